Source: an optimization exercise on an open RTL-to-GDS flow (aim: small area). Production flows keep margins and buffers that such runs may drop. At most, simulation tests tie the RTL to the original design; equivalence was not proved. Order is by start time. A run may have started before the one above it ended, and the first run may already hold edits. The series may have gaps, and a smaller design here may also do less where the tests do not look. No functional check of the RTL was part of runs 4 to 7. Power figures rest on the tool's default switching activity, not on a simulated workload.

File: flow/config.mk
export PLATFORM = sky130hd
export DESIGN_NAME = slot_machine_v2
export DESIGN_NICKNAME = slot_machine_v2
export VERILOG_FILES = /design/flow/design.v
export SDC_FILE = /design/flow/constraint.sdc
export NUM_CORES = 4
export LEC_CHECK = 0
export CAP_MARGIN = 20
export CORE_MARGIN = 2
export CORE_UTILIZATION = 40
export SLEW_MARGIN = 20
File: flow/constraint.sdc
create_clock -name core_clock -period 15.0 [get_ports {MAX10_CLK1_50}]
set_input_delay 3.0000 -clock core_clock [delete_from_list [all_inputs] [get_ports {MAX10_CLK1_50}]]
set_output_delay 3.0000 -clock core_clock [all_outputs]
set_load 0.01 [all_outputs]
File: flow/design.v
module debounce (
    input clk,
    input rst,
    input btn_in,      
    output reg state   
);
    localparam STABLE_CYCLES = 7'd99;
    reg [6:0] count;
    reg last_btn;
    always @(posedge clk) begin
        if (rst) begin
            count <= 0;
            last_btn <= 1'b1;
            state <= 1'b0;
        end else if (btn_in == last_btn) begin
            if (count < STABLE_CYCLES) count <= count + 1;
            else state <= ~btn_in;  
        end else begin
            count <= 0;
            last_btn <= btn_in;
        end
    end
endmodule
module lfsr (
    input clk,
    input rst,
    output reg [15:0] random_out
);
    always @(posedge clk) begin
        if (rst)
            random_out <= 16'hACE1;
        else if (random_out == 0) 
            random_out <= 16'hACE1;
        else begin
            random_out <= {random_out[14:0], 
                           random_out[15] ^ random_out[13] ^ random_out[12] ^ random_out[10]};
        end
    end
endmodule
module slot_machine_controller (
    input clk,
    input rst,
    input btn_spin,      
    input btn_reset,     
    input cheat_mode,    
    input [2:0] sw_bet,  
    input [15:0] random_seed, 
    output reg [2:0] symbol_left,
    output reg [2:0] symbol_right,
    output reg [9:0] leds,
    output wire [9:0] current_credits, 
    output wire [3:0] current_bet      
);
	 localparam START_CREDITS = 12'd100; 
    localparam MULT_SEVEN    = 20;
    localparam MULT_CHERRY   = 5;
    localparam MULT_BAR      = 2;
    localparam MULT_QUEST    = 1;
    localparam STATE_IDLE = 2'd0;
    localparam STATE_SPIN = 2'd1;
    localparam STATE_WIN  = 2'd2; 
    localparam TIME_STOP_LEFT  = 14'd10_000; 
    localparam TIME_STOP_RIGHT = 14'd15_000; 
    localparam TIME_FLASH_SPD  = 14'd1_250; 
    localparam TIME_ANIM       = 9'd500;
    localparam TIME_LED        = 8'd250;
    reg [1:0] state;
    reg [13:0] spin_timer;      
    reg [8:0] animation_speed;
    reg [7:0] led_timer;       
    reg prev_spin, prev_reset;
    wire start_spin = (btn_spin && !prev_spin);
    wire do_reset   = (btn_reset && !prev_reset);
    reg [2:0] target_left;
    reg [2:0] target_right;
    reg [3:0] flash_count;
    reg [11:0] balance; 
    reg [3:0] active_bet; 
    assign current_credits = balance[9:0];
    assign current_bet = {1'b0, sw_bet} + 4'd1;
    always @(posedge clk) begin
      if (rst) begin
        prev_spin <= 1'b0;
        prev_reset <= 1'b0;
        balance <= START_CREDITS;
        state <= STATE_IDLE;
        leds <= 10'b0;
        active_bet <= 4'd0;
        spin_timer <= 0;
        animation_speed <= 0;
        led_timer <= 0;
        target_left <= 3'd0;
        target_right <= 3'd0;
        flash_count <= 4'd0;
        symbol_left <= 3'd0;
        symbol_right <= 3'd0;
      end else begin
        prev_spin  <= btn_spin;
        prev_reset <= btn_reset;
        if (do_reset) begin
            balance <= START_CREDITS; 
            state <= STATE_IDLE;
            leds <= 10'b0;
        end 
        else case (state)
            STATE_IDLE: begin
                leds <= 10'b0; 
                if (start_spin) begin
                    if (balance >= current_bet) begin
                        active_bet <= current_bet;       
                        balance <= balance - current_bet; 
                        state <= STATE_SPIN;
                        spin_timer <= 0;
                        animation_speed <= 0;
                        led_timer <= 0;
                        leds <= 10'b1000000000; 
                        target_left <= random_seed[1:0]; 
                        if (cheat_mode) target_right <= random_seed[1:0]; 
                        else target_right <= random_seed[3:2]; 
                    end
                end
            end
            STATE_SPIN: begin
                spin_timer <= spin_timer + 1;
                if (animation_speed < TIME_ANIM) animation_speed <= animation_speed + 1;
                else begin
                    animation_speed <= 0;
                    if (spin_timer < TIME_STOP_LEFT) 
                        if (symbol_left >= 3'd3) symbol_left <= 0; else symbol_left <= symbol_left + 1;
                    if (spin_timer < TIME_STOP_RIGHT) 
                        if (symbol_right >= 3'd3) symbol_right <= 0; else symbol_right <= symbol_right + 1;
                end
                if (led_timer < TIME_LED) led_timer <= led_timer + 1;
                else begin
                    led_timer <= 0;
                    leds <= {leds[0], leds[9:1]}; 
                end
                if (spin_timer == TIME_STOP_LEFT) symbol_left <= target_left;
                if (spin_timer >= TIME_STOP_RIGHT) begin
                    symbol_right <= target_right;
                    if (target_left == target_right) begin
                        state <= STATE_WIN;
                        spin_timer <= 0;
                        flash_count <= 0;
                        leds <= 10'b1111111111; 
                    end else begin
                        state <= STATE_IDLE; 
                    end
                end
            end
            STATE_WIN: begin
                spin_timer <= spin_timer + 1;
                if (spin_timer >= TIME_FLASH_SPD) begin
                    spin_timer <= 0;
                    leds <= ~leds; 
                    if (leds[0] == 1'b1) begin 
                        if (flash_count < 3) begin
                            flash_count <= flash_count + 1;
                        end else begin
                            state <= STATE_IDLE;
                            case (target_left)
                                3'd0: begin  
                                    if ((balance + (active_bet * MULT_SEVEN)) > 12'd999) balance <= 12'd999;
                                    else balance <= balance + (active_bet * MULT_SEVEN);
                                end
                                3'd1: begin  
                                    if ((balance + (active_bet * MULT_CHERRY)) > 12'd999) balance <= 12'd999;
                                    else balance <= balance + (active_bet * MULT_CHERRY);
                                end
                                3'd2: begin  
                                    if ((balance + (active_bet * MULT_BAR)) > 12'd999) balance <= 12'd999;
                                    else balance <= balance + (active_bet * MULT_BAR);
                                end
                                3'd3: begin  
                                    if ((balance + (active_bet * MULT_QUEST)) > 12'd999) balance <= 12'd999;
                                    else balance <= balance + (active_bet * MULT_QUEST);
                                end
                                default: balance <= balance;
                            endcase
                        end
                    end
                end
            end
        endcase
      end
    end
endmodule
module seven_seg_decoder (
    input [3:0] num,
    output reg [6:0] seg  
);
    always @(*) begin
        case (num)
            4'd0: seg = 7'b1000000;
            4'd1: seg = 7'b1111001;
            4'd2: seg = 7'b0100100;
            4'd3: seg = 7'b0110000;
            4'd4: seg = 7'b0011001;
            4'd5: seg = 7'b0010010;
            4'd6: seg = 7'b0000010;
            4'd7: seg = 7'b1111000;
            4'd8: seg = 7'b0000000;
            4'd9: seg = 7'b0010000;
            default: seg = 7'b1111111; 
        endcase
    end
endmodule
module symbol_rom (
    input [2:0] symbol_id,
    input [2:0] row_idx,
    output reg [7:0] pixels
);
    always @(*) begin
        case (symbol_id)
            3'd0: begin
                 case (row_idx)
                    3'd0: pixels = 8'b00110000; 
                    3'd1: pixels = 8'b00110000; 
                    3'd2: pixels = 8'b00110000; 
                    3'd3: pixels = 8'b00011000; 
                    3'd4: pixels = 8'b00001100; 
                    3'd5: pixels = 8'b00000110; 
                    3'd6: pixels = 8'b01111110; 
                    3'd7: pixels = 8'b01111110; 
                endcase
            end
            3'd1: begin
                case (row_idx)
                    3'd0: pixels = 8'b00011000; 
                    3'd1: pixels = 8'b00111100; 
                    3'd2: pixels = 8'b00111100; 
                    3'd3: pixels = 8'b00011000; 
                    3'd4: pixels = 8'b00001000; 
                    3'd5: pixels = 8'b00000100; 
                    3'd6: pixels = 8'b00000010; 
                    3'd7: pixels = 8'b00001100; 
                endcase
            end
            3'd2: begin
                case (row_idx)
                    3'd0: pixels = 8'b00000000; 
                    3'd1: pixels = 8'b01111110; 
                    3'd2: pixels = 8'b01111110; 
                    3'd3: pixels = 8'b00000000; 
                    3'd4: pixels = 8'b00000000; 
                    3'd5: pixels = 8'b01111110; 
                    3'd6: pixels = 8'b01111110; 
                    3'd7: pixels = 8'b00000000;
                endcase
            end
            3'd3: begin
                 case (row_idx)
                    3'd0: pixels = 8'b00011000; 
                    3'd1: pixels = 8'b00000000;
                    3'd2: pixels = 8'b00011000; 
                    3'd3: pixels = 8'b00011100; 
                    3'd4: pixels = 8'b00001110; 
                    3'd5: pixels = 8'b01100110; 
                    3'd6: pixels = 8'b01111110; 
                    3'd7: pixels = 8'b00111100; 
                endcase
            end
            default: pixels = 8'b00000000;
        endcase
    end
endmodule
module matrix_driver (
    input clk,
    input rst,
    input [7:0] pixels_left,
    input [7:0] pixels_right,
    output reg [2:0] current_row,
    output reg [7:0] rows,       
    output reg [7:0] cols_left,  
    output reg [7:0] cols_right  
);
    reg [3:0] scan_timer;
    always @(posedge clk) begin
        if (rst) begin
            scan_timer <= 0;
            current_row <= 0;
        end else begin
            scan_timer <= scan_timer + 1;
            if (scan_timer == 0) begin
                current_row <= current_row + 1;
            end
        end
    end
    always @(*) begin
        case (current_row)
            3'd0: rows = 8'b11111110; 
            3'd1: rows = 8'b11111101;
            3'd2: rows = 8'b11111011;
            3'd3: rows = 8'b11110111;
            3'd4: rows = 8'b11101111;
            3'd5: rows = 8'b11011111;
            3'd6: rows = 8'b10111111;
            3'd7: rows = 8'b01111111;
            default: rows = 8'b11111111;
        endcase
        cols_left  = pixels_left;
        cols_right = pixels_right;
    end
endmodule
module slot_machine_v2 (
    input MAX10_CLK1_50,
    input RST,    
    input KEY0,  
    input KEY1,  
    input SW0, SW1, SW2,  
    input SW9,            
    output LEDR0, LEDR1, LEDR2, LEDR3, LEDR4, LEDR5, LEDR6, LEDR7, LEDR8, LEDR9,
    output HEX00, HEX01, HEX02, HEX03, HEX04, HEX05, HEX06, 
    output HEX30, HEX31, HEX32, HEX33, HEX34, HEX35, HEX36, 
    output HEX40, HEX41, HEX42, HEX43, HEX44, HEX45, HEX46, 
    output HEX50, HEX51, HEX52, HEX53, HEX54, HEX55, HEX56, 
    output DMR0, DMR1, DMR2, DMR3, DMR4, DMR5, DMR6, DMR7,
    output DMC10, DMC11, DMC12, DMC13, DMC14, DMC15, DMC16, DMC17,
    output DMC00, DMC01, DMC02, DMC03, DMC04, DMC05, DMC06, DMC07
);
    wire btn_spin_clean;
    wire btn_reset_clean;
    wire [2:0] idx_L, idx_R;
    wire [7:0] pixels_L, pixels_R;
    wire [2:0] row_scan_idx;
    wire [15:0] rng_value;
    wire [9:0] led_wires;
    wire [9:0] credits_wire;
    wire [3:0] bet_wire;
    debounce db_spin  (.clk(MAX10_CLK1_50), .rst(RST), .btn_in(KEY0), .state(btn_spin_clean));
    debounce db_reset (.clk(MAX10_CLK1_50), .rst(RST), .btn_in(KEY1), .state(btn_reset_clean));
    lfsr rng_inst (.clk(MAX10_CLK1_50), .rst(RST), .random_out(rng_value));
    slot_machine_controller logic_inst (
        .clk(MAX10_CLK1_50),
        .rst(RST),
        .btn_spin(btn_spin_clean),
        .btn_reset(btn_reset_clean),
        .cheat_mode(SW9),             
        .sw_bet({SW2, SW1, SW0}), 
        .random_seed(rng_value), 
        .symbol_left(idx_L),  
        .symbol_right(idx_R),
        .leds(led_wires),
        .current_credits(credits_wire),
        .current_bet(bet_wire)
    );
    wire [6:0] hex0_out, hex3_out, hex4_out, hex5_out;
    seven_seg_decoder hex0_dec (.num(bet_wire), .seg(hex0_out));
    seven_seg_decoder hex3_dec (.num(credits_wire % 10), .seg(hex3_out));
    seven_seg_decoder hex4_dec (.num((credits_wire / 10) % 10), .seg(hex4_out));
    seven_seg_decoder hex5_dec (.num((credits_wire / 100) % 10), .seg(hex5_out));
    assign HEX00=hex0_out[0]; assign HEX01=hex0_out[1]; assign HEX02=hex0_out[2]; assign HEX03=hex0_out[3]; assign HEX04=hex0_out[4]; assign HEX05=hex0_out[5]; assign HEX06=hex0_out[6];
    assign HEX30=hex3_out[0]; assign HEX31=hex3_out[1]; assign HEX32=hex3_out[2]; assign HEX33=hex3_out[3]; assign HEX34=hex3_out[4]; assign HEX35=hex3_out[5]; assign HEX36=hex3_out[6];
    assign HEX40=hex4_out[0]; assign HEX41=hex4_out[1]; assign HEX42=hex4_out[2]; assign HEX43=hex4_out[3]; assign HEX44=hex4_out[4]; assign HEX45=hex4_out[5]; assign HEX46=hex4_out[6];
    assign HEX50=hex5_out[0]; assign HEX51=hex5_out[1]; assign HEX52=hex5_out[2]; assign HEX53=hex5_out[3]; assign HEX54=hex5_out[4]; assign HEX55=hex5_out[5]; assign HEX56=hex5_out[6];
    assign LEDR0 = led_wires[0]; assign LEDR1 = led_wires[1]; assign LEDR2 = led_wires[2]; assign LEDR3 = led_wires[3]; assign LEDR4 = led_wires[4];
    assign LEDR5 = led_wires[5]; assign LEDR6 = led_wires[6]; assign LEDR7 = led_wires[7]; assign LEDR8 = led_wires[8]; assign LEDR9 = led_wires[9];
    symbol_rom rom_left  (.symbol_id(idx_L), .row_idx(row_scan_idx), .pixels(pixels_L));
    symbol_rom rom_right (.symbol_id(idx_R), .row_idx(row_scan_idx), .pixels(pixels_R));
    matrix_driver driver_inst (
        .clk(MAX10_CLK1_50),
        .rst(RST),
        .pixels_left(pixels_L), .pixels_right(pixels_R), .current_row(row_scan_idx),
        .rows({DMR7, DMR6, DMR5, DMR4, DMR3, DMR2, DMR1, DMR0}),
        .cols_left({DMC17, DMC16, DMC15, DMC14, DMC13, DMC12, DMC11, DMC10}),
        .cols_right({DMC07, DMC06, DMC05, DMC04, DMC03, DMC02, DMC01, DMC00})
    );
endmodule
File: flow/run.sh
#!/bin/bash
# synth_recipe.tcl (not shown) runs the flow's synth.tcl, then flattens the netlist and writes it again
# the make line also repeats each setting of config.mk as NAME=value (left out here)
make -C /OpenROAD-flow-scripts/flow DESIGN_CONFIG=/design/flow/config.mk WORK_HOME=/design/flow/orfs CLKGATE_MAP_FILE= SYNTH_SCRIPT=/design/flow/synth_recipe.tcl finish
==> flow_summary.ini, run 1 <==
[timing]
worst_slack_ns = 3.906
fin_crit_ns = 11.09
rsz0062_at_grt = no
hold_violations = 0
fin_crit_sh_pct = 73.96
tightestPinTransition_ns = 1.002
final.setup.tns_ns = 0
setup_violations = 0
slew_viol_final = 0
fmax_ghz = 0.09014
relSlewSlack_pct = 33.12
clock_skew_ns = 0.01115

[routing]
ant_nets = 0
firstDrtPassIters = 5
drt_iter0_markers = 580
drc = 0
wl_per_cell_um = 15.88
finalWirelength_um = 30000
via_per_inst = 5.644
vias = 10660

[cells_and_area]
num_antenna_cells = 0
area_growth_pct = 13.14
fin_util_pct = 46.10
fin_area_um2 = 12840
nets = 1603
drive_gt1_share_pct = 6.089

[die]
start_util_pct = 40.75
die_w_um = 172.5
die-area_um2 = 29740
coreArea_um2 = 27860
die-height_um = 172.5
placementRows = 61
io_pins = 70

[power_and_ir_drop]
ir_drop_mv = 0.08637
p_int_uw = 835.3
clock_power_share_pct = 33.6
seqPwrFrac_pct = 31.7
power.leakage_uw = 0.005086
switching_share_pct = 35.27
p_per_area_nw_per_um2 = 100.5
p_comb_share_pct = 34.7
power_uw = 1290
switching_power_uw = 455.1

[worst_setup_path]
cp_slowest_cell = clkdlybuf4s50_1
cp.arrival_ns = 8.09
reg2reg_slack_ns = 10.64
reg2reg_depth = 16
critPathMostFrequentCell = ha_1
crit_family = compound AO/OA/AOI/OAI gates
crit_fanout = 29
path_buf_inv = 6
r2r_start = logic_inst.balance[2]$_SDFFE_PP1P_
cpPeakStageDelay_ns = 0.58
critPathLaunchType = register
required_ns = 12.00
r2r_end = logic_inst.balance[3]$_SDFFE_PP0P_
critPathKind = register to primary output
endpoint_kind = primary output

[logic_synthesis]
ys.flop_type = dfxtp_1
postSynth.asyncResetShare_pct = 0
synth-simple-area-share_pct = 22.04
yosysSeqAreaShare_pct = 24.86
syn-cell-area_um2 = 11350
synth_top_cell_by_area = dfxtp_1
synth_edf_count = 0
netlist_top_cells_count = 178 x nor2_1, 141 x dfxtp_1, 115 x nand2_1
syn-instance-count = 1477
yosys.area_share.adder_pct = 11.02
ys_ff_latch = 141
synth_xor_area_share_pct = 7.021
netlist-cell-type-count = 95
yosysMostFrequentCell = nor2_1
synth_area_per_cell_um2 = 7.686
synth_top_family_by_area = compound AO/OA/AOI/OAI gates
synth_compound_area_share_pct = 26.64
yosysTopAreaCellShare_pct = 24.86
synth.area.top_cells = dfxtp_1 25%, ha_1 10%, nor2_1 5.9%
synthMuxAreaShare_pct = 3.031
ys_warn_count = 9

[global_routing]
grt_max_degree = 43
grt-busiest-layer = met2
grt_use_total_pct = 20.28
grt.met2_usage_pct = 34.40
gr-usage-met1_pct = 25.75
grt_use_met3_pct = 2.655
grt_first_pass_wirelength_um = 49440
grt_antenna_before_repair = 0
grt_overflow = 0
grt_pass1_vias = 10050

[cts]
cts_inserted_buffers = 17
cts_sinks = 141
cts_tree = done
cts_root_buf = clkbuf_16
path_clk_slew_ns = 0.06
cts_hold_buffers = 0
postCtsSetupBuffers = 0
cts_resized = 0
h-tree-depth = 4
clk_latency_ns = 0.42
cts_buffer_depth = 2

[hold_path]
min_path_type = register to register
min_from = rng_inst.random_out[14]$_SDFF_PP0_
whs_endpoint = rng_inst.random_out[15]$_SDFF_PP1_
worst_hold_path.num_cells = 1

[flow_run]
maxCapViolations = 0

[placement]
hpwl_um = 22160
io_buffers = 65
postPlaceCellArea_um2 = 12230
gp_routability_congestion = 0.8921
pre_cts_ws_ns = 4.462

[run_status]
status = no timing/DRC/antenna violations
==> worst reg2reg max path, delay by kind of cell (launching register included) <==
family                   cells  cell delay [ns]
AND/OR/NAND/NOR              5             0.91
XOR/XNOR                     1             0.16
flip-flops                   1             0.90
adder cells (fa/ha/maj)      1             0.37
AO/OA/AOI/OAI                9             1.92
==> cells by family after synthesis <==
group           after synthesis
simple gates                513
flops                       141
mux                          33
other cells                   1
xor+xnor                     91
compound gates              450
fa+ha+maj                    97
buf+inv                     151
==> metal layers <==
metal,vias to the layer above,wire [µm]
met5,-,0
met4,0,1002
met3,59,1037
met2,240,14210
met1,4990,13740
li1,5373,-
==> per-stage QoR <==
stage | hold slack (ns) | instances
after floorplan | 0.4113 | 1480
after global placement | 0.4222 | 1857
after detailed placement | 0.4288 | 1857
after CTS | 0.4434 | 1889
after global routing | 0.4557 | 1889
final | 0.4399 | 1889
==> power groups by stage <==
stage | combinational, µW | sequential [µW] | clock, µW
2_1_floorplan | 272 | 411 | 0
3_3_place_gp | 445 | 417 | 0
3_5_place_dp | 448 | 417 | 0
4_1_cts | 451 | 409 | 445
5_1_grt | 497 | 412 | 460
6_report | 448 | 409 | 434
==> cell type report <==
type / count / area (µm²)
clock inverters: 14 / 168.9
inverters: 76 / 285.3
multi-input cells: 1188 / 7936
repair buffers: 74 / 718.2
fillers: 2800 / 15010
flip-flops and latches: 141 / 2823
clock buffers: 18 / 439.2
well taps: 378 / 473.0
==> worst max path at each step <==
stage                       end                                from  cells after the start
after floorplan           HEX45  logic_inst.balance[7]$_SDFFE_PP0P_                     27
after global placement    HEX45  logic_inst.balance[7]$_SDFFE_PP0P_                     29
after detailed placement  HEX46  logic_inst.balance[7]$_SDFFE_PP0P_                     29
after CTS                 HEX46  logic_inst.balance[7]$_SDFFE_PP0P_                     29
after global routing      HEX43  logic_inst.balance[7]$_SDFFE_PP0P_                     29
final                     HEX46  logic_inst.balance[7]$_SDFFE_PP0P_                     29
==> cell usage in the layout, fill, tap and decap left out, types with 7 or more instances in the layout <==
cell type / n
a211o_1: 10
a211oi_1: 18
a21o_1: 23
a21oi_1: 114
a22oi_1: 30
a31oi_1: 28
and2_1: 17
and3_1: 13
buf_4: 9
clkbuf_16: 17
clkdlybuf4s50_1: 65
dfxtp_1: 141
ha_1: 92
inv_1: 69
mux2i_1: 28
nand2_1: 115
nand2b_1: 24
nand3_1: 38
nand4_1: 23
nor2_1: 178
nor2b_1: 18
nor3_1: 24
nor3b_1: 7
nor4_1: 10
o211ai_1: 14
o21ai_0: 86
o21ai_1: 13
o21bai_1: 11
o22ai_1: 18
o31ai_1: 8
or2_2: 7
or3_1: 7
xnor2_1: 54
xor2_1: 37
==> run 2: changes to the inputs <==
==> flow/design.v (replaced) <==
module debounce (
    input clk,
    input rst,
    input btn_in,      
    output reg state   
);
    localparam [6:0] END = 7'd75;
    reg [6:0] count;
    reg last_btn;
    always @(posedge clk) begin
        if (rst) begin
            count <= 7'd0;
            last_btn <= 1'b1;
            state <= 1'b0;
        end else begin
            last_btn <= btn_in;
            if (btn_in == last_btn) begin
                count <= {count[5:0], ~(count[6] ^ count[5])};
                if (count == END) state <= ~btn_in;
            end else begin
                count <= 7'd0;
            end
        end
    end
endmodule
module lfsr (
    input clk,
    input rst,
    output reg [15:0] random_out
);
    always @(posedge clk) begin
        if (rst)
            random_out <= 16'hACE1;
        else
            random_out <= {random_out[14:0],
                           random_out[15] ^ random_out[13] ^ random_out[12] ^ random_out[10]};
    end
endmodule
module slot_machine_controller (
    input clk,
    input rst,
    input btn_spin,
    input btn_reset,
    input cheat_mode,
    input [2:0] sw_bet,
    input [3:0] random_seed,
    output reg [1:0] symbol_left,
    output reg [1:0] symbol_right,
    output [9:0] leds,
    output reg [3:0] bal_h,      
    output reg [3:0] bal_t,      
    output reg [3:0] bal_o       
);
    localparam [1:0] IDLE      = 2'd0;
    localparam [1:0] IDLE_SHOW = 2'd1;
    localparam [1:0] SPIN      = 2'd2;
    localparam [1:0] WIN       = 2'd3;
    reg [1:0] state;
    reg [7:0] d;
    reg [5:0] n;
    reg [3:0] pos;
    reg [2:0] bet;           
    reg [1:0] target_left;
    reg [1:0] target_right;
    reg prev_spin, prev_reset;
    wire start_spin = btn_spin & ~prev_spin;
    wire do_reset   = btn_reset & ~prev_reset;
    wire d_zero   = (d == 8'd0);
    wire anim     = n[0] & (d == {3'd0, n[5:1]});
    wire stop_l   = (n == 6'd41) & (d == 8'd39);
    wire stop_r   = (n == 6'd61) & (d == 8'd59);
    wire flash    = (n == 6'd6) & (d == 8'd4);
    wire is_win = state[1] & state[0];
    reg [3:0] xh, xt, xo;
    wire [3:0] b_plus1 = {1'b0, bet} + 4'd1;                           
    wire [3:0] b2_ones = {1'b0, bet[1:0], 1'b0} + {2'd0, ~bet[2], 1'b0};  
    always @(*) begin
        if (!is_win) begin
            xh = 4'd9; xt = 4'd9; xo = 4'd9 - {1'b0, sw_bet};
        end else begin
            case (symbol_left)
                2'd0: begin  
                    xh = {3'd0, bet[2]}; xt = b2_ones; xo = 4'd0;
                end
                2'd1: begin  
                    xh = 4'd0; xt = {1'b0, b_plus1[3:1]}; xo = bet[0] ? 4'd0 : 4'd5;
                end
                2'd2: begin  
                    xh = 4'd0; xt = {3'd0, bet[2]}; xo = b2_ones;
                end
                default: begin  
                    xh = 4'd0; xt = 4'd0; xo = b_plus1;
                end
            endcase
        end
    end
    wire [4:0] so = bal_o + xo;
    wire co = (so > 5'd9);
    wire [3:0] ro = co ? so[3:0] + 4'd6 : so[3:0];
    wire [4:0] st_ = bal_t + xt + {4'd0, co};
    wire ct = (st_ > 5'd9);
    wire [3:0] rt = ct ? st_[3:0] + 4'd6 : st_[3:0];
    wire [4:0] sh = bal_h + xh + {4'd0, ct};
    wire ch = (sh > 5'd9);
    wire [3:0] rh = ch ? sh[3:0] + 4'd6 : sh[3:0];
    assign leds = (state == WIN) ? {10{pos[0]}} :
                  (state == IDLE) ? 10'd0 : (10'd1 << pos);
    always @(posedge clk) begin
        prev_spin  <= btn_spin;
        prev_reset <= btn_reset;
        d <= d_zero ? 8'd250 : d - 8'd1;
        if (d_zero) n <= n + 6'd1;
        if (rst) begin
            state <= IDLE;
            bal_h <= 4'd1; bal_t <= 4'd0; bal_o <= 4'd0;
            symbol_left <= 2'd0;
            symbol_right <= 2'd0;
        end else if (do_reset) begin
            bal_h <= 4'd1; bal_t <= 4'd0; bal_o <= 4'd0;
            state <= IDLE;
        end else case (state)
            IDLE, IDLE_SHOW: begin
                state <= IDLE;
                if (start_spin && ch) begin
                    bet <= sw_bet;
                    bal_h <= rh; bal_t <= rt; bal_o <= ro;
                    state <= SPIN;
                    d <= 8'd250;
                    n <= 6'd2;
                    pos <= 4'd9;
                    target_left <= random_seed[1:0];
                    target_right <= cheat_mode ? random_seed[1:0] : random_seed[3:2];
                end
            end
            SPIN: begin
                if (d_zero) pos <= (pos == 4'd0) ? 4'd9 : pos - 4'd1;
                if (anim) begin
                    if (n < 6'd40) symbol_left <= symbol_left + 2'd1;
                    symbol_right <= symbol_right + 2'd1;
                end
                if (stop_l) symbol_left <= target_left;
                if (stop_r) begin
                    symbol_right <= target_right;
                    if (symbol_left == target_right) begin
                        state <= WIN;
                        d <= 8'd250;
                        n <= 6'd2;
                        pos <= 4'd9;
                    end else begin
                        state <= IDLE_SHOW;
                    end
                end
            end
            default: begin  
                if (flash) begin
                    d <= 8'd250;
                    n <= 6'd2;
                    pos <= pos - 4'd1;
                    if (pos == 4'd3) begin
                        state <= IDLE;
                        if (ch) begin
                            bal_h <= 4'd9; bal_t <= 4'd9; bal_o <= 4'd9;
                        end else begin
                            bal_h <= rh; bal_t <= rt; bal_o <= ro;
                        end
                    end
                end
            end
        endcase
    end
endmodule
module seven_seg_decoder (
    input [3:0] num,    
    output [6:0] seg    
);
    wire A = num[3], B = num[2], C = num[1], D = num[0];
    assign seg[0] = ~(A | C | (B & D) | (~B & ~D));
    assign seg[1] = ~(~B | (~C & ~D) | (C & D));
    assign seg[2] = ~(B | ~C | D);
    assign seg[3] = ~(A | (~B & ~D) | (~B & C) | (C & ~D) | (B & ~C & D));
    assign seg[4] = ~((~B & ~D) | (C & ~D));
    assign seg[5] = ~(A | (~C & ~D) | (B & ~C) | (B & ~D));
    assign seg[6] = ~(A | (~B & C) | (B & ~C) | (C & ~D));
endmodule
module symbol_rom (
    input [1:0] symbol_id,
    input [2:0] row_idx,
    output reg [7:0] pixels
);
    always @(*) begin
        case ({symbol_id, row_idx})
            5'd0:  pixels = 8'b00110000;
            5'd1:  pixels = 8'b00110000;
            5'd2:  pixels = 8'b00110000;
            5'd3:  pixels = 8'b00011000;
            5'd4:  pixels = 8'b00001100;
            5'd5:  pixels = 8'b00000110;
            5'd6:  pixels = 8'b01111110;
            5'd7:  pixels = 8'b01111110;
            5'd8:  pixels = 8'b00011000;
            5'd9:  pixels = 8'b00111100;
            5'd10: pixels = 8'b00111100;
            5'd11: pixels = 8'b00011000;
            5'd12: pixels = 8'b00001000;
            5'd13: pixels = 8'b00000100;
            5'd14: pixels = 8'b00000010;
            5'd15: pixels = 8'b00001100;
            5'd16: pixels = 8'b00000000;
            5'd17: pixels = 8'b01111110;
            5'd18: pixels = 8'b01111110;
            5'd19: pixels = 8'b00000000;
            5'd20: pixels = 8'b00000000;
            5'd21: pixels = 8'b01111110;
            5'd22: pixels = 8'b01111110;
            5'd23: pixels = 8'b00000000;
            5'd24: pixels = 8'b00011000;
            5'd25: pixels = 8'b00000000;
            5'd26: pixels = 8'b00011000;
            5'd27: pixels = 8'b00011100;
            5'd28: pixels = 8'b00001110;
            5'd29: pixels = 8'b01100110;
            5'd30: pixels = 8'b01111110;
            default: pixels = 8'b00111100;
        endcase
    end
endmodule
module matrix_driver (
    input clk,
    input rst,
    output [2:0] current_row,
    output reg [7:0] rows        
);
    reg [6:0] scan;
    always @(posedge clk) begin
        if (rst) scan <= 7'd15;
        else     scan <= scan + 7'd1;
    end
    assign current_row = scan[6:4];
    always @(*) begin
        case (current_row)
            3'd0: rows = 8'b11111110;
            3'd1: rows = 8'b11111101;
            3'd2: rows = 8'b11111011;
            3'd3: rows = 8'b11110111;
            3'd4: rows = 8'b11101111;
            3'd5: rows = 8'b11011111;
            3'd6: rows = 8'b10111111;
            default: rows = 8'b01111111;
        endcase
    end
endmodule
module slot_machine_v2 (
    input MAX10_CLK1_50,
    input RST,    
    input KEY0,  
    input KEY1,  
    input SW0, SW1, SW2,  
    input SW9,            
    output LEDR0, LEDR1, LEDR2, LEDR3, LEDR4, LEDR5, LEDR6, LEDR7, LEDR8, LEDR9,
    output HEX00, HEX01, HEX02, HEX03, HEX04, HEX05, HEX06,
    output HEX30, HEX31, HEX32, HEX33, HEX34, HEX35, HEX36,
    output HEX40, HEX41, HEX42, HEX43, HEX44, HEX45, HEX46,
    output HEX50, HEX51, HEX52, HEX53, HEX54, HEX55, HEX56,
    output DMR0, DMR1, DMR2, DMR3, DMR4, DMR5, DMR6, DMR7,
    output DMC10, DMC11, DMC12, DMC13, DMC14, DMC15, DMC16, DMC17,
    output DMC00, DMC01, DMC02, DMC03, DMC04, DMC05, DMC06, DMC07
);
    wire btn_spin_clean;
    wire btn_reset_clean;
    wire [1:0] idx_L, idx_R;
    wire [7:0] pixels_L, pixels_R;
    wire [2:0] row_scan_idx;
    wire [15:0] rng_value;
    wire [9:0] led_wires;
    wire [3:0] bal_h, bal_t, bal_o;
    debounce db_spin  (.clk(MAX10_CLK1_50), .rst(RST), .btn_in(KEY0), .state(btn_spin_clean));
    debounce db_reset (.clk(MAX10_CLK1_50), .rst(RST), .btn_in(KEY1), .state(btn_reset_clean));
    lfsr rng_inst (.clk(MAX10_CLK1_50), .rst(RST), .random_out(rng_value));
    slot_machine_controller logic_inst (
        .clk(MAX10_CLK1_50),
        .rst(RST),
        .btn_spin(btn_spin_clean),
        .btn_reset(btn_reset_clean),
        .cheat_mode(SW9),
        .sw_bet({SW2, SW1, SW0}),
        .random_seed(rng_value[3:0]),
        .symbol_left(idx_L),
        .symbol_right(idx_R),
        .leds(led_wires),
        .bal_h(bal_h), .bal_t(bal_t), .bal_o(bal_o)
    );
    wire [6:0] hex0_out, hex3_out, hex4_out, hex5_out;
    seven_seg_decoder hex0_dec (.num({1'b0, SW2, SW1, SW0} + 4'd1), .seg(hex0_out));
    seven_seg_decoder hex3_dec (.num(bal_o), .seg(hex3_out));
    seven_seg_decoder hex4_dec (.num(bal_t), .seg(hex4_out));
    seven_seg_decoder hex5_dec (.num(bal_h), .seg(hex5_out));
    assign HEX00=hex0_out[0]; assign HEX01=hex0_out[1]; assign HEX02=hex0_out[2]; assign HEX03=hex0_out[3]; assign HEX04=hex0_out[4]; assign HEX05=hex0_out[5]; assign HEX06=hex0_out[6];
    assign HEX30=hex3_out[0]; assign HEX31=hex3_out[1]; assign HEX32=hex3_out[2]; assign HEX33=hex3_out[3]; assign HEX34=hex3_out[4]; assign HEX35=hex3_out[5]; assign HEX36=hex3_out[6];
    assign HEX40=hex4_out[0]; assign HEX41=hex4_out[1]; assign HEX42=hex4_out[2]; assign HEX43=hex4_out[3]; assign HEX44=hex4_out[4]; assign HEX45=hex4_out[5]; assign HEX46=hex4_out[6];
    assign HEX50=hex5_out[0]; assign HEX51=hex5_out[1]; assign HEX52=hex5_out[2]; assign HEX53=hex5_out[3]; assign HEX54=hex5_out[4]; assign HEX55=hex5_out[5]; assign HEX56=hex5_out[6];
    assign LEDR0 = led_wires[0]; assign LEDR1 = led_wires[1]; assign LEDR2 = led_wires[2]; assign LEDR3 = led_wires[3]; assign LEDR4 = led_wires[4];
    assign LEDR5 = led_wires[5]; assign LEDR6 = led_wires[6]; assign LEDR7 = led_wires[7]; assign LEDR8 = led_wires[8]; assign LEDR9 = led_wires[9];
    symbol_rom rom_left  (.symbol_id(idx_L), .row_idx(row_scan_idx), .pixels(pixels_L));
    symbol_rom rom_right (.symbol_id(idx_R), .row_idx(row_scan_idx), .pixels(pixels_R));
    matrix_driver driver_inst (
        .clk(MAX10_CLK1_50),
        .rst(RST),
        .current_row(row_scan_idx),
        .rows({DMR7, DMR6, DMR5, DMR4, DMR3, DMR2, DMR1, DMR0})
    );
    assign {DMC17, DMC16, DMC15, DMC14, DMC13, DMC12, DMC11, DMC10} = pixels_L;
    assign {DMC07, DMC06, DMC05, DMC04, DMC03, DMC02, DMC01, DMC00} = pixels_R;
endmodule
--- a/flow/config.mk
+++ b/flow/config.mk
@@ -5,6 +5,7 @@
 export SDC_FILE = /design/flow/constraint.sdc
 export NUM_CORES = 4
 export LEC_CHECK = 0
+export ABC_AREA = 1
 export CAP_MARGIN = 20
 export CORE_MARGIN = 2
 export CORE_UTILIZATION = 40
==> flow_summary.ini, run 2 <==
[power_and_ir_drop]
power.leakage_uw = 0.003062
p_per_area_nw_per_um2 = 100.3
ir_drop_mv = 0.07247

[cells_and_area]
area_growth_pct = 19.63
nets = 931
fin_area_um2 = 6686
layout_commonest_cell = nand2_1
drive_gt1_share_pct = 4.432
final_cell_mix = 146 x nand2_1, 125 x nor2_1, 123 x inv_1
num_antenna_cells = 0
largest_reg_flops = 16
regMostFlops = rng_inst.random_out
instances_no_fill = 1060
reg.largest.list = rng_inst.random_out x16, logic_inst.d x8

[routing]
vias = 5171
firstDrtPassIters = 5
drc = 0
ant_nets = 0
drt_iter0_markers = 422
via_per_inst = 4.878
finalWirelength_um = 12780
wl_per_cell_um = 12.06

[logic_synthesis]
ys.flop_type = dfxtp_1
synth_area_per_cell_um2 = 6.866
synth.area.top_cells = dfxtp_1 27%, ha_1 9.9%, nand2_1 9.8%
synth_edf_count = 11
postSynth.asyncResetShare_pct = 0
yosysSeqAreaShare_pct = 32.77
ys_warn_count = 5
netlist_top_cells_count = 146 x nand2_1, 125 x nor2_1, 123 x inv_1
syn-instance-count = 814
synth_top_cell_by_area = dfxtp_1
syn-cell-area_um2 = 5589
ys_ff_latch = 86
yosysTopAreaCellShare_pct = 26.86
netlist-cell-type-count = 47
yosysMostFrequentCell = nand2_1

[timing]
fmax_ghz = 0.1118
fin_crit_ns = 8.946
tightestPinTransition_ns = 0.7578
timing.hold.ws_ns = 0.3494
worst_slack_ns = 6.054
relSlewSlack_pct = 49.30
rsz0062_at_grt = no
clock_skew_ns = 0.01231
setup_violations = 0
hold_violations = 0
final.setup.tns_ns = 0
fin_crit_sh_pct = 59.64
slew_viol_final = 0

[die]
io_pins = 70
die_w_um = 122.2
die-height_um = 122.2
coreArea_um2 = 13770
placementRows = 43
die-area_um2 = 14930
start_util_pct = 40.58

[cts]
path_clk_slew_ns = 0.06
cts_hold_buffers = 0
postCtsSetupBuffers = 0
clk_latency_ns = 0.35
cts_root_buf = clkbuf_16
cts_inserted_buffers = 9
h-tree-depth = 3
cts_sinks = 86
cts_tree = done
cts_resized = 0
cts_buffer_depth = 2

[flow_run]
maxCapViolations = 0

[worst_setup_path]
critPathKind = input port to register
path_buf_inv = 6
reg2reg_slack_ns = 8.24
startpoint = SW1
endpoint_kind = register
cpPeakStageDelay_ns = 0.57
crit_end = logic_inst.bal_h[0]$_SDFFE_PN1P_
r2r_start = logic_inst.state[1]$_SDFFE_PN0P_
crit_cells = 36
critPathLaunchType = input port
crit_family = adder cells
required_ns = 15.19
reg2reg_depth = 36
critPathMostFrequentCell = nand2_1
cp_slowest_cell = clkdlybuf4s50_1
r2r_end = logic_inst.bal_h[0]$_SDFFE_PN1P_
cp.arrival_ns = 9.14
crit_fanout = 15

[placement]
pre_cts_ws_ns = 5.682
io_buffers = 65
gp_routability_congestion = 0.8873
hpwl_um = 9822
postPlaceCellArea_um2 = 6379
dp_cells = 1044

[global_routing]
grt_use_total_pct = 18.01
grt-busiest-layer = met2
grt_first_pass_wirelength_um = 21980
grt_use_met3_pct = 2.996
grt_overflow = 0
grt.met2_usage_pct = 28.78
grt_pass1_vias = 4756
grt_antenna_before_repair = 0
gr-usage-met1_pct = 24.90
grt_max_degree = 27

[run_status]
status = no timing/DRC/antenna violations

[hold_path]
min_path_type = register to register
-- run 2: worst min path at each step --
stage | startpoint | end | slack, ns | depth (start not counted)
6_report | db_reset.state$_SDFFE_PP0P_ | logic_inst.prev_reset$_DFF_P_ | 0.35 | 0
5_1_grt | db_reset.state$_SDFFE_PP0P_ | logic_inst.prev_reset$_DFF_P_ | 0.36 | 0
4_1_cts | db_reset.state$_SDFFE_PP0P_ | logic_inst.prev_reset$_DFF_P_ | 0.35 | 0
3_5_place_dp | db_reset.state$_SDFFE_PP0P_ | logic_inst.prev_reset$_DFF_P_ | 0.34 | 0
3_3_place_gp | db_reset.state$_SDFFE_PP0P_ | logic_inst.prev_reset$_DFF_P_ | 0.33 | 0
2_1_floorplan | db_reset.state$_SDFFE_PP0P_ | logic_inst.prev_reset$_DFF_P_ | 0.33 | 0
-- run 2: per-stage QoR --
step                      utilization (%)  total power, µW
after global routing                48.55            718.2
final                               48.55            670.7
after detailed placement            46.31            446.7
after CTS                           48.55            677.6
after floorplan                         -            403.6
after global placement              46.31            446.3
-- run 2: kinds of logic after synthesis --
kind of cell | share of synthesized area, %
simple gates | 28.90
buf+inv | 10.54
compound gates | 14.24
flops | 32.77
fa+ha+maj | 11.28
xor+xnor | 2.194
other cells | 0.06709
-- run 2: per-layer routing --
| metal | part of all wire, % | routed length [µm] | vias to the layer above |
|---|---|---|---|
| met2 | 45 | 5695 | 97 |
| met5 | 0 | 0 | - |
| met3 | 3.8 | 482 | 8 |
| met4 | 0.93 | 119 | 0 |
| li1 | - | - | 2763 |
| met1 | 51 | 6484 | 2303 |
-- run 2: power by group --
group,switching [µW],total [µW],internal [µW]
Sequential,32.0,289,257
Combinational,92.8,154,61.0
Clock,98.5,228,129
Total,223,671,447
-- run 2: layout make-up --
type                    instances  area [µm²]
flip-flops and latches         86        1832
repair buffers                 66       658.1
fillers                      1440        7087
inverters                     129       484.2
multi-input cells             583        3179
well taps                     180       225.2
clock buffers                  11       264.0
clock inverters                 5       43.79
==> run 3: changes to the inputs <==
==> flow/flow/run.sh (new file) <==
#!/bin/bash
# Own layout flow: the standard synthesis, then a stronger area re-mapping of the
# combinational logic between the (unchanged) registers, then the standard
# ORFS layout with small port buffers.
set -euo pipefail
WORK=$(pwd)
R=$WORK/orfs/results/$FLOW_PLATFORM/slot_machine_v2/base
YOSYS=${FLOW_HOME}/../tools/install/yosys/bin/yosys
[ -x "$YOSYS" ] || YOSYS=yosys

bash standard.sh synth > "$WORK/log_synth.txt" 2>&1

cp "$R/1_2_yosys.v" "$WORK/std_synth.v"
LIB=$FLOW_HOME/platforms/$FLOW_PLATFORM/lib/sky130_fd_sc_hd__tt_025C_1v80.lib \
IN=$WORK/std_synth.v OUT=$WORK/reopt.v SCRIPT=$WORK/flow/area.abc \
  "$YOSYS" -c "$WORK/flow/reopt.tcl" > "$WORK/log_reopt.txt" 2>&1
cp "$WORK/reopt.v" "$R/1_2_yosys.v"
rm -f "$R/1_synth.odb"

bash standard.sh "BUFFER_PORTS_ARGS=-buffer_cell sky130_fd_sc_hd__buf_1" finish > "$WORK/log_layout.txt" 2>&1
==> flow/flow/area.abc (new file) <==
strash
balance -l
resub -K 6 -l
rewrite -l
resub -K 6 -N 2 -l
refactor -l
resub -K 8 -l
balance -l
resub -K 8 -N 2 -l
rewrite -l
resub -K 10 -l
rewrite -z -l
resub -K 10 -N 2 -l
balance -l
resub -K 12 -l
refactor -z -l
resub -K 12 -N 2 -l
rewrite -z -l
balance -l
balance -l
resub -K 6 -l
rewrite -l
resub -K 6 -N 2 -l
refactor -l
resub -K 8 -l
balance -l
resub -K 8 -N 2 -l
rewrite -l
resub -K 10 -l
rewrite -z -l
resub -K 10 -N 2 -l
balance -l
resub -K 12 -l
refactor -z -l
resub -K 12 -N 2 -l
rewrite -z -l
balance -l
dch -f
amap
==> flow/flow/reopt.tcl (new file) <==
# Re-map the combinational logic of the standard synthesis for area. Registers
# keep their instances, names and cell types.
yosys -import
set lib $::env(LIB)
read_liberty -ignore_miss_func $lib
read_verilog $::env(IN)
hierarchy -top slot_machine_v2
# registers stay cell instances; every other cell is flattened into its function
blackbox sky130_fd_sc_hd__df* sky130_fd_sc_hd__edf* sky130_fd_sc_hd__sdf*
flatten
opt_clean -purge
tee -o $::env(OUT).before.txt stat -liberty $lib
set du {}
foreach c {probe_p_8 probec_p_8 lpflow_bleeder_1 lpflow_clkbufkapwr_1 lpflow_clkbufkapwr_16 lpflow_clkbufkapwr_2 lpflow_clkbufkapwr_4 lpflow_clkbufkapwr_8 lpflow_clkinvkapwr_1 lpflow_clkinvkapwr_16 lpflow_clkinvkapwr_2 lpflow_clkinvkapwr_4 lpflow_clkinvkapwr_8 lpflow_decapkapwr_12 lpflow_decapkapwr_3 lpflow_decapkapwr_4 lpflow_decapkapwr_6 lpflow_decapkapwr_8 lpflow_inputiso0n_1 lpflow_inputiso0p_1 lpflow_inputiso1n_1 lpflow_inputiso1p_1 lpflow_inputisolatch_1 lpflow_isobufsrc_1 lpflow_isobufsrc_16 lpflow_isobufsrc_2 lpflow_isobufsrc_4 lpflow_isobufsrc_8 lpflow_isobufsrckapwr_16 lpflow_lsbuf_lh_hl_isowell_tap_1 lpflow_lsbuf_lh_hl_isowell_tap_2 lpflow_lsbuf_lh_hl_isowell_tap_4 lpflow_lsbuf_lh_isowell_4 lpflow_lsbuf_lh_isowell_tap_1 lpflow_lsbuf_lh_isowell_tap_2 lpflow_lsbuf_lh_isowell_tap_4} {
  lappend du -dont_use sky130_fd_sc_hd__$c
}
abc -liberty $lib {*}$du -script $::env(SCRIPT) slot_machine_v2
opt_clean -purge
read_liberty -lib -overwrite -ignore_miss_func $lib
hilomap -singleton -hicell sky130_fd_sc_hd__conb_1 HI -locell sky130_fd_sc_hd__conb_1 LO
insbuf -buf sky130_fd_sc_hd__buf_1 A X
opt_clean -purge
yosys rename -enumerate -pattern _r%_
tee -o $::env(OUT).after.txt stat -liberty $lib
check -assert
write_verilog -noattr -nohex -nodec $::env(OUT)
==> flow/standard.sh (new file) <==
#!/bin/bash
# synth_recipe.tcl (not shown) runs the flow's synth.tcl, then flattens the netlist and writes it again
# the make line also repeats each setting of config.mk as NAME=value (left out here)
make -C /OpenROAD-flow-scripts/flow DESIGN_CONFIG=/design/flow/config.mk WORK_HOME=/design/flow/orfs CLKGATE_MAP_FILE= SYNTH_SCRIPT=/design/flow/synth_recipe.tcl "${@:-finish}"
removed: flow/run.sh
==> flow_summary.ini, run 3 <==
[logic_synthesis]
synth_area_per_cell_um2 = 7.159
ys_warn_count = 5
syn-instance-count = 611
syn-cell-area_um2 = 4374

[die]
die_w_um = 108.6
io_pins = 70
die-height_um = 108.6
placementRows = 38
start_util_pct = 40.71
die-area_um2 = 11790
coreArea_um2 = 10750

[routing]
firstDrtPassIters = 6
drc = 0
via_per_inst = 5.252
ant_nets = 0
finalWirelength_um = 10460
vias = 4370
wl_per_cell_um = 12.57
drt_iter0_markers = 370

[timing]
rsz0062_at_grt = no
final.setup.tns_ns = 0
fin_crit_ns = 8.621
setup_violations = 0
slew_viol_final = 0
tightestPinTransition_ns = 0.9453
hold_violations = 0
fin_crit_sh_pct = 57.47
relSlewSlack_pct = 36.40
clock_skew_ns = 0.01655
timing.hold.ws_ns = 0.3726
worst_slack_ns = 6.379
fmax_ghz = 0.1160

[cts]
cts_root_buf = clkbuf_8
clk_latency_ns = 0.37
cts_hold_buffers = 0
cts_buffer_depth = 2
h-tree-depth = 3
cts_inserted_buffers = 9
cts_resized = 0
cts_tree = done
path_clk_slew_ns = 0.09
postCtsSetupBuffers = 0
cts_sinks = 86

[cells_and_area]
reg.largest.list = rng_inst.random_out x16, logic_inst.d x8
final_cell_mix = 136 x nor2_1, 77 x clkinv_1, 75 x dfxtp_1
nets = 695
largest_reg_flops = 16
instances_no_fill = 832
num_antenna_cells = 0
regMostFlops = rng_inst.random_out
fillers = 1112
drive_gt1_share_pct = 2.312
fin_area_um2 = 4979
layout_commonest_cell = nor2_1
area_growth_pct = 13.82

[worst_setup_path]
crit_fanout = 8
required_ns = 15.24
reg2reg_slack_ns = 8.06
critPathMostFrequentCell = nor2_1
cp_slowest_cell = or4b_1
critPathLaunchType = input port
path_buf_inv = 4
crit_family = simple AND/OR/NAND/NOR gates
critPathKind = input port to register
endpoint_kind = register
cpPeakStageDelay_ns = 0.59
cp.arrival_ns = 8.86

[hold_path]
min_path_type = register to register

[placement]
gp_routability_congestion = 0.9053
postPlaceCellArea_um2 = 4797
pre_cts_ws_ns = 6.113
dp_cells = 816
hpwl_um = 7993
io_buffers = 65

[power_and_ir_drop]
ir_drop_mv = 0.07066
p_per_area_nw_per_um2 = 99.23
power.leakage_uw = 0.001711

[global_routing]
grt_pass1_vias = 3746
grt_overflow = 0
grt_first_pass_wirelength_um = 16910
grt_max_degree = 31
grt_use_total_pct = 17.91
grt_antenna_before_repair = 0

[flow_run]
maxCapViolations = 0

[run_status]
status = no timing/DRC/antenna violations
-- run 3: final timing paths --
check,to,cells past startpoint,start
worst max-delay path,logic_inst.d[2]$_DFF_P_,36,SW1
worst min-delay path,logic_inst.prev_reset$_DFF_P_,0,db_reset.state$_SDFFE_PP0P_
worst max register to register,logic_inst.d[2]$_DFF_P_,37,logic_inst.state[1]$_SDFFE_PN0P_
worst min register to register,logic_inst.prev_reset$_DFF_P_,0,db_reset.state$_SDFFE_PP0P_
-- run 3: power breakdown --
group | switching, µW | total, µW | internal (µW)
registers | 16.2 | 269 | 253
clock network | 89.4 | 153 | 63.5
logic | 44.9 | 72.1 | 27.2
-- run 3: stage by stage --
stage	util (%)	power, µW
after floorplan	-	325.9
after global placement	44.64	343.6
after detailed placement	44.64	346.1
after CTS	46.33	499.5
after global routing	46.33	523.0
final	46.33	494.0
-- run 3: metal layers --
metal / vias up / global-route usage, % / wire length (µm) / part of all wire, %
met4: 0 / 5.037 / 193 / 1.8
met2: 124 / 30.00 / 4864 / 47
li1: 2243 / - / - / -
met5: - / 0 / 0 / 0
met1: 1983 / 23.11 / 4891 / 47
met3: 20 / 4.099 / 511 / 4.9
-- run 3: layout make-up --
type | instances | area, µm² | area share (%)
tap | 140 | 175.2 | 3.518
timing repair buffer | 66 | 251.5 | 5.052
clock inverter | 6 | 53.80 | 1.081
sequential | 86 | 1832 | 36.79
multi-input combinational | 447 | 2250 | 45.19
clock buffer | 10 | 127.6 | 2.563
inverter | 77 | 289.0 | 5.805
==> run 4: changes to the inputs <==
--- a/flow/design.v
+++ b/flow/design.v
@@ -2,24 +2,27 @@
     input clk,
     input rst,
     input btn_in,      
-    output reg state   
+    output state,      
+    output rise        
 );
-    localparam [6:0] END = 7'd75;
+    localparam [6:0] S100 = 7'd22;
     reg [6:0] count;
     reg last_btn;
+    reg state_d;       
+    assign state = (count == S100) ? ~last_btn : state_d;
+    assign rise  = state & ~state_d;
     always @(posedge clk) begin
         if (rst) begin
             count <= 7'd0;
             last_btn <= 1'b1;
-            state <= 1'b0;
+            state_d <= 1'b0;
         end else begin
             last_btn <= btn_in;
-            if (btn_in == last_btn) begin
+            state_d <= state;
+            if (btn_in == last_btn)
                 count <= {count[5:0], ~(count[6] ^ count[5])};
-                if (count == END) state <= ~btn_in;
-            end else begin
+            else
                 count <= 7'd0;
-            end
         end
     end
 endmodule
@@ -39,8 +42,8 @@
 module slot_machine_controller (
     input clk,
     input rst,
-    input btn_spin,
-    input btn_reset,
+    input start_spin,    
+    input do_reset,      
     input cheat_mode,
     input [2:0] sw_bet,
     input [3:0] random_seed,
@@ -62,9 +65,6 @@
     reg [2:0] bet;           
     reg [1:0] target_left;
     reg [1:0] target_right;
-    reg prev_spin, prev_reset;
-    wire start_spin = btn_spin & ~prev_spin;
-    wire do_reset   = btn_reset & ~prev_reset;
     wire d_zero   = (d == 8'd0);
     wire anim     = n[0] & (d == {3'd0, n[5:1]});
     wire stop_l   = (n == 6'd41) & (d == 8'd39);
@@ -106,8 +106,6 @@
     assign leds = (state == WIN) ? {10{pos[0]}} :
                   (state == IDLE) ? 10'd0 : (10'd1 << pos);
     always @(posedge clk) begin
-        prev_spin  <= btn_spin;
-        prev_reset <= btn_reset;
         d <= d_zero ? 8'd250 : d - 8'd1;
         if (d_zero) n <= n + 6'd1;
         if (rst) begin
@@ -273,14 +271,15 @@
     wire [15:0] rng_value;
     wire [9:0] led_wires;
     wire [3:0] bal_h, bal_t, bal_o;
-    debounce db_spin  (.clk(MAX10_CLK1_50), .rst(RST), .btn_in(KEY0), .state(btn_spin_clean));
-    debounce db_reset (.clk(MAX10_CLK1_50), .rst(RST), .btn_in(KEY1), .state(btn_reset_clean));
+    wire spin_rise, reset_rise;
+    debounce db_spin  (.clk(MAX10_CLK1_50), .rst(RST), .btn_in(KEY0), .state(btn_spin_clean), .rise(spin_rise));
+    debounce db_reset (.clk(MAX10_CLK1_50), .rst(RST), .btn_in(KEY1), .state(btn_reset_clean), .rise(reset_rise));
     lfsr rng_inst (.clk(MAX10_CLK1_50), .rst(RST), .random_out(rng_value));
     slot_machine_controller logic_inst (
         .clk(MAX10_CLK1_50),
         .rst(RST),
-        .btn_spin(btn_spin_clean),
-        .btn_reset(btn_reset_clean),
+        .start_spin(spin_rise),
+        .do_reset(reset_rise),
         .cheat_mode(SW9),
         .sw_bet({SW2, SW1, SW0}),
         .random_seed(rng_value[3:0]),
--- a/flow/flow/run.sh
+++ b/flow/flow/run.sh
@@ -17,4 +17,8 @@
 cp "$WORK/reopt.v" "$R/1_2_yosys.v"
 rm -f "$R/1_synth.odb"
 
-bash standard.sh "BUFFER_PORTS_ARGS=-buffer_cell sky130_fd_sc_hd__buf_1" finish > "$WORK/log_layout.txt" 2>&1
+EXTRA=("BUFFER_PORTS_ARGS=-buffer_cell sky130_fd_sc_hd__buf_1")
+if [ -f "$WORK/flow/cts_args.txt" ]; then
+  EXTRA+=("CTS_ARGS=$(cat "$WORK/flow/cts_args.txt")")
+fi
+bash standard.sh "${EXTRA[@]}" finish > "$WORK/log_layout.txt" 2>&1
==> flow/flow/cts_args.txt (new file) <==
-sink_clustering_enable -repair_clock_nets -dont_use_dummy_load
==> flow_summary.ini, run 4 <==
[routing]
wl_per_cell_um = 12.94
drt_iter0_markers = 229
drc = 0
firstDrtPassIters = 4
vias = 4342
ant_nets = 0
via_per_inst = 5.238
finalWirelength_um = 10730

[cts]
path_clk_slew_ns = 0.08
postCtsSetupBuffers = 0
cts_tree = done
cts_resized = 0
clk_latency_ns = 0.35
cts_root_buf = clkbuf_8
h-tree-depth = 3
cts_buffer_depth = 2
cts_sinks = 84
cts_inserted_buffers = 9
cts_hold_buffers = 0

[placement]
gp_routability_congestion = 0.8555
pre_cts_ws_ns = 6.198
hpwl_um = 8369
io_buffers = 65
postPlaceCellArea_um2 = 4768

[timing]
worst_slack_ns = 6.584
fin_crit_sh_pct = 56.11
slew_viol_final = 0
rsz0062_at_grt = no
tightestPinTransition_ns = 0.8473
fin_crit_ns = 8.416
setup_violations = 0
relSlewSlack_pct = 42.05
fmax_ghz = 0.1188
clock_skew_ns = 0.01790
final.setup.tns_ns = 0
hold_violations = 0

[die]
placementRows = 38
die-height_um = 108.2
coreArea_um2 = 10700
die_w_um = 108.2
die-area_um2 = 11710
start_util_pct = 40.62
io_pins = 70

[worst_setup_path]
critPathKind = input port to register
cp_slowest_cell = clkinv_1
cpPeakStageDelay_ns = 0.47
required_ns = 15.22
critPathMostFrequentCell = nor2_1
endpoint_kind = register
crit_fanout = 11
critPathLaunchType = input port
cp.arrival_ns = 8.64

[cells_and_area]
regArea_um2 = 1792
nets = 699
multi_input_area_um2 = 2220
drive_gt1_share_pct = 1.451
fin_util_pct = 45.73
final_cell_mix = 139 x nor2_1, 88 x clkinv_1, 73 x dfxtp_1
area_growth_pct = 12.58
largest_reg_flops = 16
fillers = 1069
layout_commonest_cell = nor2_1
reg.largest.list = rng_inst.random_out x16, logic_inst.d x8
regMostFlops = rng_inst.random_out
num_antenna_cells = 0
fin_area_um2 = 4892

[global_routing]
grt_antenna_before_repair = 0
grt_max_degree = 28
grt_use_met3_pct = 4.340
grt_pass1_vias = 4016
grt_first_pass_wirelength_um = 18070
gr-usage-met1_pct = 23.34
grt_overflow = 0
grt_use_total_pct = 19.23
grt-busiest-layer = met2
grt.met2_usage_pct = 32.84

[logic_synthesis]
syn-instance-count = 615
syn-cell-area_um2 = 4345
ys_warn_count = 5
synth_area_per_cell_um2 = 7.066

[hold_path]
min_path_type = register to register

[run_status]
status = no timing/DRC/antenna violations

[flow_run]
maxCapViolations = 0

[power_and_ir_drop]
power.leakage_uw = 0.001673
power_uw = 464.4
ir_drop_mv = 0.05591
p_per_area_nw_per_um2 = 94.92
## run 4: final timing paths
check / endpoint / slack [ns] / from / cells past startpoint
worst min register to register: driver_inst.scan[0]$_SDFF_PP1_ / 0.42 / driver_inst.scan[0]$_SDFF_PP1_ / 1
worst min-delay path: driver_inst.scan[0]$_SDFF_PP1_ / 0.42 / driver_inst.scan[0]$_SDFF_PP1_ / 1
worst max register to register: logic_inst.bal_t[2]$_SDFFE_PN0P_ / 8.32 / logic_inst.state[1]$_SDFFE_PN0P_ / 35
worst max-delay path: logic_inst.bal_t[2]$_SDFFE_PN0P_ / 6.58 / SW1 / 33
## run 4: critical path, delay by kind of cell
| family | cells | cell delay [ns] |
|---|---|---|
| and+or+nand+nor | 17 | 2.27 |
| AOI/OAI and AO/OA | 11 | 2.23 |
| buffers and inverters | 5 | 1.14 |
## run 4: per-stage QoR
step / hold slack (ns) / instances
2_1_floorplan: 0.3845 / 618
3_3_place_gp: 0.3957 / 820
5_1_grt: 0.4307 / 829
4_1_cts: 0.4231 / 829
6_report: 0.4202 / 829
3_5_place_dp: 0.4045 / 820
## run 4: cell type report
class,count,area share (%)
clock buffer,9,2.532
inverter,88,6.752
multi-input combinational,442,45.37
sequential,84,36.62
tap,140,3.581
timing repair buffer,66,5.141
## run 4: report_power, final
group,internal [µW],switching [µW],leakage (µW)
Sequential,250,20.4,0.000698
Clock,53.7,68.7,0.0000647
Combinational,29.1,42.8,0.000910
Total,332,132,0.00167
## run 4: layer usage
| layer | part of all wire (%) | vias up |
|---|---|---|
| met5 | 0 | - |
| met4 | 1.6 | 0 |
| met3 | 4.1 | 16 |
| met2 | 49 | 101 |
| met1 | 45 | 1962 |
| li1 | - | 2263 |
==> run 5: changes to the inputs <==
==> flow/flow/cts_args.txt (replaced) <==
-sink_clustering_enable -repair_clock_nets -dont_use_dummy_load -buf_list sky130_fd_sc_hd__clkbuf_8 -sink_clustering_size 25
==> flow_summary.ini, run 5 <==
[timing]
relSlewSlack_pct = 42.05
rsz0062_at_grt = no
tightestPinTransition_ns = 0.8473
fin_crit_ns = 8.416
hold_violations = 0
fmax_ghz = 0.1188
final.setup.tns_ns = 0
fin_crit_sh_pct = 56.11
slew_viol_final = 0
clock_skew_ns = 0.01790
setup_violations = 0

[cells_and_area]
drive_gt1_share_pct = 1.451
reg.largest.list = rng_inst.random_out x16, logic_inst.d x8
layout_commonest_cell = nor2_1
largest_reg_flops = 16
final_cell_mix = 139 x nor2_1, 88 x clkinv_1, 73 x dfxtp_1
area_growth_pct = 12.58
regMostFlops = rng_inst.random_out
fin_util_pct = 45.73
nets = 699
num_antenna_cells = 0
fillers = 1069

[cts]
clk_latency_ns = 0.35
cts_resized = 0
cts_buffer_depth = 2
h-tree-depth = 3
cts_hold_buffers = 0
path_clk_slew_ns = 0.08
cts_tree = done
cts_root_buf = clkbuf_8
cts_sinks = 84
cts_inserted_buffers = 9
postCtsSetupBuffers = 0

[worst_setup_path]
reg2reg_depth = 35
cp.arrival_ns = 8.64
critPathLaunchType = input port
cpPeakStageDelay_ns = 0.47
required_ns = 15.22
endpoint_kind = register
critPathMostFrequentCell = nor2_1
cp_slowest_cell = clkinv_1
critPathKind = input port to register
crit_fanout = 11

[global_routing]
grt_antenna_before_repair = 0
grt_pass1_vias = 4016
grt_max_degree = 28
gr-usage-met1_pct = 23.34
grt.met2_usage_pct = 32.84
grt_use_met3_pct = 4.340
grt-busiest-layer = met2
grt_use_total_pct = 19.23
grt_first_pass_wirelength_um = 18070
grt_overflow = 0

[logic_synthesis]
syn-cell-area_um2 = 4345
synth_area_per_cell_um2 = 7.066
syn-instance-count = 615
ys_warn_count = 5

[routing]
vias = 4342
via_per_inst = 5.238
firstDrtPassIters = 4
drc = 0
finalWirelength_um = 10730
drt_iter0_markers = 229
ant_nets = 0
wl_per_cell_um = 12.94

[die]
coreArea_um2 = 10700
die_w_um = 108.2
die-height_um = 108.2
start_util_pct = 40.62
placementRows = 38
io_pins = 70
die-area_um2 = 11710

[power_and_ir_drop]
p_int_uw = 332.5
clock_power_share_pct = 26.4
power.leakage_uw = 0.001673
switching_share_pct = 28.40
seqPwrFrac_pct = 58.2
p_per_area_nw_per_um2 = 94.92
switching_power_uw = 131.9
p_comb_share_pct = 15.5
ir_drop_mv = 0.05591

[flow_run]
maxCapViolations = 0

[hold_path]
worst_hold_path.num_cells = 1
min_path_type = register to register

[placement]
hpwl_um = 8369
gp_routability_congestion = 0.8555
io_buffers = 65

[run_status]
status = no timing/DRC/antenna violations
run 5: power by group through the flow:
stage,clock [µW],combinational [µW],sequential [µW]
4_1_cts,127,71.9,270
6_report,122,71.9,270
3_5_place_dp,0,71.6,275
5_1_grt,137,83.2,274
3_3_place_gp,0,70.6,275
2_1_floorplan,0,56.2,270
run 5: worst paths after layout:
path	endpoint	startpoint	slack [ns]
worst max-delay path	logic_inst.bal_t[2]$_SDFFE_PN0P_	SW1	6.58
worst max register to register	logic_inst.bal_t[2]$_SDFFE_PN0P_	logic_inst.state[1]$_SDFFE_PN0P_	8.32
worst min-delay path	driver_inst.scan[0]$_SDFF_PP1_	driver_inst.scan[0]$_SDFF_PP1_	0.42
worst min register to register	driver_inst.scan[0]$_SDFF_PP1_	driver_inst.scan[0]$_SDFF_PP1_	0.42
run 5: routing by layer:
metal | up-vias | part of all wire (%)
met4 | 0 | 1.6
met3 | 16 | 4.1
met5 | - | 0
met1 | 1962 | 45
met2 | 101 | 49
li1 | 2263 | -
run 5: cell type report:
class | instances | area, µm² | share of cell area, %
Clock buffer | 9 | 123.9 | 2.532
Inverter | 88 | 330.3 | 6.752
Multi-Input combinational cell | 442 | 2220 | 45.37
Sequential cell | 84 | 1792 | 36.62
Tap cell | 140 | 175.2 | 3.581
Timing Repair Buffer | 66 | 251.5 | 5.141
run 5: worst max-delay path: cells and delay by family:
family | cells | cell delay, ns
compound gates | 11 | 2.23
simple gates | 17 | 2.27
buf+inv | 5 | 1.14
run 5: per-stage QoR:
step | cell area (µm²) | setup slack (ns) | instances | hold WS (ns) | total power, µW
after floorplan | 4357 | 7.456 | 618 | 0.3845 | 326.2
after global routing | 4892 | 5.842 | 829 | 0.4307 | 494.2
after CTS | 4892 | 6.555 | 829 | 0.4231 | 469.1
final | 4892 | 6.584 | 829 | 0.4202 | 464.4
after global placement | 4768 | 6.605 | 820 | 0.3957 | 345.2
after detailed placement | 4768 | 6.198 | 820 | 0.4045 | 346.8
==> run 6: changes to the inputs <==
==> flow/flow/cts_args.txt (replaced) <==
-sink_clustering_enable -repair_clock_nets -dont_use_dummy_load
--- a/flow/config.mk
+++ b/flow/config.mk
@@ -8,5 +8,5 @@
 export ABC_AREA = 1
 export CAP_MARGIN = 20
 export CORE_MARGIN = 2
-export CORE_UTILIZATION = 40
+export CORE_UTILIZATION = 70
 export SLEW_MARGIN = 20
==> flow_summary.ini, run 6 <==
[global_routing]
grt_max_degree = 28
gr-usage-met1_pct = 39.57
grt-busiest-layer = met2
grt_use_met3_pct = 9.199
grt.met2_usage_pct = 60.08
grt_pass1_vias = 4319
grt_overflow = 0
grt_first_pass_wirelength_um = 18600
grt_antenna_before_repair = 0
grt_use_total_pct = 35.17

[cts]
cts_inserted_buffers = 9
cts_resized = 0
postCtsSetupBuffers = 0
cts_tree = done
path_clk_slew_ns = 0.10
cts_buffer_depth = 2
clk_latency_ns = 0.37
cts_hold_buffers = 0
h-tree-depth = 3
cts_root_buf = clkbuf_8
cts_sinks = 84

[placement]
gp_routability_congestion = 0.9557
hpwl_um = 8364
io_buffers = 65

[cells_and_area]
num_antenna_cells = 0
reg.largest.list = rng_inst.random_out x16, logic_inst.d x8
fin_util_pct = 80.78
area_growth_pct = 10.71
regMostFlops = rng_inst.random_out
layout_commonest_cell = nor2_1
drive_gt1_share_pct = 1.451
final_cell_mix = 139 x nor2_1, 88 x clkinv_1, 73 x dfxtp_1
multi_input_area_um2 = 2220
regArea_um2 = 1792
nets = 699
fillers = 400
largest_reg_flops = 16

[power_and_ir_drop]
ir_drop_mv = 0.1126
power.leakage_uw = 0.001673
p_per_area_nw_per_um2 = 97.91

[routing]
ant_nets = 0
wl_per_cell_um = 14.96
finalWirelength_um = 11430
via_per_inst = 6.223
vias = 4754
drt_iter0_markers = 459
firstDrtPassIters = 8
drc = 0

[timing]
relSlewSlack_pct = 41.06
fmax_ghz = 0.1121
fin_crit_ns = 8.920
rsz0062_at_grt = no
final.setup.tns_ns = 0
slew_viol_final = 0
timing.hold.ws_ns = 0.4166
clock_skew_ns = 0.03316
setup_violations = 0
tightestPinTransition_ns = 0.8841
fin_crit_sh_pct = 59.46
hold_violations = 0

[worst_setup_path]
crit_family = simple AND/OR/NAND/NOR gates
endpoint_kind = register
critPathMostFrequentCell = nor2_1
cp_slowest_cell = clkinv_1
required_ns = 15.22
path_buf_inv = 5
critPathKind = input port to register
cp.arrival_ns = 9.14
crit_fanout = 11
critPathLaunchType = input port
cpPeakStageDelay_ns = 0.51

[die]
io_pins = 70
start_util_pct = 72.96
die-height_um = 82.79
placementRows = 28
die-area_um2 = 6854
coreArea_um2 = 5956
die_w_um = 82.79

[logic_synthesis]
ys_warn_count = 5
syn-instance-count = 615
syn-cell-area_um2 = 4345
synth_area_per_cell_um2 = 7.066

[hold_path]
min_path_type = register to register

[run_status]
status = no timing/DRC/antenna violations

[flow_run]
maxCapViolations = 0
[run 6: power breakdown]
group / total [µW] / switching [µW] / leakage, µW / internal, µW
clock: 124 / 70.0 / 0.0000647 / 53.7
combinational: 75.3 / 46.1 / 0.000910 / 29.2
sequential: 272 / 22.4 / 0.000698 / 250
total: 471 / 138 / 0.00167 / 333
[run 6: per-stage QoR]
stage	cell area, µm²	setup WS [ns]	cells	power, µW
global route	4811	5.352	764	488.7
global placement	4687	6.723	755	343.1
floorplan	4357	7.456	618	326.2
CTS	4811	6.341	764	467.4
detailed placement	4687	6.081	755	348.2
finish	4811	6.080	764	471.0
[run 6: cell type report]
class	count	share of cell area, %
Multi-Input combinational cell	442	46.14
Timing Repair Buffer	66	5.228
Clock buffer	9	2.575
Inverter	88	6.866
Tap cell	75	1.951
Sequential cell	84	37.24
[run 6: metal layers]
| layer | up-vias | part of all wire [%] |
|---|---|---|
| met4 | 0 | 4.1 |
| li1 | 2255 | - |
| met1 | 2140 | 37 |
| met2 | 291 | 50 |
| met5 | - | 0 |
| met3 | 68 | 8.6 |
[run 6: worst paths after layout]
check	start	endpoint	slack, ns	cells after the start
max	SW1	logic_inst.bal_h[2]$_SDFFE_PN0P_	6.08	34
min	rng_inst.random_out[5]$_SDFF_PP1_	rng_inst.random_out[6]$_SDFF_PP1_	0.42	1
max reg2reg	logic_inst.symbol_left[1]$_SDFFE_PP0P_	logic_inst.bal_h[2]$_SDFFE_PN0P_	7.91	35
min reg2reg	rng_inst.random_out[5]$_SDFF_PP1_	rng_inst.random_out[6]$_SDFF_PP1_	0.42	1
==> run 7: changes to the inputs <==
==> flow/flow/cts_args.txt (replaced) <==
-sink_clustering_enable -repair_clock_nets -dont_use_dummy_load -buf_list {sky130_fd_sc_hd__clkbuf_8 sky130_fd_sc_hd__clkbuf_16} -sink_clustering_size 40 -sink_clustering_max_diameter 300
--- a/flow/config.mk
+++ b/flow/config.mk
@@ -8,5 +8,5 @@
 export ABC_AREA = 1
 export CAP_MARGIN = 20
 export CORE_MARGIN = 2
-export CORE_UTILIZATION = 70
+export CORE_UTILIZATION = 40
 export SLEW_MARGIN = 20
==> flow_summary.ini, run 7 <==
[global_routing]
grt_overflow = 0
grt_pass1_vias = 4016
grt_use_total_pct = 19.23
grt_antenna_before_repair = 0
grt_first_pass_wirelength_um = 18070
grt_max_degree = 28

[worst_setup_path]
crit_fanout = 11
reg2reg_depth = 35
cp_slowest_cell = clkinv_1
critPathMostFrequentCell = nor2_1
required_ns = 15.22
critPathLaunchType = input port
endpoint_kind = register
cpPeakStageDelay_ns = 0.47
cp.arrival_ns = 8.64
critPathKind = input port to register

[die]
die_w_um = 108.2
io_pins = 70
die-area_um2 = 11710
coreArea_um2 = 10700
start_util_pct = 40.62
placementRows = 38
die-height_um = 108.2

[routing]
finalWirelength_um = 10730
ant_nets = 0
via_per_inst = 5.238
drc = 0
firstDrtPassIters = 4
wl_per_cell_um = 12.94
drt_iter0_markers = 229
vias = 4342

[timing]
final.setup.tns_ns = 0
clock_skew_ns = 0.01790
rsz0062_at_grt = no
worst_slack_ns = 6.584
hold_violations = 0
fin_crit_sh_pct = 56.11
setup_violations = 0
fmax_ghz = 0.1188
slew_viol_final = 0
tightestPinTransition_ns = 0.8473
fin_crit_ns = 8.416
relSlewSlack_pct = 42.05

[logic_synthesis]
synth_area_per_cell_um2 = 7.066
syn-instance-count = 615
ys_warn_count = 5
syn-cell-area_um2 = 4345

[power_and_ir_drop]
power.leakage_uw = 0.001673
power_uw = 464.4
ir_drop_mv = 0.05591
p_per_area_nw_per_um2 = 94.92

[cells_and_area]
largest_reg_flops = 16
multi_input_area_um2 = 2220
area_growth_pct = 12.58
fillers = 1069
reg.largest.list = rng_inst.random_out x16, logic_inst.d x8
regMostFlops = rng_inst.random_out
nets = 699
regArea_um2 = 1792
num_antenna_cells = 0
drive_gt1_share_pct = 1.451
layout_commonest_cell = nor2_1
final_cell_mix = 139 x nor2_1, 88 x clkinv_1, 73 x dfxtp_1

[cts]
cts_buffer_depth = 2
postCtsSetupBuffers = 0
cts_root_buf = clkbuf_8
cts_sinks = 84
cts_resized = 0
cts_inserted_buffers = 9
cts_tree = done
path_clk_slew_ns = 0.08
clk_latency_ns = 0.35
h-tree-depth = 3
cts_hold_buffers = 0

[placement]
io_buffers = 65
pre_cts_ws_ns = 6.198
gp_routability_congestion = 0.8555
hpwl_um = 8369

[flow_run]
maxCapViolations = 0

[run_status]
status = no timing/DRC/antenna violations

[hold_path]
min_path_type = register to register
worst_hold_path.num_cells = 1
-- run 7: metal layers --
layer  wire length (µm)  GRT usage, %  share of wire [%]  up-vias
met3                440         4.340                4.1       16
li1                   -             -                  -     2263
met2               5286         32.84                 49      101
met1               4828         23.34                 45     1962
met5                  0             0                  0        -
met4                174         7.967                1.6        0
-- run 7: area by class of cell --
| type | instances | area share, % |
|---|---|---|
| Tap cell | 140 | 3.581 |
| Multi-Input combinational cell | 442 | 45.37 |
| Clock buffer | 9 | 2.532 |
| Inverter | 88 | 6.752 |
| Timing Repair Buffer | 66 | 5.141 |
| Sequential cell | 84 | 36.62 |
-- run 7: power by group --
part	switching, µW	internal [µW]	total, µW
sequential	20.4	250	270
clock	68.7	53.7	122
combinational	42.8	29.1	71.9
total	132	332	464
-- run 7: worst max-delay path, delay by kind of cell --
family | cells | cell delay (ns)
AND/OR/NAND/NOR | 17 | 2.27
AO/OA/AOI/OAI | 11 | 2.23
buffers and inverters | 5 | 1.14
-- run 7: final timing paths --
kind                                         start                                to  slack [ns]
setup / recovery                               SW1  logic_inst.bal_t[2]$_SDFFE_PN0P_        6.58
hold / removal      driver_inst.scan[0]$_SDFF_PP1_    driver_inst.scan[0]$_SDFF_PP1_        0.42
setup reg to reg  logic_inst.state[1]$_SDFFE_PN0P_  logic_inst.bal_t[2]$_SDFFE_PN0P_        8.32
hold reg to reg     driver_inst.scan[0]$_SDFF_PP1_    driver_inst.scan[0]$_SDFF_PP1_        0.42
-- run 7: per-stage QoR --
step / hold WS, ns / cell area [µm²] / std cells / utilization [%]
detailed placement: 0.4045 / 4768 / 820 / 44.57
global placement: 0.3957 / 4768 / 820 / 44.57
CTS: 0.4231 / 4892 / 829 / 45.73
global route: 0.4307 / 4892 / 829 / 45.73
floorplan: 0.3845 / 4357 / 618 / -
finish: 0.4202 / 4892 / 829 / 45.73
==> run 8: changes to the inputs <==
--- a/flow/design.v
+++ b/flow/design.v
@@ -61,7 +61,12 @@
     reg [1:0] state;
     reg [7:0] d;
     reg [5:0] n;
-    reg [3:0] pos;
+    reg [4:0] jc;
+    wire [4:0] jc_next = {jc[3:0], ~jc[4]};
+    wire [9:0] onehot = {~jc[4] & ~jc[0], jc[0] & ~jc[1], jc[1] & ~jc[2], jc[2] & ~jc[3], jc[3] & ~jc[4],
+                         jc[4] & jc[0], ~jc[0] & jc[1], ~jc[1] & jc[2], ~jc[2] & jc[3], ~jc[3] & jc[4]};
+    wire win_on = ~^jc;
+    wire win_last = ~jc[0] & jc[1];
     reg [2:0] bet;           
     reg [1:0] target_left;
     reg [1:0] target_right;
@@ -103,11 +108,19 @@
     wire [4:0] sh = bal_h + xh + {4'd0, ct};
     wire ch = (sh > 5'd9);
     wire [3:0] rh = ch ? sh[3:0] + 4'd6 : sh[3:0];
-    assign leds = (state == WIN) ? {10{pos[0]}} :
-                  (state == IDLE) ? 10'd0 : (10'd1 << pos);
+    assign leds = (state == WIN) ? {10{win_on}} :
+                  (state == IDLE) ? 10'd0 : onehot;
     always @(posedge clk) begin
         d <= d_zero ? 8'd250 : d - 8'd1;
         if (d_zero) n <= n + 6'd1;
+        if (!state[1]) begin
+            d <= 8'd250;
+            n <= 6'd2;
+            jc <= 5'd0;
+            bet <= sw_bet;
+            target_left <= random_seed[1:0];
+            target_right <= cheat_mode ? random_seed[1:0] : random_seed[3:2];
+        end
         if (rst) begin
             state <= IDLE;
             bal_h <= 4'd1; bal_t <= 4'd0; bal_o <= 4'd0;
@@ -120,18 +133,12 @@
             IDLE, IDLE_SHOW: begin
                 state <= IDLE;
                 if (start_spin && ch) begin
-                    bet <= sw_bet;
                     bal_h <= rh; bal_t <= rt; bal_o <= ro;
                     state <= SPIN;
-                    d <= 8'd250;
-                    n <= 6'd2;
-                    pos <= 4'd9;
-                    target_left <= random_seed[1:0];
-                    target_right <= cheat_mode ? random_seed[1:0] : random_seed[3:2];
                 end
             end
             SPIN: begin
-                if (d_zero) pos <= (pos == 4'd0) ? 4'd9 : pos - 4'd1;
+                if (d_zero) jc <= jc_next;
                 if (anim) begin
                     if (n < 6'd40) symbol_left <= symbol_left + 2'd1;
                     symbol_right <= symbol_right + 2'd1;
@@ -143,7 +150,7 @@
                         state <= WIN;
                         d <= 8'd250;
                         n <= 6'd2;
-                        pos <= 4'd9;
+                        jc <= 5'd0;
                     end else begin
                         state <= IDLE_SHOW;
                     end
@@ -153,8 +160,8 @@
                 if (flash) begin
                     d <= 8'd250;
                     n <= 6'd2;
-                    pos <= pos - 4'd1;
-                    if (pos == 4'd3) begin
+                    jc <= jc_next;
+                    if (win_last) begin
                         state <= IDLE;
                         if (ch) begin
                             bal_h <= 4'd9; bal_t <= 4'd9; bal_o <= 4'd9;
--- a/flow/flow/run.sh
+++ b/flow/flow/run.sh
@@ -11,10 +11,21 @@
 bash standard.sh synth > "$WORK/log_synth.txt" 2>&1
 
 cp "$R/1_2_yosys.v" "$WORK/std_synth.v"
-LIB=$FLOW_HOME/platforms/$FLOW_PLATFORM/lib/sky130_fd_sc_hd__tt_025C_1v80.lib \
-IN=$WORK/std_synth.v OUT=$WORK/reopt.v SCRIPT=$WORK/flow/area.abc \
-  "$YOSYS" -c "$WORK/flow/reopt.tcl" > "$WORK/log_reopt.txt" 2>&1
-cp "$WORK/reopt.v" "$R/1_2_yosys.v"
+# Re-map with a few ABC scripts and keep the smallest result.
+best=""; best_area=""
+for s in "$WORK"/flow/s_*.abc; do
+  tag=$(basename "$s" .abc)
+  LIB=$FLOW_HOME/platforms/$FLOW_PLATFORM/lib/sky130_fd_sc_hd__tt_025C_1v80.lib \
+  IN=$WORK/std_synth.v OUT=$WORK/reopt_$tag.v SCRIPT=$s \
+    "$YOSYS" -c "$WORK/flow/reopt.tcl" > "$WORK/log_reopt_$tag.txt" 2>&1 || continue
+  a=$(awk '/Chip area for module/ {print $NF}' "$WORK/reopt_$tag.v.after.txt" | tail -1)
+  echo "$tag $a" >> "$WORK/reopt_areas.txt"
+  if [ -z "$best" ] || awk -v a="$a" -v b="$best_area" 'BEGIN{exit !(a<b)}'; then
+    best=$WORK/reopt_$tag.v; best_area=$a
+  fi
+done
+[ -n "$best" ] || { echo "no re-mapping succeeded" >&2; exit 1; }
+cp "$best" "$R/1_2_yosys.v"
 rm -f "$R/1_synth.odb"
 
 EXTRA=("BUFFER_PORTS_ARGS=-buffer_cell sky130_fd_sc_hd__buf_1")
==> flow/flow/cts_args.txt (replaced) <==
-sink_clustering_enable -repair_clock_nets -dont_use_dummy_load
==> flow/flow/s_a1.abc (new file) <==
strash
balance -l
resub -K 6 -l
rewrite -l
resub -K 6 -N 2 -l
refactor -l
resub -K 8 -l
balance -l
resub -K 8 -N 2 -l
rewrite -l
resub -K 10 -l
rewrite -z -l
resub -K 10 -N 2 -l
balance -l
resub -K 12 -l
refactor -z -l
resub -K 12 -N 2 -l
rewrite -z -l
balance -l
balance -l
resub -K 6 -l
rewrite -l
resub -K 6 -N 2 -l
refactor -l
resub -K 8 -l
balance -l
resub -K 8 -N 2 -l
rewrite -l
resub -K 10 -l
rewrite -z -l
resub -K 10 -N 2 -l
balance -l
resub -K 12 -l
refactor -z -l
resub -K 12 -N 2 -l
rewrite -z -l
balance -l
dch -f
amap
==> flow/flow/s_b1.abc (new file) <==
strash
balance -l
resub -K 6 -l
rewrite -l
resub -K 6 -N 2 -l
refactor -l
resub -K 8 -l
balance -l
resub -K 8 -N 2 -l
rewrite -l
resub -K 10 -l
rewrite -z -l
resub -K 10 -N 2 -l
balance -l
resub -K 12 -l
refactor -z -l
resub -K 12 -N 2 -l
rewrite -z -l
balance -l
dch -f
amap
==> flow/flow/s_b4.abc (new file) <==
strash
balance -l
resub -K 6 -l
rewrite -l
resub -K 6 -N 2 -l
refactor -l
resub -K 8 -l
balance -l
resub -K 8 -N 2 -l
rewrite -l
resub -K 10 -l
rewrite -z -l
resub -K 10 -N 2 -l
balance -l
resub -K 12 -l
refactor -z -l
resub -K 12 -N 2 -l
rewrite -z -l
balance -l
balance -l
resub -K 6 -l
rewrite -l
resub -K 6 -N 2 -l
refactor -l
resub -K 8 -l
balance -l
resub -K 8 -N 2 -l
rewrite -l
resub -K 10 -l
rewrite -z -l
resub -K 10 -N 2 -l
balance -l
resub -K 12 -l
refactor -z -l
resub -K 12 -N 2 -l
rewrite -z -l
balance -l
balance -l
resub -K 6 -l
rewrite -l
resub -K 6 -N 2 -l
refactor -l
resub -K 8 -l
balance -l
resub -K 8 -N 2 -l
rewrite -l
resub -K 10 -l
rewrite -z -l
resub -K 10 -N 2 -l
balance -l
resub -K 12 -l
refactor -z -l
resub -K 12 -N 2 -l
rewrite -z -l
balance -l
dch -f
amap
==> flow/flow/s_b6.abc (new file) <==
strash
balance -l
resub -K 6 -l
rewrite -l
resub -K 6 -N 2 -l
refactor -l
resub -K 8 -l
balance -l
resub -K 8 -N 2 -l
rewrite -l
resub -K 10 -l
rewrite -z -l
resub -K 10 -N 2 -l
balance -l
resub -K 12 -l
refactor -z -l
resub -K 12 -N 2 -l
rewrite -z -l
balance -l
balance -l
resub -K 6 -l
rewrite -l
resub -K 6 -N 2 -l
refactor -l
resub -K 8 -l
balance -l
resub -K 8 -N 2 -l
rewrite -l
resub -K 10 -l
rewrite -z -l
resub -K 10 -N 2 -l
balance -l
resub -K 12 -l
refactor -z -l
resub -K 12 -N 2 -l
rewrite -z -l
balance -l
dch
amap
removed: flow/flow/area.abc
==> flow_summary.ini, run 8 <==
[global_routing]
grt_antenna_before_repair = 0
grt_max_degree = 30
grt_pass1_vias = 3721
grt_overflow = 0
grt_use_total_pct = 17.96
grt_first_pass_wirelength_um = 16740

[power_and_ir_drop]
ir_drop_mv = 0.04815
power_uw = 392.4
power.leakage_uw = 0.001576
p_per_area_nw_per_um2 = 81.06

[worst_setup_path]
critPathLaunchType = input port
r2r_start = logic_inst.state[1]$_SDFFE_PP0P_
startpoint = SW1
critPathMostFrequentCell = nor2_1
required_ns = 15.22
reg2reg_slack_ns = 7.39
reg2reg_depth = 32
critPathKind = input port to register
cp_slowest_cell = o21ai_1
cpPeakStageDelay_ns = 0.47
cp.arrival_ns = 8.76
r2r_end = logic_inst.bal_o[1]$_SDFFE_PP0P_
crit_fanout = 13
endpoint_kind = register

[cells_and_area]
area_growth_pct = 12.80
layout_commonest_cell = nor2_1
final_cell_mix = 115 x nor2_1, 85 x clkinv_1, 78 x dfxtp_1
instances_no_fill = 803
nets = 677
fin_area_um2 = 4841
regMostFlops = rng_inst.random_out
fillers = 1080
reg.largest.list = rng_inst.random_out x16, logic_inst.d x8
num_antenna_cells = 0
largest_reg_flops = 16
drive_gt1_share_pct = 1.649

[die]
placementRows = 37
die-height_um = 107.6
io_pins = 70
die-area_um2 = 11570
die_w_um = 107.6
start_util_pct = 41.39
coreArea_um2 = 10370

[routing]
via_per_inst = 5.289
wl_per_cell_um = 12.72
finalWirelength_um = 10210
drt_iter0_markers = 255
firstDrtPassIters = 5
highest_layer = met4
wl_met2_um = 4311
vias = 4247
drc = 0
dr_wl_met3_um = 609
wl_met1_um = 5033
ant_nets = 0

[cts]
cts_tree = done
cts_inserted_buffers = 9
clk_latency_ns = 0.36
cts_root_buf = clkbuf_8
h-tree-depth = 3
cts_sinks = 85
cts_buffer_depth = 2
postCtsSetupBuffers = 0
path_clk_slew_ns = 0.09
cts_resized = 0
cts_hold_buffers = 0

[timing]
hold_violations = 0
fmax_ghz = 0.1172
fin_crit_ns = 8.533
relSlewSlack_pct = 35.70
clock_skew_ns = 0.01661
fin_crit_sh_pct = 56.89
slew_viol_final = 0
rsz0062_at_grt = no
final.setup.tns_ns = 0
timing.hold.ws_ns = 0.4015
tightestPinTransition_ns = 0.9544
setup_violations = 0

[hold_path]
whs_endpoint = rng_inst.random_out[3]$_SDFF_PP0_
min_from = rng_inst.random_out[2]$_SDFF_PP0_
worst_hold_path.num_cells = 2
min_path_type = register to register

[placement]
postPlaceCellArea_um2 = 4717
gp_routability_congestion = 0.9347
hpwl_um = 7847
io_buffers = 65
dp_cells = 794

[logic_synthesis]
ys_warn_count = 5
syn-cell-area_um2 = 4292
syn-instance-count = 592
synth_area_per_cell_um2 = 7.249

[flow_run]
maxCapViolations = 0

[run_status]
status = no timing/DRC/antenna violations
[run 8: worst max-delay path by stage]
stage | slack [ns] | endpoint
6_report | 6.47 | logic_inst.bal_o[1]$_SDFFE_PP0P_
5_1_grt | 5.73 | logic_inst.bal_o[2]$_SDFFE_PP0P_
4_1_cts | 6.47 | logic_inst.bal_o[0]$_SDFFE_PP0P_
3_5_place_dp | 6.17 | logic_inst.bal_o[0]$_SDFFE_PP0P_
3_3_place_gp | 6.54 | logic_inst.bal_t[3]$_SDFFE_PP0P_
2_1_floorplan | 6.85 | logic_inst.bal_h[3]$_SDFFE_PP0P_
[run 8: metrics by stage]
stage	setup slack, ns	util, %
3_3_place_gp	6.536	45.49
6_report	6.467	46.68
2_1_floorplan	6.849	-
3_5_place_dp	6.174	45.49
4_1_cts	6.474	46.68
5_1_grt	5.728	46.68
[run 8: critical path, delay by kind of cell]
family,cells,cell delay [ns]
compound gates,14,3.22
buf+inv,4,0.76
simple gates,13,1.75
[run 8: power breakdown]
part,internal (µW),switching (µW),total (µW)
Clock,53.6,67.9,122
Sequential,236,3.70,239
Combinational,10.3,21.1,31.4
Total,300,92.7,392
[run 8: routing by layer]
metal  global-route usage [%]  vias up
li1                         -     2197
met1                    24.32     1895
met2                    27.13      128
met3                    3.632       27
met4                    8.883        0
met5                        0        -
[run 8: final cells by class]
cell class / count / area (µm²) / area share, %
Inverter: 85 / 319.1 / 6.591
Timing Repair Buffer: 67 / 259.0 / 5.350
Multi-Input combinational cell: 421 / 2197 / 45.39
Clock buffer: 9 / 123.9 / 2.559
Sequential cell: 85 / 1772 / 36.60
Tap cell: 136 / 170.2 / 3.515
==> run 9: changes to the inputs <==
--- a/flow/flow/run.sh
+++ b/flow/flow/run.sh
@@ -11,19 +11,34 @@
 bash standard.sh synth > "$WORK/log_synth.txt" 2>&1
 
 cp "$R/1_2_yosys.v" "$WORK/std_synth.v"
-# Re-map with a few ABC scripts and keep the smallest result.
-best=""; best_area=""
-for s in "$WORK"/flow/s_*.abc; do
+# Re-map with several ABC scripts (some with randomised deep synthesis), four
+# at a time, and keep the smallest result.
+remap() {
+  local s=$1 tag
   tag=$(basename "$s" .abc)
   LIB=$FLOW_HOME/platforms/$FLOW_PLATFORM/lib/sky130_fd_sc_hd__tt_025C_1v80.lib \
   IN=$WORK/std_synth.v OUT=$WORK/reopt_$tag.v SCRIPT=$s \
-    "$YOSYS" -c "$WORK/flow/reopt.tcl" > "$WORK/log_reopt_$tag.txt" 2>&1 || continue
-  a=$(awk '/Chip area for module/ {print $NF}' "$WORK/reopt_$tag.v.after.txt" | tail -1)
-  echo "$tag $a" >> "$WORK/reopt_areas.txt"
-  if [ -z "$best" ] || awk -v a="$a" -v b="$best_area" 'BEGIN{exit !(a<b)}'; then
-    best=$WORK/reopt_$tag.v; best_area=$a
-  fi
-done
+    timeout 900 "$YOSYS" -c "$WORK/flow/reopt.tcl" > "$WORK/log_reopt_$tag.txt" 2>&1 || return 0
+  echo "$tag $(awk '/Chip area for module/ {print $NF}' "$WORK/reopt_$tag.v.after.txt" | tail -1)" >> "$WORK/reopt_areas.txt"
+}
+export -f remap
+export WORK YOSYS FLOW_HOME FLOW_PLATFORM
+rm -f "$WORK/reopt_areas.txt"
+ls "$WORK"/flow/s_*.abc | xargs -P "${NUM_CORES:-4}" -I{} bash -c 'remap {}'
+# Take the smallest re-mapping that Yosys proves equivalent to the standard
+# synthesis (same registers, paired by name).
+best=""
+if [ -s "$WORK/reopt_areas.txt" ]; then
+  for tag in $(sort -k2 -g "$WORK/reopt_areas.txt" | cut -d' ' -f1); do
+    if LIB=$FLOW_HOME/platforms/$FLOW_PLATFORM/lib/sky130_fd_sc_hd__tt_025C_1v80.lib \
+       GOLD=$WORK/std_synth.v GATE=$WORK/reopt_$tag.v \
+       timeout 900 "$YOSYS" -c "$WORK/flow/equiv.tcl" > "$WORK/log_equiv_$tag.txt" 2>&1; then
+      best=$WORK/reopt_$tag.v
+      echo "chosen $tag" >> "$WORK/reopt_areas.txt"
+      break
+    fi
+  done
+fi
 [ -n "$best" ] || { echo "no re-mapping succeeded" >&2; exit 1; }
 cp "$best" "$R/1_2_yosys.v"
 rm -f "$R/1_synth.odb"
==> flow/flow/equiv.tcl (new file) <==
yosys -import
set lib $::env(LIB)
read_liberty -ignore_miss_func $lib
read_verilog $::env(GOLD)
yosys rename slot_machine_v2 gold
read_verilog $::env(GATE)
yosys rename slot_machine_v2 gate
hierarchy -check
flatten gold gate
opt_clean
equiv_make gold gate equiv
hierarchy -top equiv
equiv_simple -seq 2
equiv_induct -seq 2
equiv_status -assert
--- a/flow/flow/reopt.tcl
+++ b/flow/flow/reopt.tcl
@@ -22,5 +22,5 @@
 opt_clean -purge
 yosys rename -enumerate -pattern _r%_
 tee -o $::env(OUT).after.txt stat -liberty $lib
-check -assert
+check -assert -mapped
 write_verilog -noattr -nohex -nodec $::env(OUT)
==> flow/flow/s_d0.abc (new file) <==
strash
balance -l
resub -K 6 -l
rewrite -l
resub -K 6 -N 2 -l
refactor -l
resub -K 8 -l
balance -l
resub -K 8 -N 2 -l
rewrite -l
resub -K 10 -l
rewrite -z -l
resub -K 10 -N 2 -l
balance -l
resub -K 12 -l
refactor -z -l
resub -K 12 -N 2 -l
rewrite -z -l
balance -l
balance -l
resub -K 6 -l
rewrite -l
resub -K 6 -N 2 -l
refactor -l
resub -K 8 -l
balance -l
resub -K 8 -N 2 -l
rewrite -l
resub -K 10 -l
rewrite -z -l
resub -K 10 -N 2 -l
balance -l
resub -K 12 -l
refactor -z -l
resub -K 12 -N 2 -l
rewrite -z -l
balance -l
&get -n
&deepsyn -T 150 -S 0
&put
balance -l
resub -K 6 -l
rewrite -l
resub -K 6 -N 2 -l
refactor -l
resub -K 8 -l
balance -l
resub -K 8 -N 2 -l
rewrite -l
resub -K 10 -l
rewrite -z -l
resub -K 10 -N 2 -l
balance -l
resub -K 12 -l
refactor -z -l
resub -K 12 -N 2 -l
rewrite -z -l
balance -l
dch -f
amap
==> flow/flow/s_d1.abc (new file) <==
strash
balance -l
resub -K 6 -l
rewrite -l
resub -K 6 -N 2 -l
refactor -l
resub -K 8 -l
balance -l
resub -K 8 -N 2 -l
rewrite -l
resub -K 10 -l
rewrite -z -l
resub -K 10 -N 2 -l
balance -l
resub -K 12 -l
refactor -z -l
resub -K 12 -N 2 -l
rewrite -z -l
balance -l
balance -l
resub -K 6 -l
rewrite -l
resub -K 6 -N 2 -l
refactor -l
resub -K 8 -l
balance -l
resub -K 8 -N 2 -l
rewrite -l
resub -K 10 -l
rewrite -z -l
resub -K 10 -N 2 -l
balance -l
resub -K 12 -l
refactor -z -l
resub -K 12 -N 2 -l
rewrite -z -l
balance -l
&get -n
&deepsyn -T 150 -S 1
&put
balance -l
resub -K 6 -l
rewrite -l
resub -K 6 -N 2 -l
refactor -l
resub -K 8 -l
balance -l
resub -K 8 -N 2 -l
rewrite -l
resub -K 10 -l
rewrite -z -l
resub -K 10 -N 2 -l
balance -l
resub -K 12 -l
refactor -z -l
resub -K 12 -N 2 -l
rewrite -z -l
balance -l
dch -f
amap
==> flow/flow/s_d2.abc (new file) <==
strash
balance -l
resub -K 6 -l
rewrite -l
resub -K 6 -N 2 -l
refactor -l
resub -K 8 -l
balance -l
resub -K 8 -N 2 -l
rewrite -l
resub -K 10 -l
rewrite -z -l
resub -K 10 -N 2 -l
balance -l
resub -K 12 -l
refactor -z -l
resub -K 12 -N 2 -l
rewrite -z -l
balance -l
balance -l
resub -K 6 -l
rewrite -l
resub -K 6 -N 2 -l
refactor -l
resub -K 8 -l
balance -l
resub -K 8 -N 2 -l
rewrite -l
resub -K 10 -l
rewrite -z -l
resub -K 10 -N 2 -l
balance -l
resub -K 12 -l
refactor -z -l
resub -K 12 -N 2 -l
rewrite -z -l
balance -l
&get -n
&deepsyn -T 150 -S 2
&put
balance -l
resub -K 6 -l
rewrite -l
resub -K 6 -N 2 -l
refactor -l
resub -K 8 -l
balance -l
resub -K 8 -N 2 -l
rewrite -l
resub -K 10 -l
rewrite -z -l
resub -K 10 -N 2 -l
balance -l
resub -K 12 -l
refactor -z -l
resub -K 12 -N 2 -l
rewrite -z -l
balance -l
dch -f
amap
==> flow/flow/s_d3.abc (new file) <==
strash
balance -l
resub -K 6 -l
rewrite -l
resub -K 6 -N 2 -l
refactor -l
resub -K 8 -l
balance -l
resub -K 8 -N 2 -l
rewrite -l
resub -K 10 -l
rewrite -z -l
resub -K 10 -N 2 -l
balance -l
resub -K 12 -l
refactor -z -l
resub -K 12 -N 2 -l
rewrite -z -l
balance -l
balance -l
resub -K 6 -l
rewrite -l
resub -K 6 -N 2 -l
refactor -l
resub -K 8 -l
balance -l
resub -K 8 -N 2 -l
rewrite -l
resub -K 10 -l
rewrite -z -l
resub -K 10 -N 2 -l
balance -l
resub -K 12 -l
refactor -z -l
resub -K 12 -N 2 -l
rewrite -z -l
balance -l
&get -n
&deepsyn -T 150 -S 3
&put
balance -l
resub -K 6 -l
rewrite -l
resub -K 6 -N 2 -l
refactor -l
resub -K 8 -l
balance -l
resub -K 8 -N 2 -l
rewrite -l
resub -K 10 -l
rewrite -z -l
resub -K 10 -N 2 -l
balance -l
resub -K 12 -l
refactor -z -l
resub -K 12 -N 2 -l
rewrite -z -l
balance -l
dch -f
amap
==> flow_summary.ini, run 9 <==
[run_status]
status = no timing/DRC/antenna violations

[cts]
cts_tree = done
path_clk_slew_ns = 0.10
cts_inserted_buffers = 9
h-tree-depth = 3
postCtsSetupBuffers = 0
clk_latency_ns = 0.36
cts_root_buf = clkbuf_8
cts_resized = 0
cts_sinks = 85
cts_buffer_depth = 2
cts_hold_buffers = 0

[timing]
tightestPinTransition_ns = 1.027
hold_violations = 0
clock_skew_ns = 0.03330
relSlewSlack_pct = 30.79
setup_violations = 0
fin_crit_ns = 7.642
fmax_ghz = 0.1309
final.setup.tns_ns = 0
fin_crit_sh_pct = 50.95
slew_viol_final = 0
worst_slack_ns = 7.358
rsz0062_at_grt = no

[cells_and_area]
regMostFlops = rng_inst.random_out
area_growth_pct = 13.17
largest_reg_flops = 16
layout_commonest_cell = nor2_1
reg.largest.list = rng_inst.random_out x16, logic_inst.d x8
drive_gt1_share_pct = 1.826
instances_no_fill = 793
num_antenna_cells = 0
final_cell_mix = 111 x nor2_1, 86 x clkinv_1, 78 x dfxtp_1
regArea_um2 = 1772
nets = 667
fillers = 1110
multi_input_area_um2 = 2130

[routing]
vias = 4246
drt_iter0_markers = 233
highest_layer = met4
ant_nets = 0
wl_per_cell_um = 13.02
firstDrtPassIters = 5
via_per_inst = 5.354
wl_met1_um = 4772
drc = 0
wl_met2_um = 4833
dr_wl_met3_um = 514
finalWirelength_um = 10320

[die]
die-height_um = 106.8
placementRows = 37
start_util_pct = 41.14
die_w_um = 106.8
coreArea_um2 = 10280
io_pins = 70
die-area_um2 = 11410

[logic_synthesis]
syn-instance-count = 581
ys_warn_count = 5
synth_area_per_cell_um2 = 7.277
syn-cell-area_um2 = 4228

[worst_setup_path]
endpoint_kind = register
required_ns = 15.22
critPathLaunchType = input port
critPathKind = input port to register
cp.arrival_ns = 7.86
crit_fanout = 7

[flow_run]
maxCapViolations = 0

[placement]
dp_cells = 784
io_buffers = 65
gp_routability_congestion = 0.9486
pre_cts_ws_ns = 7.172
hpwl_um = 7890

[global_routing]
grt_max_degree = 23
grt_antenna_before_repair = 0
grt_pass1_vias = 3802
grt_overflow = 0
grt_use_total_pct = 18.07
grt_first_pass_wirelength_um = 16770

[power_and_ir_drop]
p_per_area_nw_per_um2 = 81.72
ir_drop_mv = 0.05070
power.leakage_uw = 0.001605

[hold_path]
min_path_type = register to register
[run 9: layout make-up]
cell class	count	area share [%]
clock buffers	9	2.589
flip-flops and latches	85	37.03
multi-input cells	409	44.51
inverters	86	6.747
repair buffers	68	5.570
well taps	136	3.556
[run 9: per-stage QoR]
| stage | power, µW | util (%) | instance area (µm²) | hold slack (ns) |
|---|---|---|---|---|
| 4_1_cts | 395.5 | 46.55 | 4785 | 0.4210 |
| 3_5_place_dp | 272.6 | 45.35 | 4661 | 0.3967 |
| 3_3_place_gp | 272.0 | 45.35 | 4661 | 0.3882 |
| 6_report | 391.0 | 46.55 | 4785 | 0.4113 |
| 5_1_grt | 410.0 | 46.55 | 4785 | 0.4291 |
| 2_1_floorplan | 263.1 | - | 4239 | 0.3761 |
[run 9: final timing paths]
check	startpoint	endpoint	slack [ns]	cells past startpoint
hold reg to reg	rng_inst.random_out[3]$_SDFF_PP0_	rng_inst.random_out[4]$_SDFF_PP0_	0.41	2
setup / recovery	SW1	logic_inst.bal_o[3]$_SDFFE_PP0P_	7.36	25
hold / removal	rng_inst.random_out[3]$_SDFF_PP0_	rng_inst.random_out[4]$_SDFF_PP0_	0.41	2
setup reg to reg	logic_inst.state[1]$_SDFFE_PP0P_	logic_inst.bal_o[3]$_SDFFE_PP0P_	8.39	25
[run 9: report_power, final]
| part | total, µW | internal, µW | leakage [µW] | switching (µW) |
|---|---|---|---|---|
| Combinational | 27.8 | 9.09 | 0.000829 | 18.7 |
| Sequential | 240 | 236 | 0.000711 | 4.29 |
| Clock | 123 | 53.7 | 0.0000647 | 69.6 |
[run 9: per-layer routing]
metal  up-vias  track usage (%)
met1      1930            22.84
met5         -                0
li1       2176                -
met4         0            6.679
met2       122            30.30
met3        18            3.891
[run 9: worst max-delay path, stage by stage]
cell	delay (ns)
buf_1	0.11
clkinv_1	0.14
o21ai_0	0.36
nor2_1	0.07
nor2_1	0.19
clkinv_1	0.13
nor3_1	0.24
a31oi_1	0.07
o21ai_0	0.13
o21bai_1	0.22
nor2_1	0.11
o21ai_0	0.38
nor3_1	0.08
o21ai_0	0.21
nor2_1	0.09
or2_0	0.27
nor2_1	0.16
a21oi_1	0.08
a2111oi_0	0.70
nor2_1	0.26
clkinv_1	0.13
nand3_1	0.26
o22ai_1	0.26
o22a_1	0.18
nor2_1	0.04

afterwards: timing with drivers on the ports:
The flow's constraints put no driver on any port. The routed layouts listed below were extracted and timed again, unchanged, in two steps.
Step 1 sets driving cells, clkbuf_16 on the clock port and buf_2 on the other inputs (assumed; they add their load-dependent delay and slew).
Step 2 adds t to the input delays and takes it off the output delays; t is the mean of the earliest and latest rising clock arrival at the registers after step 1. Input paths then give back, and output paths get back, about the clock's delay inside the block.
Three values: no drivers, after step 1, after step 2; two values: the first two.
| run | t (ns) | setup WS [ns] | hold WS [ns] | worst setup path after step 2 | slew at the worst register clock pin (ns) |
|---|---|---|---|---|---|
| run 1 | 0.465 | 3.906 / 3.861 / 4.325 | 0.440 / 0.440 / 0.440 | register to output | 0.07 / 0.07 |
| run 2 | 0.377 | 6.054 / 6.065 / 5.688 | 0.349 / 0.349 / 0.349 | input to register | 0.07 / 0.07 |
| run 3 | 0.388 | 6.379 / 6.387 / 5.999 | 0.373 / 0.373 / 0.373 | input to register | 0.10 / 0.10 |
| run 4 | 0.371 | 6.584 / 6.593 / 6.222 | 0.420 / 0.420 / 0.420 | input to register | 0.08 / 0.08 |
| run 5 | 0.371 | 6.584 / 6.593 / 6.222 | 0.420 / 0.420 / 0.420 | input to register | 0.08 / 0.08 |
| run 6 | 0.378 | 6.080 / 6.085 / 5.707 | 0.417 / 0.417 / 0.417 | input to register | 0.10 / 0.10 |
| run 7 | 0.371 | 6.584 / 6.593 / 6.222 | 0.420 / 0.420 / 0.420 | input to register | 0.08 / 0.08 |
| run 8 | 0.378 | 6.467 / 6.476 / 6.098 | 0.402 / 0.402 / 0.402 | input to register | 0.09 / 0.09 |
| run 9 | 0.378 | 7.358 / 7.367 / 6.990 | 0.411 / 0.411 / 0.411 | input to register | 0.10 / 0.10 |
After both steps every run listed still meets setup and hold. For run 3, which loses most, drivers alone change the setup slack by +0.008 ns; drivers and shift together by -0.380 ns.
